This design comes from an exercise in tuning for small area on the open sky130 flow, not from production work. Only simulation tests tie the RTL to the original design; equivalence was not proved. The runs stand in the order in which they began. Some may have run side by side, so a run need not build on the results above it, and the first need not be the original design. Not every run is shown, and edits may drop behaviour that the tests do not exercise. Power figures rest on the tool's default switching activity, not on a simulated workload.

==> flow/design.v <==
module cpu (
    input  logic clk,
    input  logic cpu_en,
    input  logic reset,
    output logic [15:0] mem_addr,
    input  logic [7:0] mem_rdata,
    output logic [7:0] mem_wdata,
    output logic mem_read,
    output logic mem_write,
    input  logic nmi,
    input  logic irq
);
    localparam logic [3:0] S0 = 4'd0, S1 = 4'd1, S2 = 4'd2, S3 = 4'd3,
                           S4 = 4'd4, S5 = 4'd5, S6 = 4'd6,
                           SI1 = 4'd8, SI2 = 4'd9, SI3 = 4'd10,
                           SI4 = 4'd11, SI5 = 4'd12, SI6 = 4'd13;
    logic [3:0] state, next_state;
    logic [7:0] a, x, y, s, op, al, ah, data, pcl, pch;
    logic p_c, p_z, p_i, p_d, p_b, p_v, p_n;
    logic [7:0] p;
    logic vsel;        
    logic reset_flg, nmi_flg, brk_flg, nmi_prev;
    assign p = {p_n, p_v, 1'b1, p_b, p_d, p_i, p_z, p_c};
    wire [7:0] rd = mem_rdata;
    wire c_nop    = (op == 8'hEA);
    wire c_flag   = (op[4:0] == 5'b11000) && (op[7:5] != 3'b100);
    wire c_inxy   = ({op[7:6], op[4:0]} == 7'b1101000);
    wire c_dex    = (op == 8'hCA);
    wire c_dey    = (op == 8'h88);
    wire c_taxy   = ({op[7:2], op[0]} == 7'b1010100);
    wire c_txas   = ({op[7:5], op[3:0]} == 7'b1001010);
    wire c_tya    = (op == 8'h98);
    wire c_tsx    = (op == 8'hBA);
    wire c_stk    = ({op[7], op[4:0]} == 6'b001000);
    wire c_br     = (op[4:0] == 5'b10000);
    wire c_bit    = ({op[7:4], op[2:0]} == 7'b0010100);
    wire c_jmp    = ({op[7:6], op[4:0]} == 7'b0101100);
    wire c_jsr    = (op == 8'h20);
    wire c_rt     = ({op[7:6], op[4:0]} == 7'b0100000);
    wire c_brk    = (op == 8'h00);
    wire c_lda    = (op[1:0] == 2'b01);
    wire c_sh     = ({op[7], op[1:0]} == 3'b010);
    wire c_incdec = ({op[7:6], op[2:0]} == 5'b11110);
    wire c_cpxy   = ({op[7:6], op[4], op[1:0]} == 5'b11000) && !c_inxy;
    wire c_stxy   = ({op[7:5], op[2], op[0]} == 5'b10010);
    wire c_ldxy   = ({op[7:5], op[0]} == 4'b1010) && !c_taxy && !c_tsx && !c_br && !c_flag;
    logic lo_al, lo_s, lo_vec;       
    logic hi_ah, hi_zero, hi_pc;     
    logic sa_a, sa_x, sa_y, sa_s, sa_p, sa_pch, sa_pcl, sa_ah, sa_data;
    logic sb_y, sb_al, sb_rd;
    logic f_inv, f_cin1, f_cinc, f_and, f_or, f_xor, f_shl, f_shr, f_bit;
    logic we_a, we_x, we_y, we_s, s_inc, s_dec;
    logic we_al, we_ah, ah_rd, we_data, we_pcl, we_pch, pch_rd, pc_inc, we_op;
    logic we_vec, vec_next;
    logic nz_w, c_w, v_w, p_load, we_i, we_d, we_b, i_val;
    logic flag_c, flag_v;
    logic brk_set, brk_clear, intflg_clear;
    wire int_pend = nmi_flg | (irq & ~p_i);
    wire abort = brk_flg & (nmi_flg | irq);
    logic alu_c;
    always_comb begin
        next_state = S0;
        mem_read = 1'b0; mem_write = 1'b0;
        lo_al = 1'b0; lo_s = 1'b0; lo_vec = 1'b0;
        hi_ah = 1'b0; hi_zero = 1'b0; hi_pc = 1'b0;
        sa_a = 1'b0; sa_x = 1'b0; sa_y = 1'b0; sa_s = 1'b0; sa_p = 1'b0;
        sa_pch = 1'b0; sa_pcl = 1'b0; sa_ah = 1'b0; sa_data = 1'b0;
        sb_y = 1'b0; sb_al = 1'b0; sb_rd = 1'b0;
        f_inv = 1'b0; f_cin1 = 1'b0; f_cinc = 1'b0;
        f_and = 1'b0; f_or = 1'b0; f_xor = 1'b0; f_shl = 1'b0; f_shr = 1'b0; f_bit = 1'b0;
        we_a = 1'b0; we_x = 1'b0; we_y = 1'b0; we_s = 1'b0; s_inc = 1'b0; s_dec = 1'b0;
        we_al = 1'b0; we_ah = 1'b0; ah_rd = 1'b0; we_data = 1'b0;
        we_pcl = 1'b0; we_pch = 1'b0; pch_rd = 1'b0; pc_inc = 1'b0; we_op = 1'b0;
        we_vec = 1'b0; vec_next = 1'b0;
        nz_w = 1'b0; c_w = 1'b0; v_w = 1'b0; p_load = 1'b0;
        we_i = 1'b0; we_d = 1'b0; we_b = 1'b0; i_val = op[5];
        flag_c = 1'b0; flag_v = 1'b0;
        brk_set = 1'b0; brk_clear = 1'b0; intflg_clear = 1'b0;
        case (state)
        S0: begin
            if (int_pend) begin
                we_vec = 1'b1;
                vec_next = nmi_flg;
                we_b = 1'b1;
                next_state = SI1;
            end else begin
                mem_read = 1'b1; hi_pc = 1'b1;
                we_op = 1'b1; pc_inc = 1'b1;
                next_state = S1;
            end
        end
        SI1: begin
            if (abort) brk_clear = 1'b1;
            else next_state = SI2;
        end
        SI2, SI3: begin
            lo_s = 1'b1;
            sa_pch = (state == SI2); sa_pcl = (state == SI3);
            mem_write = ~reset_flg;
            s_dec = 1'b1;
            if (abort) brk_clear = 1'b1;
            else next_state = (state == SI2) ? SI3 : SI4;
        end
        SI4: begin
            lo_s = 1'b1; sa_p = 1'b1;
            mem_write = ~reset_flg;
            s_dec = 1'b1;
            next_state = SI5;
        end
        SI5: begin
            mem_read = 1'b1; lo_vec = 1'b1;
            sb_rd = 1'b1; we_pcl = 1'b1;
            next_state = SI6;
        end
        SI6: begin
            mem_read = 1'b1; lo_vec = 1'b1;
            we_pch = 1'b1; pch_rd = 1'b1;
            we_i = 1'b1; i_val = 1'b1;
            brk_clear = 1'b1; intflg_clear = 1'b1;
        end
        S1: begin
            we_al = 1'b1; sb_rd = 1'b1;
            hi_pc = 1'b1;
            if (c_flag) begin
                c_w = (op[7:6] == 2'b00); flag_c = 1'b1;
                we_i = (op[7:6] == 2'b01);
                we_d = (op[7:6] == 2'b11);
                v_w = (op[7:6] == 2'b10); flag_v = 1'b1;
            end else if (c_inxy) begin
                sb_rd = 1'b0;
                sa_x = op[5]; sa_y = ~op[5]; f_cin1 = 1'b1;
                we_x = op[5]; we_y = ~op[5]; nz_w = 1'b1;
            end else if (c_dex | c_dey) begin
                sb_rd = 1'b0;
                sa_x = c_dex; sa_y = c_dey; f_inv = 1'b1;
                we_x = c_dex; we_y = c_dey; nz_w = 1'b1;
            end else if (c_taxy) begin
                sb_rd = 1'b0;
                sa_a = 1'b1;
                we_x = op[1]; we_y = ~op[1]; nz_w = 1'b1;
            end else if (c_txas) begin
                sb_rd = 1'b0;
                sa_x = 1'b1;
                we_a = ~op[4]; we_s = op[4]; nz_w = ~op[4];
            end else if (c_tya) begin
                sb_rd = 1'b0;
                sa_y = 1'b1; we_a = 1'b1; nz_w = 1'b1;
            end else if (c_tsx) begin
                sb_rd = 1'b0;
                sa_s = 1'b1; we_x = 1'b1; nz_w = 1'b1;
            end else if (c_stk | c_rt) begin
                next_state = S2;
            end else if (c_br) begin
                mem_read = 1'b1; pc_inc = 1'b1;
                case (op[7:6])
                    2'b00: next_state = (p_n == op[5]) ? S2 : S0;
                    2'b01: next_state = (p_v == op[5]) ? S2 : S0;
                    2'b10: next_state = (p_c == op[5]) ? S2 : S0;
                    default: next_state = (p_z == op[5]) ? S2 : S0;
                endcase
            end else if (c_bit) begin
                mem_read = 1'b1; pc_inc = 1'b1;
                next_state = op[3] ? S2 : S3;
            end else if (c_jmp | c_jsr) begin
                mem_read = 1'b1; pc_inc = 1'b1;
                next_state = S2;
            end else if (c_brk) begin
                if (~p_i) begin
                    we_b = 1'b1; brk_set = 1'b1;
                    we_vec = 1'b1;
                    pc_inc = 1'b1;
                    next_state = SI2;
                end
            end else if (c_lda) begin
                mem_read = 1'b1; pc_inc = 1'b1;
                if (op[4:2] == 3'b010) begin
                    sa_a = (op[7:6] != 2'b10);
                    we_a = ({op[7], op[5]} != 2'b10);
                    case (op[7:5])
                        3'b000: f_or = 1'b1;
                        3'b001: f_and = 1'b1;
                        3'b010: f_xor = 1'b1;
                        3'b011: f_cinc = 1'b1;
                        3'b110: begin f_inv = 1'b1; f_cin1 = 1'b1; end
                        3'b111: begin f_inv = 1'b1; f_cinc = 1'b1; end
                        default: ;
                    endcase
                    nz_w = 1'b1;
                    c_w = (op[7:5] == 3'b011) | (op[7:6] == 2'b11);
                    v_w = (op[6:5] == 2'b11);
                end else if (op[4:2] == 3'b001) begin
                    next_state = S6;
                end else if (op[4:2] == 3'b100) begin
                    next_state = S3;
                end else begin
                    next_state = S2;
                end
            end else if (c_sh) begin
                mem_read = 1'b1;
                if (op[4:2] == 3'b010) begin
                    sb_rd = 1'b0;
                    sa_a = 1'b1; f_shl = ~op[6]; f_shr = op[6]; f_cinc = op[5];
                    we_a = 1'b1; nz_w = 1'b1; c_w = 1'b1;
                end else begin
                    pc_inc = 1'b1;
                    next_state = (op[4:3] == 2'b00) ? S4 : S2;
                end
            end else if (c_incdec) begin
                mem_read = 1'b1; pc_inc = 1'b1;
                next_state = (op[4:3] == 2'b00) ? S4 : S2;
            end else if (c_cpxy) begin
                mem_read = 1'b1; pc_inc = 1'b1;
                if (~op[2]) begin
                    sa_x = op[5]; sa_y = ~op[5]; f_inv = 1'b1; f_cin1 = 1'b1;
                    nz_w = 1'b1; c_w = 1'b1;
                end else begin
                    next_state = op[3] ? S2 : S3;
                end
            end else if (c_stxy) begin
                mem_read = 1'b1; pc_inc = 1'b1;
                case (op[4:3])
                    2'b00: next_state = S4;
                    2'b01: next_state = S2;
                    2'b10: next_state = S3;
                    default: ;
                endcase
            end else if (c_ldxy) begin
                mem_read = 1'b1; pc_inc = 1'b1;
                if (op[4:2] == 3'b000) begin
                    we_x = op[1]; we_y = ~op[1]; nz_w = 1'b1;
                end else begin
                    next_state = (op[4:2] == 3'b001) ? S4 : S2;
                end
            end
        end
        S2: begin
            we_ah = 1'b1; ah_rd = 1'b1;
            hi_pc = 1'b1;
            if (c_stk) begin
                if (op[5]) begin
                    s_inc = 1'b1;
                    next_state = S3;
                end else begin
                    lo_s = 1'b1;
                    sa_a = op[6]; sa_p = ~op[6];
                    mem_write = 1'b1;
                    s_dec = 1'b1;
                end
            end else if (c_br) begin
                sa_pcl = 1'b1; sb_al = 1'b1; we_pcl = 1'b1;
                if ((pcl[7] == alu_c) & (al[7] != alu_c))
                    next_state = alu_c ? S3 : S4;
            end else if (c_jmp) begin
                mem_read = 1'b1;
                we_pch = 1'b1; pch_rd = 1'b1;
                sb_al = 1'b1; we_pcl = 1'b1;
                next_state = op[5] ? S3 : S0;
            end else if (c_jsr) begin
                next_state = S3;
            end else if (c_rt) begin
                s_inc = 1'b1;
                next_state = op[5] ? S4 : S3;
            end else if (c_bit | c_cpxy) begin
                mem_read = 1'b1; pc_inc = 1'b1;
                next_state = S3;
            end else if (c_stxy) begin
                mem_read = 1'b1; pc_inc = 1'b1;
                next_state = S4;
            end else if (c_lda) begin
                mem_read = 1'b1; pc_inc = op[3];
                sa_y = (op[4:2] == 3'b110); sa_x = (op[4:2] != 3'b110);
                sb_al = 1'b1; we_al = (op[4:2] != 3'b011);
                if (op[4:3] == 2'b00) next_state = S3;
                else if (op[4:3] == 2'b11) next_state = alu_c ? S5 : S6;
                else next_state = S6;
            end else if (c_sh | c_incdec) begin
                mem_read = 1'b1; pc_inc = op[3];
                sa_x = 1'b1; sb_al = 1'b1; we_al = op[4];
                next_state = ((op[4:2] == 3'b111) & alu_c) ? S3 : S4;
            end else if (c_ldxy) begin
                mem_read = 1'b1; pc_inc = op[3];
                sa_y = op[1]; sa_x = ~op[1];
                sb_al = 1'b1; we_al = op[4];
                next_state = ((op[4:2] == 3'b111) & alu_c) ? S3 : S4;
            end
        end
        S3: begin
            if (c_stk) begin
                mem_read = 1'b1; lo_s = 1'b1;
                sb_rd = 1'b1;
                we_a = op[6]; nz_w = op[6];
                p_load = ~op[6];
            end else if (c_br) begin
                sa_pch = 1'b1; f_cin1 = 1'b1; we_pch = 1'b1;
            end else if (c_bit) begin
                mem_read = 1'b1; lo_al = 1'b1; hi_ah = op[3]; hi_zero = ~op[3];
                sa_a = 1'b1; sb_rd = 1'b1; f_and = 1'b1; f_bit = 1'b1;
                nz_w = 1'b1; v_w = 1'b1;
            end else if (c_jmp) begin
                mem_read = 1'b1; lo_al = 1'b1; hi_ah = 1'b1;
                sb_rd = 1'b1; we_data = 1'b1;
                pc_inc = 1'b1;
                next_state = S4;
            end else if (c_jsr) begin
                lo_s = 1'b1; sa_pch = 1'b1; mem_write = 1'b1; s_dec = 1'b1;
                next_state = S4;
            end else if (c_rt) begin
                mem_read = 1'b1; lo_s = 1'b1;
                sb_rd = 1'b1; p_load = 1'b1; s_inc = 1'b1;
                next_state = S4;
            end else if (c_lda) begin
                mem_read = 1'b1; lo_al = 1'b1; hi_zero = 1'b1;
                we_ah = 1'b1; ah_rd = 1'b1;
                sb_al = 1'b1; f_cin1 = 1'b1; we_al = 1'b1;
                next_state = S4;
            end else if (c_sh | c_incdec | c_ldxy) begin
                sa_ah = 1'b1; f_cin1 = 1'b1; we_ah = 1'b1;
                next_state = S4;
            end else if (c_cpxy) begin
                mem_read = 1'b1; lo_al = 1'b1; hi_ah = op[3]; hi_zero = ~op[3];
                sa_x = op[5]; sa_y = ~op[5]; sb_rd = 1'b1;
                f_inv = 1'b1; f_cin1 = 1'b1;
                nz_w = 1'b1; c_w = 1'b1;
            end else if (c_stxy) begin
                sa_y = op[1]; sa_x = ~op[1]; sb_al = 1'b1; we_al = 1'b1;
                next_state = S4;
            end
        end
        S4: begin
            if (c_br) begin
                sa_pch = 1'b1; f_inv = 1'b1; we_pch = 1'b1;
            end else if (c_jmp) begin
                mem_read = 1'b1; hi_ah = 1'b1;
                we_pch = 1'b1; pch_rd = 1'b1;
                sa_data = 1'b1; we_pcl = 1'b1;
            end else if (c_jsr) begin
                lo_s = 1'b1; sa_pcl = 1'b1; mem_write = 1'b1; s_dec = 1'b1;
                next_state = S5;
            end else if (c_rt) begin
                mem_read = 1'b1; lo_s = 1'b1;
                sb_rd = 1'b1; we_pcl = 1'b1; s_inc = 1'b1;
                next_state = S5;
            end else if (c_lda) begin
                mem_read = 1'b1; lo_al = 1'b1; hi_zero = 1'b1;
                we_ah = 1'b1; ah_rd = 1'b1;
                sa_ah = 1'b1; sb_y = op[4]; we_al = 1'b1;
                next_state = alu_c ? S5 : S6;
            end else if (c_sh | c_incdec) begin
                mem_read = 1'b1; lo_al = 1'b1; hi_ah = op[3]; hi_zero = ~op[3];
                sb_rd = 1'b1; we_data = 1'b1;
                next_state = S5;
            end else if (c_stxy) begin
                mem_write = 1'b1; lo_al = 1'b1; hi_ah = op[3]; hi_zero = ~op[3];
                sa_x = op[1]; sa_y = ~op[1];
            end else if (c_ldxy) begin
                mem_read = 1'b1; lo_al = 1'b1; hi_ah = op[3]; hi_zero = ~op[3];
                sb_rd = 1'b1;
                we_x = op[1]; we_y = ~op[1]; nz_w = 1'b1;
            end
        end
        S5: begin
            if (c_jsr) begin
                mem_read = 1'b1; hi_pc = 1'b1;
                we_pch = 1'b1; pch_rd = 1'b1;
                sb_al = 1'b1; we_pcl = 1'b1;
            end else if (c_rt) begin
                mem_read = 1'b1; lo_s = 1'b1;
                we_pch = 1'b1; pch_rd = 1'b1;
                next_state = op[5] ? S6 : S0;
            end else if (c_lda) begin
                sa_ah = 1'b1; f_cin1 = 1'b1; we_ah = 1'b1;
                next_state = S6;
            end else if (c_sh) begin
                sa_data = 1'b1; f_shl = ~op[6]; f_shr = op[6]; f_cinc = op[5];
                we_data = 1'b1; nz_w = 1'b1; c_w = 1'b1;
                next_state = S6;
            end else if (c_incdec) begin
                sa_data = 1'b1; f_cin1 = op[5]; f_inv = ~op[5];
                we_data = 1'b1; nz_w = 1'b1;
                next_state = S6;
            end
        end
        S6: begin
            if (c_rt) begin
                pc_inc = 1'b1;
            end else if (c_lda) begin
                lo_al = 1'b1;
                hi_ah = op[3] | ~op[2]; hi_zero = ~(op[3] | ~op[2]);
                mem_write = (op[7:5] == 3'b100);
                mem_read = (op[7:5] != 3'b100);
                sa_a = (op[7:5] != 3'b101);
                sb_rd = (op[7:5] != 3'b100);
                we_a = ({op[7], op[5]} != 2'b10);
                case (op[7:5])
                    3'b000: f_or = 1'b1;
                    3'b001: f_and = 1'b1;
                    3'b010: f_xor = 1'b1;
                    3'b011: f_cinc = 1'b1;
                    3'b110: begin f_inv = 1'b1; f_cin1 = 1'b1; end
                    3'b111: begin f_inv = 1'b1; f_cinc = 1'b1; end
                    default: ;
                endcase
                nz_w = (op[7:5] != 3'b100);
                c_w = (op[7:5] == 3'b011) | (op[7:6] == 2'b11);
                v_w = (op[6:5] == 2'b11);
            end else if (c_sh | c_incdec) begin
                mem_write = 1'b1; lo_al = 1'b1; hi_ah = op[3]; hi_zero = ~op[3];
                sa_data = 1'b1;
            end
        end
        default: ;
        endcase
    end
    logic [7:0] alu_a, alu_b, bx, alu_y;
    assign alu_a = ({8{sa_a}} & a) | ({8{sa_x}} & x) | ({8{sa_y}} & y) |
                   ({8{sa_s}} & s) | ({8{sa_p}} & p) | ({8{sa_pch}} & pch) |
                   ({8{sa_pcl}} & pcl) | ({8{sa_ah}} & ah) | ({8{sa_data}} & data);
    assign alu_b = ({8{sb_y}} & y) | ({8{sb_al}} & al) | ({8{sb_rd}} & rd);
    assign bx = alu_b ^ {8{f_inv}};
    wire cin = f_cin1 | (f_cinc & p_c);
    wire [8:0] sum = {1'b0, alu_a} + {1'b0, bx} + {8'h00, cin};
    wire f_add = ~(f_and | f_or | f_xor | f_shl | f_shr);
    always_comb begin
        alu_y = ({8{f_add}} & sum[7:0]) |
                ({8{f_and}} & (alu_a & alu_b)) |
                ({8{f_or}}  & (alu_a | alu_b)) |
                ({8{f_xor}} & (alu_a ^ alu_b)) |
                ({8{f_shl}} & {alu_a[6:0], f_cinc & p_c}) |
                ({8{f_shr}} & {f_cinc & p_c, alu_a[7:1]});
        alu_c = (f_add & sum[8]) | (f_shl & alu_a[7]) | (f_shr & alu_a[0]);
    end
    wire alu_z = (alu_y == 8'h00);
    wire alu_v = f_bit ? alu_b[6] : ((~(alu_a[7] ^ bx[7])) & (alu_a[7] ^ alu_y[7]));
    wire alu_n = f_bit ? alu_b[7] : alu_y[7];
    always_comb begin
        if (lo_vec) mem_addr = {8'hff, 5'b11111, reset_flg | ~vsel, ~reset_flg, state[0]};
        else if (lo_s) mem_addr = {8'h01, s};
        else begin
            mem_addr[7:0] = lo_al ? al : pcl;
            mem_addr[15:8] = hi_pc ? pch : hi_ah ? ah : 8'h00;
        end
    end
    assign mem_wdata = alu_a;    
    always_ff @(posedge clk) begin
        if (reset) state <= SI1;
        else if (cpu_en) state <= next_state;
    end
    always_ff @(posedge clk) begin
        if (reset) begin
            reset_flg <= 1'b1;
            brk_flg <= 1'b0;
        end else if (cpu_en) begin
            if (intflg_clear) reset_flg <= 1'b0;
            if (brk_clear) brk_flg <= 1'b0;
            else if (brk_set) brk_flg <= 1'b1;
        end
    end
    always_ff @(posedge clk) begin
        if (cpu_en) begin
            nmi_prev <= nmi;
            if (intflg_clear) nmi_flg <= 1'b0;
            else nmi_flg <= nmi_flg | (~nmi_prev & nmi);
        end
    end
    always_ff @(posedge clk) begin
        if (cpu_en & we_vec) vsel <= vec_next;
    end
    always_ff @(posedge clk) begin
        if (reset) begin
            a <= 8'h00;
            x <= 8'h00;
            y <= 8'h00;
            s <= 8'hfd;
        end else if (cpu_en) begin
            if (we_a) a <= alu_y;
            if (we_x) x <= alu_y;
            if (we_y) y <= alu_y;
            if (we_s) s <= alu_y;
            else if (s_inc) s <= s + 8'h01;
            else if (s_dec) s <= s - 8'h01;
        end
    end
    always_ff @(posedge clk) begin
        if (cpu_en) begin
            if (we_op) op <= rd;
            if (we_al) al <= alu_y;
            if (we_ah) ah <= ah_rd ? rd : alu_y;
            if (we_data) data <= alu_y;
            if (pc_inc) {pch, pcl} <= {pch, pcl} + 16'h0001;
            else begin
                if (we_pcl) pcl <= alu_y;
                if (we_pch) pch <= pch_rd ? rd : alu_y;
            end
        end
    end
    always_ff @(posedge clk) begin
        if (reset) begin
            p_c <= 1'b0;
            p_z <= 1'b0;
            p_d <= 1'b0;
            p_b <= 1'b1;
            p_v <= 1'b0;
            p_n <= 1'b0;
        end else if (cpu_en) begin
            if (p_load) begin
                {p_n, p_v, p_b, p_d, p_z, p_c} <= {alu_y[7:6], alu_y[4:3], alu_y[1:0]};
            end else begin
                if (nz_w) begin
                    p_n <= alu_n;
                    p_z <= alu_z;
                end
                if (c_w) p_c <= flag_c ? op[5] : alu_c;
                if (v_w) p_v <= flag_v ? 1'b0 : alu_v;
                if (we_d) p_d <= op[5];
                if (we_b) p_b <= brk_set;
            end
        end
    end
    always_ff @(posedge clk) begin
        if (cpu_en) begin
            if (p_load) p_i <= alu_y[2];
            else if (we_i) p_i <= i_val;
        end
    end
endmodule
==> flow/flow/run.sh <==
#!/bin/bash
# Layout flow: the standard flow, with one extra step after synthesis.
# The standard synthesis (standard.sh synth) is kept as is, registers included;
# only its combinational logic is re-mapped by ABC with an area-oriented script
# (flow/reopt.ys, flow/reopt.abc), then the standard flow lays the design out.
set -euo pipefail
HERE=$(pwd)
RES=$HERE/orfs/results/$FLOW_PLATFORM/cpu/base
LIB=$FLOW_HOME/platforms/$FLOW_PLATFORM/lib/sky130_fd_sc_hd__tt_025C_1v80.lib

bash standard.sh synth > synth.log 2>&1

cp "$RES/1_2_yosys.v" "$HERE/std_1_2_yosys.v"
sed -e "s#@LIB@#$LIB#g" -e "s#@IN@#$HERE/std_1_2_yosys.v#g" \
    -e "s#@OUT@#$HERE/reopt_1_2_yosys.v#g" -e "s#@ABC@#$HERE/flow/reopt.abc#g" \
    flow/reopt.ys > reopt_run.ys
yosys -s reopt_run.ys > reopt_yosys.log 2>&1

cp "$HERE/reopt_1_2_yosys.v" "$RES/1_2_yosys.v"
rm -f "$RES/1_synth.odb" "$RES/1_synth.sdc"
bash standard.sh finish > finish.log 2>&1
==> flow/flow/reopt.abc <==
strash
&get -n
&deepsyn -T 30
&put
dch -f
map -a
topo
==> flow/flow/reopt.ys <==
# Re-map the combinational logic of the standard synthesis netlist.
# Flip-flops are kept as they are (same cells, same instance names).
read_liberty -ignore_miss_func @LIB@
read_verilog @IN@
hierarchy -top cpu
setattr -mod -set keep_hierarchy 1 sky130_fd_sc_hd__df* sky130_fd_sc_hd__edf* sky130_fd_sc_hd__sdf* sky130_fd_sc_hd__dl* sky130_fd_sc_hd__sed*
flatten
opt_clean
abc -script @ABC@ -liberty @LIB@ -dont_use sky130_fd_sc_hd__probe_p_8 -dont_use sky130_fd_sc_hd__probec_p_8 -dont_use sky130_fd_sc_hd__lpflow_*
opt_clean -purge
hilomap -singleton -hicell sky130_fd_sc_hd__conb_1 HI -locell sky130_fd_sc_hd__conb_1 LO
insbuf -buf sky130_fd_sc_hd__buf_4 A X
read_liberty -overwrite -setattr liberty_cell -lib @LIB@
check -assert -mapped
stat -liberty @LIB@
write_verilog -noattr -nohex -nodec @OUT@
==> flow/standard.sh <==
#!/bin/bash
# synth_recipe.tcl (not shown) runs the flow's synth.tcl, then flattens the netlist and writes it again
# the make line also repeats each setting of config.mk as NAME=value (left out here)
make -C /OpenROAD-flow-scripts/flow DESIGN_CONFIG=/design/flow/config.mk WORK_HOME=/design/flow/orfs CLKGATE_MAP_FILE= SYNTH_SCRIPT=/design/flow/synth_recipe.tcl "${@:-finish}"
==> flow/config.mk <==
export PLATFORM = sky130hd
export DESIGN_NAME = cpu
export DESIGN_NICKNAME = cpu
export VERILOG_FILES = /design/flow/design.v
export SDC_FILE = /design/flow/constraint.sdc
export NUM_CORES = 4
export LEC_CHECK = 0
export ABC_AREA = 1
export CAP_MARGIN = 20
export CORE_MARGIN = 2
export CORE_UTILIZATION = 40
export SLEW_MARGIN = 20
==> flow/constraint.sdc <==
create_clock -name core_clock -period 12.0 [get_ports {clk}]
set_input_delay 2.4000 -clock core_clock [delete_from_list [all_inputs] [get_ports {clk}]]
set_output_delay 2.4000 -clock core_clock [all_outputs]
set_load 0.01 [all_outputs]
==> impl_metrics.ini, run 1 <==
[outcome]
status = no timing/DRC/antenna violations

[clock_tree]
path_clk_slew_ps = 70
h-tree-depth = 3
ctsResizeCount = 0
cts_tree = done
clkLatencyLatePin_ps = 370
cts-root-buf = clkbuf_16
clockBufferDepth = 2
cts_num_sinks = 96
hold_buffers = 0
cts_buffers = 9
cts_setup_buffers = 0

[final_layout]
mostFrequentLayoutCells = 182 x clkinv_1, 178 x nor2_1, 116 x nand2_1
instances_no_fill = 1272
drive_gt1_frac = 0.0342
fin_area_sq_um = 7760
area_growth_pct = 14.9
final_common_cell = clkinv_1
fin_nets = 1060
antenna_cells = 0

[routing]
wire_per_inst_microns = 23.6
drc = 0
ant_nets = 0
first_pass_iters = 5
wl_microns = 30000
vias = 7897
drt_iter0_markers = 1144
via_per_inst = 6.21

[place]
place.gp.congestion = 1.02
post-place-ws_ps = 4860
dp_cells = 1255
hpwl_microns = 23400
placed_area_sq_um = 7470
numPortBuffers = 38

[critical_path]
start_kind = flop
cp_max_fo = 6
reg2reg_slack_ps = 5040
cp_num_buf_inv = 5
critPathKind = reg -> out
crit_path_max_incr_delay_ps = 570
crit_chain = clkinv_1 > nor2_1 > clkinv_1 > nor2_1 > nand2_1 > nor2_1 > o21ai_0 > a21oi_1 > a21oi_1 > o21ai_0 > a31o_2 > nand2_1 > nor2_1 > clkinv_1 > o21ai_0 > a21oi_1 > clkinv_1 > clkdlybuf4s50_1
worst-r2r-cell-count = 33
critPathLaunch = op[3]
slowest_stage = edfxtp_1
r2r-start = state[0]
regToRegEndpoint = state[2]
critical_path_arrival_ps = 5000
crit_path_end_kind = primary output
cp_top_family = compound AO/OA/AOI/OAI gates
endpoint = mem_wdata[5]
crit_required_ps = 9600
worstSetupPathDepth = 18

[sta]
finalSetupViolCount = 0
tightestPinTransition_ps = 1150
fin_crit_sh = 0.617
max_slew_margin = 0.227
tns_ps = 0
fin_ws_ps = 4600
finClkSkew_ps = 13.6
maxSlewViolCount = 0
rsz0062_at_grt = no
hold_violations = 0
timing.fmax_ghz = 0.135
timing.final.crit_period_ps = 7400

[floorplan]
start_util = 0.408
die_area_sq_um = 17900
core_area_sq_um = 16500
io_pins = 39
fp.dieW_microns = 134
rows = 47
die-height_microns = 134

[global_routing]
grt_max_degree = 23
antenna_found_initial = 0
overflow = 0
grt_pass1_vias = 7279
grt_use_total = 0.336
grt_pass1_wl_microns = 45100

[power]
leakage_nw = 2.58
p_total_w = 0.000829
powerDensity_nw_per_um2 = 107
ir_worst_vdd_uv = 76.6

[flow_run]
maxCapViolCount = 0

[min_path]
worstHoldPathType = reg -> reg

[synthesis]
synth_area_sq_um = 6750
ys_warn_count = 1
syn-mean-instance-area_sq_um = 6.83
syn_nets = 1002
synth_cells = 989
==> power breakdown <==
part	switching, W	internal [W]
combinational	0.000116	0.0000552
clock	0.000150	0.000145
sequential	0.00000468	0.000357
total	0.000271	0.000557
==> worst min-delay path by stage <==
stage | endpoint | startpoint | depth (start not counted)
after floorplan | brk_flg | brk_flg | 2
after global placement | a[5] | a[5] | 2
after detailed placement | a[5] | a[5] | 2
after CTS | a[5] | a[5] | 2
after global routing | a[5] | a[5] | 2
final | a[5] | a[5] | 2
==> flip-flops by register name, summed over array words and instances (netlist names) <==
register / cells
a: 8
ah: 8
al: 8
data: 8
op: 8
pch: 8
pcl: 8
s: 8
x: 8
y: 8
state: 4
brk_flg: 1
nmi_flg: 1
nmi_prev: 1
p_b: 1
p_c: 1
p_d: 1
p_i: 1
p_n: 1
p_v: 1
p_z: 1
reset_flg: 1
vsel: 1
==> area by class of cell <==
type,instances,area [sq um]
timing repair buffer,47,448
tap,220,275
multi-input combinational,711,3620
sequential,96,2440
clock inverter,7,60.1
inverter,182,683
clock buffer,9,225
fill,1686,8770
==> metrics by stage <==
step | util | hold slack, ps
after floorplan | - | 440
after detailed placement | 0.452 | 465
after global placement | 0.452 | 458
after CTS | 0.469 | 477
final | 0.470 | 479
after global routing | 0.470 | 495
==> layer usage <==
| metal | routed length, microns | track usage | vias to the layer above | part of all wire |
|---|---|---|---|---|
| li1 | - | - | 3617 | - |
| met1 | 12700 | 0.460 | 3673 | 0.42 |
| met2 | 13300 | 0.524 | 507 | 0.44 |
| met3 | 2780 | 0.0525 | 100 | 0.093 |
| met4 | 1310 | 0.148 | 0 | 0.044 |
| met5 | 0 | 0 | - | 0 |
==> tightest hold or removal path, stage by stage, from the launching register on <==
cell and delay, ps:
dfxtp_1 300, clkinv_1 50, o22ai_1 70
==> run 2, diff against run 1 <==
--- a/flow/design.v
+++ b/flow/design.v
@@ -12,7 +12,8 @@
 );
     localparam logic [3:0] S0 = 4'd0, S1 = 4'd1, S2 = 4'd2, S3 = 4'd3,
-                           S4 = 4'd4, S5 = 4'd5, S6 = 4'd6,
+                           S4 = 4'd4, S5 = 4'd5, S6 = 4'd6, MOD = 4'd7,
                            SI1 = 4'd8, SI2 = 4'd9, SI3 = 4'd10,
-                           SI4 = 4'd11, SI5 = 4'd12, SI6 = 4'd13;
+                           SI4 = 4'd11, SI5 = 4'd12, SI6 = 4'd13, WR = 4'd14;
+    localparam logic [3:0] P1 = S3, IXA = S3, P2 = S4, FIX = S5, EA = S6;
     logic [3:0] state, next_state;
     logic [7:0] a, x, y, s, op, al, ah, data, pcl, pch;
@@ -47,9 +48,9 @@
     logic lo_al, lo_s, lo_vec;       
     logic hi_ah, hi_zero, hi_pc;     
-    logic sa_a, sa_x, sa_y, sa_s, sa_p, sa_pch, sa_pcl, sa_ah, sa_data;
-    logic sb_y, sb_al, sb_rd;
+    logic sa_a, sa_x, sa_y, sa_s, sa_p, sa_pch, sa_pcl, sa_data;
+    logic sb_ah, sb_al, sb_rd;
     logic f_inv, f_cin1, f_cinc, f_and, f_or, f_xor, f_shl, f_shr, f_bit;
     logic we_a, we_x, we_y, we_s, s_inc, s_dec;
-    logic we_al, we_ah, ah_rd, we_data, we_pcl, we_pch, pch_rd, pc_inc, we_op;
+    logic we_al, we_ah, ah_rd, we_pcl, we_pch, pch_rd, pc_inc, we_op;
     logic we_vec, vec_next;
     logic nz_w, c_w, v_w, p_load, we_i, we_d, we_b, i_val;
@@ -65,10 +66,10 @@
         hi_ah = 1'b0; hi_zero = 1'b0; hi_pc = 1'b0;
         sa_a = 1'b0; sa_x = 1'b0; sa_y = 1'b0; sa_s = 1'b0; sa_p = 1'b0;
-        sa_pch = 1'b0; sa_pcl = 1'b0; sa_ah = 1'b0; sa_data = 1'b0;
-        sb_y = 1'b0; sb_al = 1'b0; sb_rd = 1'b0;
+        sa_pch = 1'b0; sa_pcl = 1'b0; sa_data = 1'b0;
+        sb_ah = 1'b0; sb_al = 1'b0; sb_rd = 1'b0;
         f_inv = 1'b0; f_cin1 = 1'b0; f_cinc = 1'b0;
         f_and = 1'b0; f_or = 1'b0; f_xor = 1'b0; f_shl = 1'b0; f_shr = 1'b0; f_bit = 1'b0;
         we_a = 1'b0; we_x = 1'b0; we_y = 1'b0; we_s = 1'b0; s_inc = 1'b0; s_dec = 1'b0;
-        we_al = 1'b0; we_ah = 1'b0; ah_rd = 1'b0; we_data = 1'b0;
+        we_al = 1'b0; we_ah = 1'b0; ah_rd = 1'b0;
         we_pcl = 1'b0; we_pch = 1'b0; pch_rd = 1'b0; pc_inc = 1'b0; we_op = 1'b0;
         we_vec = 1'b0; vec_next = 1'b0;
@@ -161,5 +162,5 @@
             end else if (c_bit) begin
                 mem_read = 1'b1; pc_inc = 1'b1;
-                next_state = op[3] ? S2 : S3;
+                next_state = op[3] ? S2 : EA;
             end else if (c_jmp | c_jsr) begin
                 mem_read = 1'b1; pc_inc = 1'b1;
@@ -190,7 +191,7 @@
                     v_w = (op[6:5] == 2'b11);
                 end else if (op[4:2] == 3'b001) begin
-                    next_state = S6;
+                    next_state = EA;
                 end else if (op[4:2] == 3'b100) begin
-                    next_state = S3;
+                    next_state = P1;
                 end else begin
                     next_state = S2;
@@ -204,9 +205,9 @@
                 end else begin
                     pc_inc = 1'b1;
-                    next_state = (op[4:3] == 2'b00) ? S4 : S2;
+                    next_state = (op[4:3] == 2'b00) ? EA : S2;
                 end
             end else if (c_incdec) begin
                 mem_read = 1'b1; pc_inc = 1'b1;
-                next_state = (op[4:3] == 2'b00) ? S4 : S2;
+                next_state = (op[4:3] == 2'b00) ? EA : S2;
             end else if (c_cpxy) begin
                 mem_read = 1'b1; pc_inc = 1'b1;
@@ -215,12 +216,12 @@
                     nz_w = 1'b1; c_w = 1'b1;
                 end else begin
-                    next_state = op[3] ? S2 : S3;
+                    next_state = op[3] ? S2 : EA;
                 end
             end else if (c_stxy) begin
                 mem_read = 1'b1; pc_inc = 1'b1;
                 case (op[4:3])
-                    2'b00: next_state = S4;
+                    2'b00: next_state = EA;
                     2'b01: next_state = S2;
-                    2'b10: next_state = S3;
+                    2'b10: next_state = IXA;
                     default: ;
                 endcase
@@ -230,5 +231,5 @@
                     we_x = op[1]; we_y = ~op[1]; nz_w = 1'b1;
                 end else begin
-                    next_state = (op[4:2] == 3'b001) ? S4 : S2;
+                    next_state = (op[4:2] == 3'b001) ? EA : S2;
                 end
             end
@@ -261,29 +262,26 @@
                 s_inc = 1'b1;
                 next_state = op[5] ? S4 : S3;
-            end else if (c_bit | c_cpxy) begin
-                mem_read = 1'b1; pc_inc = 1'b1;
-                next_state = S3;
-            end else if (c_stxy) begin
+            end else if (c_bit | c_cpxy | c_stxy) begin
                 mem_read = 1'b1; pc_inc = 1'b1;
-                next_state = S4;
+                next_state = EA;
             end else if (c_lda) begin
                 mem_read = 1'b1; pc_inc = op[3];
                 sa_y = (op[4:2] == 3'b110); sa_x = (op[4:2] != 3'b110);
                 sb_al = 1'b1; we_al = (op[4:2] != 3'b011);
-                if (op[4:3] == 2'b00) next_state = S3;
-                else if (op[4:3] == 2'b11) next_state = alu_c ? S5 : S6;
-                else next_state = S6;
+                if (op[4:3] == 2'b00) next_state = P1;
+                else if ((op[4:3] == 2'b11) & alu_c) next_state = FIX;
+                else next_state = EA;
             end else if (c_sh | c_incdec) begin
                 mem_read = 1'b1; pc_inc = op[3];
                 sa_x = 1'b1; sb_al = 1'b1; we_al = op[4];
-                next_state = ((op[4:2] == 3'b111) & alu_c) ? S3 : S4;
+                next_state = ((op[4:2] == 3'b111) & alu_c) ? FIX : EA;
             end else if (c_ldxy) begin
                 mem_read = 1'b1; pc_inc = op[3];
                 sa_y = op[1]; sa_x = ~op[1];
                 sb_al = 1'b1; we_al = op[4];
-                next_state = ((op[4:2] == 3'b111) & alu_c) ? S3 : S4;
+                next_state = ((op[4:2] == 3'b111) & alu_c) ? FIX : EA;
             end
         end
-        S3: begin
+        S3: begin    
             if (c_stk) begin
                 mem_read = 1'b1; lo_s = 1'b1;
@@ -293,11 +291,7 @@
             end else if (c_br) begin
                 sa_pch = 1'b1; f_cin1 = 1'b1; we_pch = 1'b1;
-            end else if (c_bit) begin
-                mem_read = 1'b1; lo_al = 1'b1; hi_ah = op[3]; hi_zero = ~op[3];
-                sa_a = 1'b1; sb_rd = 1'b1; f_and = 1'b1; f_bit = 1'b1;
-                nz_w = 1'b1; v_w = 1'b1;
             end else if (c_jmp) begin
                 mem_read = 1'b1; lo_al = 1'b1; hi_ah = 1'b1;
-                sb_rd = 1'b1; we_data = 1'b1;
+                sb_rd = 1'b1;
                 pc_inc = 1'b1;
                 next_state = S4;
@@ -310,22 +304,14 @@
                 next_state = S4;
             end else if (c_lda) begin
-                mem_read = 1'b1; lo_al = 1'b1; hi_zero = 1'b1;
+                mem_read = 1'b1; lo_al = 1'b1;
                 we_ah = 1'b1; ah_rd = 1'b1;
                 sb_al = 1'b1; f_cin1 = 1'b1; we_al = 1'b1;
-                next_state = S4;
-            end else if (c_sh | c_incdec | c_ldxy) begin
-                sa_ah = 1'b1; f_cin1 = 1'b1; we_ah = 1'b1;
-                next_state = S4;
-            end else if (c_cpxy) begin
-                mem_read = 1'b1; lo_al = 1'b1; hi_ah = op[3]; hi_zero = ~op[3];
-                sa_x = op[5]; sa_y = ~op[5]; sb_rd = 1'b1;
-                f_inv = 1'b1; f_cin1 = 1'b1;
-                nz_w = 1'b1; c_w = 1'b1;
+                next_state = P2;
             end else if (c_stxy) begin
                 sa_y = op[1]; sa_x = ~op[1]; sb_al = 1'b1; we_al = 1'b1;
-                next_state = S4;
+                next_state = EA;
             end
         end
-        S4: begin
+        S4: begin    
             if (c_br) begin
                 sa_pch = 1'b1; f_inv = 1'b1; we_pch = 1'b1;
@@ -342,22 +328,11 @@
                 next_state = S5;
             end else if (c_lda) begin
-                mem_read = 1'b1; lo_al = 1'b1; hi_zero = 1'b1;
+                mem_read = 1'b1; lo_al = 1'b1;
                 we_ah = 1'b1; ah_rd = 1'b1;
-                sa_ah = 1'b1; sb_y = op[4]; we_al = 1'b1;
-                next_state = alu_c ? S5 : S6;
-            end else if (c_sh | c_incdec) begin
-                mem_read = 1'b1; lo_al = 1'b1; hi_ah = op[3]; hi_zero = ~op[3];
-                sb_rd = 1'b1; we_data = 1'b1;
-                next_state = S5;
-            end else if (c_stxy) begin
-                mem_write = 1'b1; lo_al = 1'b1; hi_ah = op[3]; hi_zero = ~op[3];
-                sa_x = op[1]; sa_y = ~op[1];
-            end else if (c_ldxy) begin
-                mem_read = 1'b1; lo_al = 1'b1; hi_ah = op[3]; hi_zero = ~op[3];
-                sb_rd = 1'b1;
-                we_x = op[1]; we_y = ~op[1]; nz_w = 1'b1;
+                sb_ah = 1'b1; sa_y = op[4]; we_al = 1'b1;
+                next_state = alu_c ? FIX : EA;
             end
         end
-        S5: begin
+        S5: begin    
             if (c_jsr) begin
                 mem_read = 1'b1; hi_pc = 1'b1;
@@ -368,23 +343,15 @@
                 we_pch = 1'b1; pch_rd = 1'b1;
                 next_state = op[5] ? S6 : S0;
-            end else if (c_lda) begin
-                sa_ah = 1'b1; f_cin1 = 1'b1; we_ah = 1'b1;
-                next_state = S6;
-            end else if (c_sh) begin
-                sa_data = 1'b1; f_shl = ~op[6]; f_shr = op[6]; f_cinc = op[5];
-                we_data = 1'b1; nz_w = 1'b1; c_w = 1'b1;
-                next_state = S6;
-            end else if (c_incdec) begin
-                sa_data = 1'b1; f_cin1 = op[5]; f_inv = ~op[5];
-                we_data = 1'b1; nz_w = 1'b1;
-                next_state = S6;
+            end else begin
+                sb_ah = 1'b1; f_cin1 = 1'b1; we_ah = 1'b1;
+                next_state = EA;
             end
         end
-        S6: begin
+        S6: begin    
+            lo_al = 1'b1;
+            hi_ah = op[3] | (~op[2] & op[0]);
             if (c_rt) begin
                 pc_inc = 1'b1;
             end else if (c_lda) begin
-                lo_al = 1'b1;
-                hi_ah = op[3] | ~op[2]; hi_zero = ~(op[3] | ~op[2]);
                 mem_write = (op[7:5] == 3'b100);
                 mem_read = (op[7:5] != 3'b100);
@@ -404,9 +371,41 @@
                 c_w = (op[7:5] == 3'b011) | (op[7:6] == 2'b11);
                 v_w = (op[6:5] == 2'b11);
+            end else if (c_bit) begin
+                mem_read = 1'b1;
+                sa_a = 1'b1; sb_rd = 1'b1; f_and = 1'b1; f_bit = 1'b1;
+                nz_w = 1'b1; v_w = 1'b1;
             end else if (c_sh | c_incdec) begin
-                mem_write = 1'b1; lo_al = 1'b1; hi_ah = op[3]; hi_zero = ~op[3];
-                sa_data = 1'b1;
+                mem_read = 1'b1;
+                sb_rd = 1'b1;
+                next_state = MOD;
+            end else if (c_cpxy) begin
+                mem_read = 1'b1;
+                sa_x = op[5]; sa_y = ~op[5]; sb_rd = 1'b1;
+                f_inv = 1'b1; f_cin1 = 1'b1;
+                nz_w = 1'b1; c_w = 1'b1;
+            end else if (c_stxy) begin
+                mem_write = 1'b1;
+                sa_x = op[1]; sa_y = ~op[1];
+            end else if (c_ldxy) begin
+                mem_read = 1'b1;
+                sb_rd = 1'b1;
+                we_x = op[1]; we_y = ~op[1]; nz_w = 1'b1;
             end
         end
+        MOD: begin    
+            sa_data = 1'b1;
+            if (c_sh) begin
+                f_shl = ~op[6]; f_shr = op[6]; f_cinc = op[5];
+                c_w = 1'b1;
+            end else begin
+                f_cin1 = op[5]; f_inv = ~op[5];
+            end
+            nz_w = 1'b1;
+            next_state = WR;
+        end
+        WR: begin     
+            mem_write = 1'b1; lo_al = 1'b1; hi_ah = op[3];
+            sa_data = 1'b1;
+        end
         default: ;
         endcase
@@ -415,6 +414,6 @@
     assign alu_a = ({8{sa_a}} & a) | ({8{sa_x}} & x) | ({8{sa_y}} & y) |
                    ({8{sa_s}} & s) | ({8{sa_p}} & p) | ({8{sa_pch}} & pch) |
-                   ({8{sa_pcl}} & pcl) | ({8{sa_ah}} & ah) | ({8{sa_data}} & data);
-    assign alu_b = ({8{sb_y}} & y) | ({8{sb_al}} & al) | ({8{sb_rd}} & rd);
+                   ({8{sa_pcl}} & pcl) | ({8{sa_data}} & data);
+    assign alu_b = ({8{sb_ah}} & ah) | ({8{sb_al}} & al) | ({8{sb_rd}} & rd);
     assign bx = alu_b ^ {8{f_inv}};
     wire cin = f_cin1 | (f_cinc & p_c);
@@ -463,4 +462,23 @@
         end
     end
+    logic [15:0] pc_next;
+    logic [16:0] pc_cy;
+    wire [15:0] pc = {pch, pcl};
+    always_comb begin
+        pc_cy[0] = 1'b1;
+        for (int i = 0; i < 16; i++) begin
+            pc_next[i] = pc[i] ^ pc_cy[i];
+            pc_cy[i+1] = pc_cy[i] & pc[i];
+        end
+    end
+    logic [7:0] s_step;
+    logic [8:0] s_cy;
+    always_comb begin
+        s_cy[0] = 1'b1;
+        for (int i = 0; i < 8; i++) begin
+            s_step[i] = s[i] ^ s_cy[i];
+            s_cy[i+1] = s_cy[i] & (s[i] ^ s_dec);
+        end
+    end
     always_ff @(posedge clk) begin
         if (cpu_en & we_vec) vsel <= vec_next;
@@ -477,6 +495,5 @@
             if (we_y) y <= alu_y;
             if (we_s) s <= alu_y;
-            else if (s_inc) s <= s + 8'h01;
-            else if (s_dec) s <= s - 8'h01;
+            else if (s_inc | s_dec) s <= s_step;
         end
     end
@@ -486,6 +503,6 @@
             if (we_al) al <= alu_y;
             if (we_ah) ah <= ah_rd ? rd : alu_y;
-            if (we_data) data <= alu_y;
-            if (pc_inc) {pch, pcl} <= {pch, pcl} + 16'h0001;
+            data <= alu_y;    
+            if (pc_inc) {pch, pcl} <= pc_next;
             else begin
                 if (we_pcl) pcl <= alu_y;
==> flow/flow/run.sh (replaced) <==
#!/bin/bash
# Layout flow: the standard flow, with one extra step after synthesis.
# The standard synthesis (standard.sh synth) is kept as is, registers included;
# only its combinational logic is re-mapped by ABC with an area-oriented script
# (flow/reopt.ys, flow/reopt.abc): four runs with different seeds in parallel,
# keeping the smallest netlist. The standard flow then lays the design out,
# with smaller port buffers and clock buffers.
set -euo pipefail
HERE=$(pwd)
RES=$HERE/orfs/results/$FLOW_PLATFORM/cpu/base
LIB=$FLOW_HOME/platforms/$FLOW_PLATFORM/lib/sky130_fd_sc_hd__tt_025C_1v80.lib
T=150

bash standard.sh synth > synth.log 2>&1

cp "$RES/1_2_yosys.v" "$HERE/std_1_2_yosys.v"
for seed in 1 2 3 4; do
    sed -e "s#@T@#$T#g" -e "s#@SEED@#$seed#g" flow/reopt.abc > "reopt_$seed.abc"
    sed -e "s#@LIB@#$LIB#g" -e "s#@IN@#$HERE/std_1_2_yosys.v#g" \
        -e "s#@OUT@#$HERE/reopt_$seed.v#g" -e "s#@ABC@#$HERE/reopt_$seed.abc#g" \
        flow/reopt.ys > "reopt_$seed.ys"
    yosys -s "reopt_$seed.ys" > "reopt_yosys_$seed.log" 2>&1 &
done
wait
best=""
best_area=""
for seed in 1 2 3 4; do
    area=$(grep -i "chip area" "reopt_yosys_$seed.log" | tail -1 | awk '{print $NF}')
    echo "seed $seed: $area" >> reopt_areas.log
    if [[ -n "$area" && -s "reopt_$seed.v" ]]; then
        if [[ -z "$best" ]] || awk "BEGIN{exit !($area < $best_area)}"; then
            best=$seed; best_area=$area
        fi
    fi
done
echo "best: seed $best, $best_area" >> reopt_areas.log

cp "$HERE/reopt_$best.v" "$RES/1_2_yosys.v"
rm -f "$RES/1_synth.odb" "$RES/1_synth.sdc"
# Port buffers: the smallest buffer cell instead of the default delay cell.
# Clock tree: small clock buffers and no dummy loads.
bash standard.sh \
    BUFFER_PORTS_ARGS="-buffer_cell sky130_fd_sc_hd__buf_1" \
    CTS_ARGS="-sink_clustering_enable -repair_clock_nets -buf_list sky130_fd_sc_hd__clkbuf_8 -dont_use_dummy_load" \
    finish > finish.log 2>&1
==> flow/flow/reopt.abc (replaced) <==
strash
&get -n
&deepsyn -T @T@ -S @SEED@
&put
&get -n
&nf -a -R 1000
&put
topo
==> run 2 against run 1 <==
Highest routed layer is now met5. Non-clock buffer count grew 10. Hold slack lost 12 ps. Via count shrank 11%. Synthesized cell count shrank 19%. Critical path type is now reg -> reg. Maximum frequency shrank 15%. Die area shrank 5.6%. Sequential share of layout area grew 3.1 points. Global-route usage shrank 1.6 points.
==> impl_metrics.ini, run 2 <==
[sta]
max_slew_margin = 0.242
finClkSkew_ps = 47.7
fin_crit_sh = 0.724
hold_violations = 0
whs_ps = 466
tns_ps = 0
timing.fmax_ghz = 0.115
timing.final.crit_period_ps = 8690
finalSetupViolCount = 0
tightestPinTransition_ps = 1130
maxSlewViolCount = 0
fin_ws_ps = 3310
rsz0062_at_grt = no

[clock_tree]
ctsResizeCount = 0
cts_num_sinks = 96
cts-root-buf = clkbuf_8
cts_setup_buffers = 0
hold_buffers = 0
clockBufferDepth = 2
cts_tree = done
clkLatencyLatePin_ps = 400
cts_buffers = 9
h-tree-depth = 3
path_clk_slew_ps = 120

[global_routing]
overflow = 0
grt_use_met3 = 0.0722
grt_pass1_wl_microns = 40000
grtUsageMet2 = 0.471
busiest_layer = met2
grt_use_total = 0.320
use_met1 = 0.460
antenna_found_initial = 0
grt_pass1_vias = 6450
grt_max_degree = 32

[power]
p_sw_w = 0.000227
leakage_nw = 2.35
ir_worst_vdd_uv = 82.0
combPwrFrac = 0.218
p_sw_frac = 0.322
pwr-share-seq = 0.530
internal_power_w = 0.000477
powerDensity_nw_per_um2 = 99.7
p_clk_frac = 0.252
p_total_w = 0.000704

[synthesis]
ys_warn_count = 1
syn-mean-instance-area_sq_um = 7.93
synth_area_sq_um = 6360
syn_nets = 815
synth_cells = 802

[min_path]
worstHoldPathType = reg -> reg

[place]
hpwl_microns = 20200
numPortBuffers = 38
post-place-ws_ps = 3660
place.gp.congestion = 0.997
dp_cells = 1075

[final_layout]
area_growth_pct = 11.0
antenna_cells = 0
instances_no_fill = 1084
drive_gt1_frac = 0.0357
mostFrequentLayoutCells = 135 x nand2_1, 93 x nor2_1, 82 x o21ai_0
final_common_cell = nand2_1
fin_nets = 883

[routing]
via_per_inst = 6.47
vias = 7017
drt_iter0_markers = 1309
wl_microns = 26500
wire_per_inst_microns = 24.5
drc = 0
ant_nets = 0
first_pass_iters = 8

[critical_path]
crit_path_max_incr_delay_ps = 930
crit_required_ps = 12230
critPathKind = reg -> reg
start_kind = flop
crit_top_cell = maj3_1
crit_path_end_kind = flop
slowest_stage = o32ai_1
critical_path_arrival_ps = 8920
cp_max_fo = 19

[flow_run]
maxCapViolCount = 0

[outcome]
status = no timing/DRC/antenna violations

[floorplan]
core_area_sq_um = 15700
start_util = 0.405
fp.dieW_microns = 130
die_area_sq_um = 16900
io_pins = 39
die-height_microns = 130
rows = 46
## run 2: layout make-up
class                   count  area [sq um]
clock buffers               9           124
fillers                  1597          8650
inverters                  40           150
multi-input cells         666          3790
flip-flops and latches     96          2440
well taps                 216           270
repair buffers             57           285
## run 2: through the flow
stage / cell area [sq um] / utilization
2_1_floorplan: 6360 / -
3_3_place_gp: 6930 / 0.441
3_5_place_dp: 6940 / 0.441
4_1_cts: 7060 / 0.449
5_1_grt: 7060 / 0.449
6_report: 7060 / 0.449
## run 2: power groups by stage
stage	registers, W	logic [W]	clock network, W
floorplan	0.000376	0.0000865	0
finish	0.000373	0.000153	0.000178
global placement	0.000380	0.000149	0
global route	0.000375	0.000164	0.000189
CTS	0.000373	0.000149	0.000179
detailed placement	0.000380	0.000149	0
## run 2: worst max-delay path, delay by kind of cell (launching register included)
kind / cells / cell delay [ps]
adder cells (fa/ha/maj): 4 / 1260
multiplexers: 1 / 170
AND/OR/NAND/NOR: 11 / 2930
XOR/XNOR: 2 / 500
AO/OA/AOI/OAI: 11 / 3040
flip-flops: 1 / 670
## run 2: final timing paths
path         startpoint        to  slack [ps]  depth (start not counted)
max reg2reg       op[6]  state[0]        3310                         29
min                x[2]      x[2]         470                          2
min reg2reg        x[2]      x[2]         470                          2
max               op[6]  state[0]        3310                         29
## run 2: layer usage
metal | vias to the layer above | wire length [microns] | share of wire
met2 | 480 | 11100 | 0.42
met5 | - | 15 | 0.00057
met1 | 3291 | 11300 | 0.43
met3 | 58 | 3160 | 0.12
li1 | 3186 | - | -
met4 | 2 | 944 | 0.036
==> run 3, diff against run 2 <==
==> flow/flow/run.sh (replaced) <==
#!/bin/bash
# Layout flow: the standard flow, with one extra step after synthesis.
# The standard synthesis (standard.sh synth) is kept as is, registers included;
# only its combinational logic is re-mapped by ABC with an area-oriented script
# (flow/reopt.ys, flow/reopt.abc): two rounds of four runs with different
# seeds in parallel, each keeping the smallest netlist. The standard flow then lays the design out,
# with smaller port buffers and clock buffers.
set -euo pipefail
HERE=$(pwd)
RES=$HERE/orfs/results/$FLOW_PLATFORM/cpu/base
LIB=$FLOW_HOME/platforms/$FLOW_PLATFORM/lib/sky130_fd_sc_hd__tt_025C_1v80.lib
T=150

bash standard.sh synth > synth.log 2>&1

cp "$RES/1_2_yosys.v" "$HERE/std_1_2_yosys.v"

# reopt ROUND INPUT: four seeds in parallel from INPUT, keeping the smallest
reopt() {
    local round=$1 input=$2 seed best="" best_area="" area
    for seed in 1 2 3 4; do
        local tag="r${round}_s${seed}"
        sed -e "s#@T@#$T#g" -e "s#@SEED@#$((seed + 4 * (round - 1)))#g" flow/reopt.abc > "reopt_$tag.abc"
        sed -e "s#@LIB@#$LIB#g" -e "s#@IN@#$input#g" \
            -e "s#@OUT@#$HERE/reopt_$tag.v#g" -e "s#@ABC@#$HERE/reopt_$tag.abc#g" \
            flow/reopt.ys > "reopt_$tag.ys"
        yosys -s "reopt_$tag.ys" > "reopt_yosys_$tag.log" 2>&1 &
    done
    wait
    for seed in 1 2 3 4; do
        local tag="r${round}_s${seed}"
        area=$(grep -i "chip area" "reopt_yosys_$tag.log" | tail -1 | awk '{print $NF}')
        echo "round $round seed $seed: $area" >> reopt_areas.log
        if [[ -n "$area" && -s "reopt_$tag.v" ]]; then
            if [[ -z "$best" ]] || awk "BEGIN{exit !($area < $best_area)}"; then
                best=$tag; best_area=$area
            fi
        fi
    done
    echo "round $round best: $best, $best_area" >> reopt_areas.log
    cp "reopt_$best.v" "reopt_round$round.v"
}

reopt 1 "$HERE/std_1_2_yosys.v"
reopt 2 "$HERE/reopt_round1.v"
r1=$(grep "round 1 best" reopt_areas.log | awk '{print $NF}')
r2=$(grep "round 2 best" reopt_areas.log | awk '{print $NF}')
if awk "BEGIN{exit !($r2 < $r1)}"; then final=reopt_round2.v; else final=reopt_round1.v; fi
echo "final: $final" >> reopt_areas.log

cp "$HERE/$final" "$RES/1_2_yosys.v"
rm -f "$RES/1_synth.odb" "$RES/1_synth.sdc"
# Port buffers: the smallest buffer cell instead of the default delay cell.
# Clock tree: small clock buffers and no dummy loads.
bash standard.sh \
    BUFFER_PORTS_ARGS="-buffer_cell sky130_fd_sc_hd__buf_1" \
    CTS_ARGS="-sink_clustering_enable -repair_clock_nets -buf_list sky130_fd_sc_hd__clkbuf_8 -dont_use_dummy_load" \
    finish > finish.log 2>&1
--- a/flow/config.mk
+++ b/flow/config.mk
@@ -10,3 +10,4 @@
 export CORE_MARGIN = 2
 export CORE_UTILIZATION = 40
+export GPL_TIMING_DRIVEN = 0
 export SLEW_MARGIN = 20
==> run 3 against run 2 <==
Clock power is 3% lower. Via count is 0.20% higher. Register-to-register slack worse by 1400 ps. Sequential power hardly changed. Still clean. Setup slack worse by 1400 ps. First-iteration DRC count is 6.3% lower. Synthesized cell count is 3.6% lower. Area after synthesis is 0.85% lower. Total power is 2.3% higher. Critical path depth is 1 higher.
==> impl_metrics.ini, run 3 <==
[floorplan]
io_pins = 39
die-height_microns = 130
core_area_sq_um = 15300
die_area_sq_um = 16800
start_util = 0.412
fp.dieW_microns = 130
rows = 45

[sta]
max_slew_margin = 0.248
whs_ps = 471
finClkSkew_ps = 38.0
hold_violations = 0
tns_ps = 0
timing.fmax_ghz = 0.0989
tightestPinTransition_ps = 1130
rsz0062_at_grt = no
maxSlewViolCount = 0
fin_crit_sh = 0.842
timing.final.crit_period_ps = 10110
finalSetupViolCount = 0

[final_layout]
fin_area_sq_um = 6960
final_common_cell = nand2_1
final-seq-area_sq_um = 2440
mostFrequentLayoutCells = 113 x nand2_1, 85 x nor2_1, 71 x o21ai_0
area_growth_pct = 10.2
fin_nets = 845
multi_input_area_sq_um = 3770
drive_gt1_frac = 0.0349
fill_cells = 1592
fin_util = 0.454

[power]
p_sw_w = 0.000235
p_clk_frac = 0.240
ir_worst_vdd_uv = 56.1
p_sw_frac = 0.327
leakage_nw = 2.30
internal_power_w = 0.000485
pwr-share-seq = 0.520
combPwrFrac = 0.240
powerDensity_nw_per_um2 = 104
p_total_w = 0.000720

[clock_tree]
clkLatencyLatePin_ps = 390
cts_setup_buffers = 0
cts_buffers = 9
cts-root-buf = clkbuf_8
h-tree-depth = 3
path_clk_slew_ps = 90
ctsResizeCount = 0
clockBufferDepth = 2
hold_buffers = 0
cts_tree = done
cts_num_sinks = 96

[critical_path]
critPathKind = reg -> reg
crit_path_end_kind = flop
reg2reg_slack_ps = 1890
critical_path_arrival_ps = 10430
worst-r2r-cell-count = 30
crit_path_max_incr_delay_ps = 900
slowest_stage = nor4_1
crit_required_ps = 12320
regToRegEndpoint = p_z
cp_max_fo = 22
start_kind = flop
r2r-start = op[1]

[global_routing]
grt_pass1_vias = 6290
busiest_layer = met2
grtUsageMet2 = 0.466
grt_use_met3 = 0.0652
grt_max_degree = 33
grt_use_total = 0.308
grt_pass1_wl_microns = 38900
overflow = 0
antenna_found_initial = 1
use_met1 = 0.443

[synthesis]
synth_area_sq_um = 6310
ys_warn_count = 1
syn-mean-instance-area_sq_um = 8.16
syn_nets = 786
synth_cells = 773

[routing]
drt_iter0_markers = 1226
wl_microns = 25800
wire_per_inst_microns = 24.7
first_pass_iters = 9
vias = 7031
via_per_inst = 6.75
drc = 0
ant_nets = 0

[place]
placed_area_sq_um = 6820
place.gp.congestion = 1.00
numPortBuffers = 38
hpwl_microns = 19500

[outcome]
status = no timing/DRC/antenna violations

[min_path]
holdPathStages = 2
worstHoldPathType = reg -> reg
min_delay_worst_endpoint = a[0]
hold_start = a[0]

[flow_run]
maxCapViolCount = 0
[run 3: cell type report]
class                           count  area share
Multi-Input combinational cell    639       0.543
Inverter                           38      0.0205
Timing Repair Buffer               48      0.0297
Tap cell                          211      0.0380
Clock buffer                        9      0.0178
Sequential cell                    96       0.351
Antenna cell                        1    0.000360
[run 3: metrics by stage]
stage	worst slack [ps]	std cells
floorplan	4690	773
global placement	1850	1022
detailed placement	2060	1032
CTS	2030	1041
global route	1390	1041
finish	1890	1042
[run 3: power by group through the flow]
stage	registers, W	clock network (W)	logic, W
3_3_place_gp	0.000381	0	0.000155
2_1_floorplan	0.000377	0	0.0000986
6_report	0.000375	0.000173	0.000173
5_1_grt	0.000376	0.000186	0.000184
4_1_cts	0.000374	0.000175	0.000167
3_5_place_dp	0.000381	0	0.000166
[run 3: worst max-delay path by stage]
stage | to | cells after the start | slack (ps) | startpoint
2_1_floorplan | state[1] | 32 | 4690 | op[1]
3_3_place_gp | p_z | 28 | 1850 | op[1]
3_5_place_dp | p_z | 27 | 2060 | op[6]
4_1_cts | p_z | 27 | 2030 | op[6]
5_1_grt | p_z | 30 | 1390 | op[1]
6_report | p_z | 30 | 1890 | op[1]
[run 3: layer usage]
metal / up-vias / share of wire
met2: 420 / 0.44
met1: 3448 / 0.43
met5: - / 0
li1: 3101 / -
met4: 0 / 0.030
met3: 62 / 0.10
[run 3: worst max-delay path: cells and delay by family (launching register included)]
kind	cells	cell delay (ps)
xor gates and xnor gates	2	390
AOI/OAI and AO/OA	11	3230
buffers and inverters	2	550
adders and majority gates	4	1610
DFF	1	750
and+or+nand+nor	11	3530
==> run 4, diff against run 3 <==
--- a/flow/design.v
+++ b/flow/design.v
@@ -20,5 +20,4 @@
     logic p_c, p_z, p_i, p_d, p_b, p_v, p_n;
     logic [7:0] p;
-    logic vsel;        
     logic reset_flg, nmi_flg, brk_flg, nmi_prev;
     assign p = {p_n, p_v, 1'b1, p_b, p_d, p_i, p_z, p_c};
@@ -47,11 +46,10 @@
     wire c_ldxy   = ({op[7:5], op[0]} == 4'b1010) && !c_taxy && !c_tsx && !c_br && !c_flag;
     logic lo_al, lo_s, lo_vec;       
-    logic hi_ah, hi_zero, hi_pc;     
+    logic hi_ah, hi_pc;     
     logic sa_a, sa_x, sa_y, sa_s, sa_p, sa_pch, sa_pcl, sa_data;
     logic sb_ah, sb_al, sb_rd;
     logic f_inv, f_cin1, f_cinc, f_and, f_or, f_xor, f_shl, f_shr, f_bit;
     logic we_a, we_x, we_y, we_s, s_inc, s_dec;
-    logic we_al, we_ah, ah_rd, we_pcl, we_pch, pch_rd, pc_inc, we_op;
-    logic we_vec, vec_next;
+    logic we_al, we_ah, ah_rd, we_pcl, we_pch, pch_rd, pc_inc;
     logic nz_w, c_w, v_w, p_load, we_i, we_d, we_b, i_val;
     logic flag_c, flag_v;
@@ -64,5 +62,5 @@
         mem_read = 1'b0; mem_write = 1'b0;
         lo_al = 1'b0; lo_s = 1'b0; lo_vec = 1'b0;
-        hi_ah = 1'b0; hi_zero = 1'b0; hi_pc = 1'b0;
+        hi_ah = 1'b0; hi_pc = 1'b0;
         sa_a = 1'b0; sa_x = 1'b0; sa_y = 1'b0; sa_s = 1'b0; sa_p = 1'b0;
         sa_pch = 1'b0; sa_pcl = 1'b0; sa_data = 1'b0;
@@ -72,6 +70,5 @@
         we_a = 1'b0; we_x = 1'b0; we_y = 1'b0; we_s = 1'b0; s_inc = 1'b0; s_dec = 1'b0;
         we_al = 1'b0; we_ah = 1'b0; ah_rd = 1'b0;
-        we_pcl = 1'b0; we_pch = 1'b0; pch_rd = 1'b0; pc_inc = 1'b0; we_op = 1'b0;
-        we_vec = 1'b0; vec_next = 1'b0;
+        we_pcl = 1'b0; we_pch = 1'b0; pch_rd = 1'b0; pc_inc = 1'b0;
         nz_w = 1'b0; c_w = 1'b0; v_w = 1'b0; p_load = 1'b0;
         we_i = 1'b0; we_d = 1'b0; we_b = 1'b0; i_val = op[5];
@@ -80,18 +77,17 @@
         case (state)
         S0: begin
+            we_al = 1'b1; f_inv = nmi_flg;
             if (int_pend) begin
-                we_vec = 1'b1;
-                vec_next = nmi_flg;
                 we_b = 1'b1;
                 next_state = SI1;
             end else begin
                 mem_read = 1'b1; hi_pc = 1'b1;
-                we_op = 1'b1; pc_inc = 1'b1;
+                pc_inc = 1'b1;
                 next_state = S1;
             end
         end
         SI1: begin
-            if (abort) brk_clear = 1'b1;
-            else next_state = SI2;
+            we_a = reset_flg; we_x = reset_flg; we_y = reset_flg;
+            next_state = SI2;
         end
         SI2, SI3: begin
@@ -167,7 +163,7 @@
                 next_state = S2;
             end else if (c_brk) begin
+                sb_rd = 1'b0;    
                 if (~p_i) begin
                     we_b = 1'b1; brk_set = 1'b1;
-                    we_vec = 1'b1;
                     pc_inc = 1'b1;
                     next_state = SI2;
@@ -433,5 +429,5 @@
     wire alu_n = f_bit ? alu_b[7] : alu_y[7];
     always_comb begin
-        if (lo_vec) mem_addr = {8'hff, 5'b11111, reset_flg | ~vsel, ~reset_flg, state[0]};
+        if (lo_vec) mem_addr = {8'hff, 5'b11111, reset_flg | ~al[0], ~reset_flg, state[0]};
         else if (lo_s) mem_addr = {8'h01, s};
         else begin
@@ -482,23 +478,21 @@
     end
     always_ff @(posedge clk) begin
-        if (cpu_en & we_vec) vsel <= vec_next;
-    end
-    always_ff @(posedge clk) begin
         if (reset) begin
-            a <= 8'h00;
-            x <= 8'h00;
-            y <= 8'h00;
             s <= 8'hfd;
         end else if (cpu_en) begin
+            if (we_s) s <= alu_y;
+            else if (s_inc | s_dec) s <= s_step;
+        end
+    end
+    always_ff @(posedge clk) begin
+        if (cpu_en) begin
             if (we_a) a <= alu_y;
             if (we_x) x <= alu_y;
             if (we_y) y <= alu_y;
-            if (we_s) s <= alu_y;
-            else if (s_inc | s_dec) s <= s_step;
         end
     end
     always_ff @(posedge clk) begin
         if (cpu_en) begin
-            if (we_op) op <= rd;
+            if (state == S0) op <= rd;    
             if (we_al) al <= alu_y;
             if (we_ah) ah <= ah_rd ? rd : alu_y;
--- a/flow/flow/run.sh
+++ b/flow/flow/run.sh
@@ -3,6 +3,7 @@
 # The standard synthesis (standard.sh synth) is kept as is, registers included;
 # only its combinational logic is re-mapped by ABC with an area-oriented script
-# (flow/reopt.ys, flow/reopt.abc): two rounds of four runs with different
-# seeds in parallel, each keeping the smallest netlist. The standard flow then lays the design out,
+# (flow/reopt.ys, flow/reopt.abc): five rounds of four runs with different
+# seeds in parallel, each keeping the smallest netlist. The standard flow then
+# lays the design out,
 # with smaller port buffers and clock buffers.
 set -euo pipefail
@@ -10,5 +11,5 @@
 RES=$HERE/orfs/results/$FLOW_PLATFORM/cpu/base
 LIB=$FLOW_HOME/platforms/$FLOW_PLATFORM/lib/sky130_fd_sc_hd__tt_025C_1v80.lib
-T=150
+T=75
 
 bash standard.sh synth > synth.log 2>&1
@@ -42,12 +43,17 @@
 }
 
-reopt 1 "$HERE/std_1_2_yosys.v"
-reopt 2 "$HERE/reopt_round1.v"
-r1=$(grep "round 1 best" reopt_areas.log | awk '{print $NF}')
-r2=$(grep "round 2 best" reopt_areas.log | awk '{print $NF}')
-if awk "BEGIN{exit !($r2 < $r1)}"; then final=reopt_round2.v; else final=reopt_round1.v; fi
-echo "final: $final" >> reopt_areas.log
+# each round starts from the best netlist so far
+final="$HERE/std_1_2_yosys.v"
+final_area=""
+for round in 1 2 3 4 5; do
+    reopt $round "$final"
+    area=$(grep "round $round best" reopt_areas.log | awk '{print $NF}')
+    if [[ -z "$final_area" ]] || awk "BEGIN{exit !($area < $final_area)}"; then
+        final="$HERE/reopt_round$round.v"; final_area=$area
+    fi
+done
+echo "final: $final $final_area" >> reopt_areas.log
 
-cp "$HERE/$final" "$RES/1_2_yosys.v"
+cp "$final" "$RES/1_2_yosys.v"
 rm -f "$RES/1_synth.odb" "$RES/1_synth.sdc"
 # Port buffers: the smallest buffer cell instead of the default delay cell.
==> run 4 against run 3 <==
Clock skew is 0.76 ps higher. Highest routed layer unchanged. Flip-flop and latch count fell by 1. Core utilization fell by 0.16 points. Hold slack improved by 43 ps. Final cell count fell by 3.9%. Sequential share of layout area rose by 3.2 points. Combinational power down 9%. Setup slack better by 460 ps. Via count shrank 2.8%. Register-to-register slack better by 460 ps.
==> impl_metrics.ini, run 4 <==
[critical_path]
crit_path_end_kind = flop
cp_num_buf_inv = 1
reg2reg_slack_ps = 2350
worst-r2r-cell-count = 33
slowest_stage = edfxtp_1
critPathKind = reg -> reg
cp_top_family = simple AND/OR/NAND/NOR gates
crit_top_cell = nand2_1
critical_path_arrival_ps = 9880
cp_max_fo = 24
start_kind = flop
r2r-start = op[5]
regToRegEndpoint = state[1]
crit_path_max_incr_delay_ps = 980
crit_required_ps = 12230

[clock_tree]
h-tree-depth = 3
ctsResizeCount = 0
hold_buffers = 0
clockBufferDepth = 2
cts_setup_buffers = 0
cts_tree = done
clkLatencyLatePin_ps = 400
cts_buffers = 9
cts-root-buf = clkbuf_8
cts_num_sinks = 95
path_clk_slew_ps = 110

[routing]
drt_iter0_markers = 916
first_pass_iters = 9
drc = 0
wire_per_inst_microns = 25.7
vias = 6831
via_per_inst = 6.82
ant_nets = 0
wl_microns = 25700

[global_routing]
overflow = 0
grt_use_met3 = 0.0496
busiest_layer = met2
grt_max_degree = 27
grtUsageMet2 = 0.495
use_met1 = 0.408
grt_pass1_wl_microns = 38400
antenna_found_initial = 0
grt_pass1_vias = 6294
grt_use_total = 0.309

[sta]
tightestPinTransition_ps = 1070
fin_crit_sh = 0.804
rsz0062_at_grt = no
timing.final.crit_period_ps = 9650
timing.fmax_ghz = 0.104
maxSlewViolCount = 0
max_slew_margin = 0.280
tns_ps = 0
hold_violations = 0
finalSetupViolCount = 0
finClkSkew_ps = 38.8

[synthesis]
synth_cells = 737
synth_area_sq_um = 6320
syn_nets = 750
ys_warn_count = 1
syn-mean-instance-area_sq_um = 8.58

[min_path]
min_delay_worst_endpoint = p_z
worstHoldPathType = reg -> reg
hold_start = p_z
holdPathStages = 2

[final_layout]
antenna_cells = 0
fin_nets = 805
drive_gt1_frac = 0.0291
fin_area_sq_um = 6930
mostFrequentLayoutCells = 113 x nand2_1, 75 x edfxtp_1, 73 x nor2_1
fill_cells = 1567
multi_input_area_sq_um = 3600
final_common_cell = nand2_1
area_growth_pct = 9.64
final-seq-area_sq_um = 2650

[power]
ir_worst_vdd_uv = 66.8
leakage_nw = 2.30
powerDensity_nw_per_um2 = 106

[place]
place.gp.congestion = 0.987
placed_area_sq_um = 6800
hpwl_microns = 19400
numPortBuffers = 38

[flow_run]
maxCapViolCount = 0

[floorplan]
core_area_sq_um = 15300
io_pins = 39
start_util = 0.413
die_area_sq_um = 16800
fp.dieW_microns = 130
die-height_microns = 130
rows = 45

[outcome]
status = no timing/DRC/antenna violations
==> run 4: tightest hold or removal path, stage by stage, from the launching register on <==
cell     delay [ps]
dfxtp_1         350
nand2_1          60
o21ai_0          60
==> run 4: final cells by class <==
class | count | share of cell area
repair buffers | 44 | 0.0265
flip-flops and latches | 95 | 0.383
multi-input cells | 614 | 0.520
clock buffers | 9 | 0.0179
inverters | 28 | 0.0152
well taps | 211 | 0.0381
==> run 4: worst max path at each step <==
stage | to | from | cells after the start | slack (ps)
after floorplan | state[1] | op[7] | 32 | 4910
after global placement | pch[6] | op[5] | 27 | 2520
after detailed placement | state[1] | op[5] | 33 | 2540
after CTS | state[1] | op[5] | 33 | 2510
after global routing | state[1] | op[5] | 33 | 1770
final | state[1] | op[5] | 33 | 2350
==> run 4: layer usage <==
layer / vias to the layer above / wire length [microns]
li1: 3001 / -
met1: 3329 / 10500
met2: 410 / 11900
met3: 91 / 1970
met4: 0 / 1370
met5: - / 0
==> run 4: power breakdown <==
| part | leakage (nW) | internal [W] | switching (W) |
|---|---|---|---|
| clock | 0.0647 | 0.0000675 | 0.000107 |
| combinational | 1.37 | 0.0000470 | 0.000111 |
| sequential | 0.869 | 0.000386 | 0.0000146 |
| total | 2.30 | 0.000500 | 0.000233 |
==> run 4: metrics by stage <==
stage / utilization / hold WS, ps / std cells / power (W) / worst slack, ps
6_report: 0.453 / 513 / 1001 / 0.000733 / 2350
5_1_grt: 0.453 / 538 / 1001 / 0.000761 / 1770
4_1_cts: 0.452 / 520 / 1000 / 0.000732 / 2510
3_5_place_dp: 0.444 / 497 / 991 / 0.000562 / 2540
3_3_place_gp: 0.439 / 487 / 986 / 0.000556 / 2520
2_1_floorplan: - / 442 / 737 / 0.000494 / 4910
==> run 5, diff against run 4 <==
--- a/flow/design.v
+++ b/flow/design.v
@@ -89,4 +89,5 @@
         SI1: begin
             we_a = reset_flg; we_x = reset_flg; we_y = reset_flg;
+            p_load = reset_flg;
             next_state = SI2;
         end
@@ -506,14 +507,7 @@
     end
     always_ff @(posedge clk) begin
-        if (reset) begin
-            p_c <= 1'b0;
-            p_z <= 1'b0;
-            p_d <= 1'b0;
-            p_b <= 1'b1;
-            p_v <= 1'b0;
-            p_n <= 1'b0;
-        end else if (cpu_en) begin
+        if (cpu_en) begin
             if (p_load) begin
-                {p_n, p_v, p_b, p_d, p_z, p_c} <= {alu_y[7:6], alu_y[4:3], alu_y[1:0]};
+                {p_n, p_v, p_b, p_d, p_z, p_c} <= {alu_y[7:6], alu_y[4] | reset_flg, alu_y[3], alu_y[1:0]};
             end else begin
                 if (nz_w) begin
--- a/flow/flow/run.sh
+++ b/flow/flow/run.sh
@@ -3,5 +3,5 @@
 # The standard synthesis (standard.sh synth) is kept as is, registers included;
 # only its combinational logic is re-mapped by ABC with an area-oriented script
-# (flow/reopt.ys, flow/reopt.abc): five rounds of four runs with different
+# (flow/reopt.ys, flow/reopt.abc): four rounds of four runs with different
 # seeds in parallel, each keeping the smallest netlist. The standard flow then
 # lays the design out,
@@ -11,5 +11,5 @@
 RES=$HERE/orfs/results/$FLOW_PLATFORM/cpu/base
 LIB=$FLOW_HOME/platforms/$FLOW_PLATFORM/lib/sky130_fd_sc_hd__tt_025C_1v80.lib
-T=75
+T=150
 
 bash standard.sh synth > synth.log 2>&1
@@ -46,5 +46,5 @@
 final="$HERE/std_1_2_yosys.v"
 final_area=""
-for round in 1 2 3 4 5; do
+for round in 1 2 3 4; do
     reopt $round "$final"
     area=$(grep "round $round best" reopt_areas.log | awk '{print $NF}')
==> run 5 against run 4 <==
Still clean on timing, DRC and antenna. Area after synthesis up 0.16%. Maximum frequency decreased by 3.2%. Total power up 7.7%. Sequential power rose by 5%. Clock skew is 4.6 ps higher. Routed wire length shrank 3.0%. Non-clock buffer count decreased by 2. Die area is 0.15% higher. Register-to-register slack worse by 320 ps. Combinational power increased by 25%. Hold slack improved by 18 ps. Critical path type unchanged.
==> impl_metrics.ini, run 5 <==
[final_layout]
final_common_cell = nand2_1
fin_area_sq_um = 6930
fin_util = 0.452
drive_gt1_frac = 0.0265
antenna_cells = 0
area_growth_pct = 9.41
fin_nets = 807
mostFrequentLayoutCells = 125 x nand2_1, 96 x nor2_1, 81 x edfxtp_1

[min_path]
worstHoldPathType = reg -> reg

[clock_tree]
clockBufferDepth = 2
path_clk_slew_ps = 80
cts_num_sinks = 95
clkLatencyLatePin_ps = 390
cts-root-buf = clkbuf_8
cts_tree = done
ctsResizeCount = 0
cts_setup_buffers = 0
h-tree-depth = 3
hold_buffers = 0
cts_buffers = 9

[global_routing]
grt_pass1_vias = 6120
grt_pass1_wl_microns = 37700
grt_use_total = 0.300
overflow = 0
antenna_found_initial = 0
grt_max_degree = 22

[place]
numPortBuffers = 38
hpwl_microns = 19000
placed_area_sq_um = 6780
place.gp.congestion = 0.981

[critical_path]
crit_path_max_incr_delay_ps = 820
critPathLaunch = op[1]
crit_top_cell = nand2_1
worst-r2r-cell-count = 42
regToRegEndpoint = state[1]
endpoint = state[1]
critPathKind = reg -> reg
reg2reg_slack_ps = 2030
start_kind = flop
slowest_stage = edfxtp_1
critical_path_arrival_ps = 10160
crit_path_end_kind = flop
crit_required_ps = 12200
cp_max_fo = 16
r2r-start = op[1]

[routing]
wl_microns = 25000
vias = 6686
wire_per_inst_microns = 24.9
drt_iter0_markers = 1120
first_pass_iters = 6
via_per_inst = 6.67
ant_nets = 0
drc = 0

[sta]
maxSlewViolCount = 0
finalSetupViolCount = 0
tns_ps = 0
max_slew_margin = 0.284
tightestPinTransition_ps = 1060
rsz0062_at_grt = no
fin_crit_sh = 0.831
finClkSkew_ps = 43.4
hold_violations = 0
timing.fmax_ghz = 0.100
timing.final.crit_period_ps = 9970

[floorplan]
core_area_sq_um = 15300
start_util = 0.413
io_pins = 39
die_area_sq_um = 16900
rows = 45
fp.dieW_microns = 130
die-height_microns = 130

[power]
leakage_nw = 2.29
powerDensity_nw_per_um2 = 114
p_total_w = 0.000789
ir_worst_vdd_uv = 80.6

[outcome]
status = no timing/DRC/antenna violations

[synthesis]
synth_cells = 741
synth_area_sq_um = 6330
syn-mean-instance-area_sq_um = 8.54
syn_nets = 754
ys_warn_count = 1

[flow_run]
maxCapViolCount = 0
==> run 5: how the worst min path moves through the flow <==
stage,to,depth (start not counted),from,slack (ps)
floorplan,brk_flg,2,brk_flg,470
global placement,brk_flg,2,brk_flg,490
detailed placement,brk_flg,2,brk_flg,510
CTS,brk_flg,2,brk_flg,520
global route,s[7],1,s[7],560
finish,brk_flg,2,brk_flg,530
==> run 5: layout make-up <==
| class | count | area (sq um) |
|---|---|---|
| sequential | 95 | 2710 |
| clock buffer | 9 | 124 |
| multi-input combinational | 610 | 3520 |
| fill | 1575 | 8390 |
| inverter | 36 | 135 |
| timing repair buffer | 42 | 173 |
| tap | 211 | 264 |
==> run 5: critical path, delay by kind of cell, from the launching register on <==
family                   cells  cell delay (ps)
flip-flops                   1              820
adder cells (fa/ha/maj)      1              370
AO/OA/AOI/OAI               18             3720
XOR/XNOR                     2              400
buffers and inverters        3              700
AND/OR/NAND/NOR             18             3760
==> run 5: metal layers <==
layer  vias to the layer above  share of wire  global-route usage
li1                       2962              -                   -
met1                      3196           0.43               0.447
met2                       474           0.43               0.448
met3                        54           0.12              0.0607
met4                         0          0.024              0.0746
met5                         -              0                   0
==> run 5: power breakdown <==
group          total, W  switching (W)  leakage [nW]  internal, W
clock network  0.000173       0.000105        0.0647    0.0000675
logic          0.000197       0.000137          1.35    0.0000604
registers      0.000419      0.0000184         0.874     0.000401
==> run 5: through the flow <==
stage / cells / hold WS [ps] / worst slack [ps]
2_1_floorplan: 741 / 471 / 4310
3_3_place_gp: 990 / 485 / 1340
3_5_place_dp: 994 / 508 / 2420
4_1_cts: 1003 / 525 / 2370
5_1_grt: 1003 / 560 / 1400
6_report: 1003 / 531 / 2030
==> run 6, diff against run 5 <==
--- a/flow/config.mk
+++ b/flow/config.mk
@@ -7,7 +7,7 @@
 export LEC_CHECK = 0
 export ABC_AREA = 1
-export CAP_MARGIN = 20
+export CAP_MARGIN = 10
 export CORE_MARGIN = 2
 export CORE_UTILIZATION = 40
 export GPL_TIMING_DRIVEN = 0
-export SLEW_MARGIN = 20
+export SLEW_MARGIN = 10
==> run 6 against run 5 <==
Global-route usage grew 0.35 points. Non-clock buffer count unchanged. Clock power about the same. Still clean. Core utilization decreased by 0.95 points. Setup slack got worse by 1000 ps. Critical path depth shrank 9. Total power grew 8.1%.
==> impl_metrics.ini, run 6 <==
[clock_tree]
cts_setup_buffers = 0
ctsResizeCount = 0
path_clk_slew_ps = 80
cts_buffers = 9
cts_tree = done
cts_num_sinks = 95
h-tree-depth = 3
cts-root-buf = clkbuf_8
clockBufferDepth = 2
hold_buffers = 0
clkLatencyLatePin_ps = 380

[synthesis]
synth_area_sq_um = 6360
ys_warn_count = 1
syn_nets = 734
synth_cells = 721
syn-mean-instance-area_sq_um = 8.82

[routing]
wire_per_inst_microns = 25.6
first_pass_iters = 9
vias = 6566
drc = 0
drt_iter0_markers = 930
via_per_inst = 6.65
ant_nets = 0
wl_microns = 25300

[final_layout]
fin_util = 0.443
fill_cells = 1603
mostFrequentLayoutCells = 104 x nand2_1, 98 x nor2_1, 81 x edfxtp_1
area_growth_pct = 9.45
fin_nets = 787
antenna_cells = 0
drive_gt1_frac = 0.0246
fin_area_sq_um = 6960
final_common_cell = nand2_1

[sta]
finClkSkew_ps = 22.7
maxSlewViolCount = 0
timing.final.crit_period_ps = 10990
timing.fmax_ghz = 0.0910
tns_ps = 0
hold_violations = 0
max_slew_margin = 0.108
rsz0062_at_grt = no
tightestPinTransition_ps = 1330
whs_ps = 546
fin_crit_sh = 0.916
finalSetupViolCount = 0

[critical_path]
crit_path_end_kind = flop
slowest_stage = nor3_1
start_kind = flop
crit_top_cell = a21oi_1
cp_top_family = compound AO/OA/AOI/OAI gates
crit_required_ps = 12240
critPathKind = reg -> reg
critical_path_arrival_ps = 11230
crit_path_max_incr_delay_ps = 1090
cp_num_buf_inv = 0
cp_max_fo = 20

[floorplan]
fp.dieW_microns = 130
io_pins = 39
rows = 46
die_area_sq_um = 16900
start_util = 0.405
core_area_sq_um = 15700
die-height_microns = 130

[flow_run]
maxCapViolCount = 0

[global_routing]
grt_use_met3 = 0.0619
grt_use_total = 0.304
overflow = 0
antenna_found_initial = 0
grt_pass1_vias = 6050
grt_pass1_wl_microns = 37600
use_met1 = 0.440
busiest_layer = met2
grtUsageMet2 = 0.455
grt_max_degree = 38

[place]
hpwl_microns = 19000
place.gp.congestion = 0.974
numPortBuffers = 38
placed_area_sq_um = 6830

[power]
powerDensity_nw_per_um2 = 123
leakage_nw = 2.24
p_total_w = 0.000853
ir_worst_vdd_uv = 64.2

[outcome]
status = no timing/DRC/antenna violations

[min_path]
worstHoldPathType = reg -> reg
[run 6: routing by layer]
metal | vias up | share of wire
met2 | 426 | 0.44
met4 | 0 | 0.026
met5 | - | 0
li1 | 2913 | -
met3 | 53 | 0.11
met1 | 3174 | 0.42
[run 6: per-stage QoR]
step | std cells | setup WS [ps]
after floorplan | 721 | 4040
after global placement | 975 | 267
after detailed placement | 978 | 1400
after CTS | 987 | 1330
after global routing | 988 | 527
final | 988 | 1010
[run 6: worst reg2reg max path, delay by kind of cell, from the launching register on]
family,cells,cell delay (ps)
flip-flops,1,790
adder cells (fa/ha/maj),5,1950
AO/OA/AOI/OAI,15,4560
XOR/XNOR,3,600
AND/OR/NAND/NOR,10,2950
[run 6: cell type report]
| cell class | count | area, sq um | area share |
|---|---|---|---|
| inverters | 30 | 113 | 0.0162 |
| flip-flops and latches | 95 | 2710 | 0.390 |
| well taps | 216 | 270 | 0.0388 |
| repair buffers | 42 | 179 | 0.0257 |
| multi-input cells | 596 | 3560 | 0.512 |
| clock buffers | 9 | 124 | 0.0178 |
[run 6: path summary, 6_finish.rpt]
| kind | startpoint | to | slack [ps] | cells past startpoint |
|---|---|---|---|---|
| setup reg to reg | state[1] | state[1] | 1010 | 33 |
| setup / recovery | state[1] | state[1] | 1010 | 33 |
| hold reg to reg | x[0] | s[0] | 550 | 2 |
| hold / removal | x[0] | s[0] | 550 | 2 |
[run 6: report_power, final]
part	switching (W)	internal [W]	leakage [nW]
Combinational	0.000163	0.0000788	1.30
Sequential	0.0000271	0.000410	0.873
Clock	0.000107	0.0000675	0.0647
Total	0.000297	0.000556	2.24

port drivers added, routing unchanged:
How much do the figures lean on ideal ports? The routed layouts below were timed once more, with nothing changed but the port constraints.
Step 1 assumes that a clkbuf_16 drives the clock port and a buf_2 every other input.
Step 2, shift: input delay + t, output delay - t, t = (earliest + latest rising clock arrival at the registers) / 2. This alone moves slack from input paths to output paths.
Slacks: ideal / step 1 / step 2; pairs: ideal / step 1.
run | t (ns) | slack for setup (ns) | worst data-port slew with drivers (ns)
run 1 | 0.410 | 4.599 / 4.551 / 4.751 | 0.03
run 2 | 0.419 | 3.311 / 3.311 / 3.311 | 0.05
run 3 | 0.405 | 1.891 / 1.891 / 1.891 | 0.04
run 4 | 0.413 | 2.354 / 2.354 / 2.354 | 0.04
run 5 | 0.405 | 2.032 / 2.032 / 2.032 | 0.03
run 6 | 0.410 | 1.006 / 1.006 / 1.006 | 0.03
After both steps setup and hold are still met in every run listed.
